This is an optimization exercise on Yosys and OpenROAD, whose aim is small area, not a production implementation. At most, simulation tests tie the RTL to the original design; equivalence was not proved. Order is by start time. A run may have started before the one above it ended, and the first run may already hold edits. The series may have gaps, and a smaller design here may also do less where the tests do not look. No functional check of the RTL was part of run 2. Power figures rest on the tool's default switching activity, not on a simulated workload.

File: flow/run.sh
#!/bin/bash
# synth_recipe.tcl (not shown) runs the flow's synth.tcl, then flattens the netlist and writes it again
# the make line also repeats each setting of config.mk as NAME=value (left out here)
make -C /OpenROAD-flow-scripts/flow DESIGN_CONFIG=/design/flow/config.mk WORK_HOME=/design/flow/orfs CLKGATE_MAP_FILE= SYNTH_SCRIPT=/design/flow/synth_recipe.tcl finish
File: flow/config.mk
export PLATFORM = sky130hd
export DESIGN_NAME = pong_lcd
export DESIGN_NICKNAME = pong_lcd
export VERILOG_FILES = /design/flow/design.v
export SDC_FILE = /design/flow/constraint.sdc
export NUM_CORES = 4
export LEC_CHECK = 0
export CAP_MARGIN = 20
export CORE_MARGIN = 2
export CORE_UTILIZATION = 40
export SLEW_MARGIN = 20
File: flow/constraint.sdc
create_clock -name core_clock -period 10.0 [get_ports {CLK}]
set_input_delay 2.0000 -clock core_clock [delete_from_list [all_inputs] [get_ports {CLK}]]
set_output_delay 2.0000 -clock core_clock [all_outputs]
set_load 0.01 [all_outputs]
File: flow/design.v
module lcdSync
#(
	parameter LCD_HEIGHT = 280,  
	parameter LCD_WIDTH = 480  
)
(
	input wire CLK,
	input wire RST_IN,
	output wire LCD_PWM,
	output wire LCD_HSYNC,
	output wire LCD_VSYNC,
	output wire LCD_DEN,
	output wire [10:0] X,
	output wire [10:0] Y
);
localparam tvf = 4;  
localparam tvp = 9;  
localparam tvb = 1;  
localparam tv = tvf+tvp+tvb+LCD_HEIGHT;  
localparam thf = 2;  
localparam thp = 40;  
localparam thb = 1;  
localparam th = thf+thp+thb+LCD_WIDTH;  
reg [10:0] counter_hs;
reg [10:0] counter_vs;
always @(posedge CLK)
begin
	if (RST_IN == 1'b0)
	begin
		counter_hs <= 0;
		counter_vs <= 0;
	end
	else
	begin
		if (counter_hs == th)
		begin
			if (counter_vs == tv)
				counter_vs <= 0;
			else
				counter_vs <= counter_vs + 1;
			counter_hs <= 0;
		end
		else
			counter_hs <= counter_hs + 1;
	end
end
assign LCD_PWM = (RST_IN == 1) ? 1'b1 : 1'b0;
assign LCD_VSYNC = (counter_vs < tvp) ? 0 : 1;
assign LCD_HSYNC = (counter_hs < thp) ? 0 : 1;
assign LCD_DEN = (thp+thb<=counter_hs && counter_hs<=th-thf && tvp+tvb<=counter_vs && counter_vs<=tv-tvf) ? 1 : 0;
assign X = LCD_DEN ? counter_hs-thp-thb : 10'b0;
assign Y = LCD_DEN ? counter_vs-tvp-tvb : 10'b0;
endmodule
module lcdPong
  #(
    parameter LCD_HEIGHT = 280,
    parameter LCD_WIDTH = 480
    )
  (
   input wire 	      CLK,
   input wire 	      RST_IN,
   output wire [4:0]  R,
   output wire [5:0]  G,
   output wire [4:0]  B,
   input wire 	      DEN,
   input wire [10:0]  X,
   input wire [10:0]  Y,
   output wire [31:0] SEG_HEX_ALL,
   input wire [7:0]   BUTTONS
   );
  localparam BALL_SLOW = 32'd2_343;  
  localparam BALL_SIZE = 5;
  localparam RACKET_SIZE = 40;
  localparam RACKET_Y_SLOW = 9;  
  reg [23:0] 	      color;
  reg [31:0] 	      cptTime;
  reg [8:0] 	      ballX;
  reg [8:0] 	      ballY;
  reg 		      ballDirX;
  reg 		      ballDirY;
  reg [8:0] 	      racket1Y;
  reg [8:0] 	      racket2Y;
  reg [RACKET_Y_SLOW:0] racket1YSlowCpt;
  reg [RACKET_Y_SLOW:0] racket2YSlowCpt;
  reg [7:0] 		score1;
  reg [7:0] 		score2;
  always@(posedge CLK)
    begin
      if (RST_IN == 0)
	begin
	  racket1Y <= 0;
	  racket1YSlowCpt <= 0;
	  racket2Y <= 0;
	  racket2YSlowCpt <= 0;
	  score1 <= 0;
	  score2 <= 0;
	  cptTime <= 0;
	  ballX <= LCD_WIDTH/2;
	  ballY <= LCD_HEIGHT/2;
	  ballDirX <= 1'b1;
	  ballDirY <= 1'b1;
	  color <= 24'h000000;
	end
      else
	begin
	  if (cptTime == BALL_SLOW)
	    begin
	      cptTime <= 0;
	      if (ballDirX)
		begin
		  if (ballX == LCD_WIDTH-1-BALL_SIZE && racket2Y <= ballY && ballY <= racket2Y+RACKET_SIZE)
		    ballDirX <= ~ballDirX;
		  else if (ballX == LCD_WIDTH-1)
		    begin
		      ballX <= BALL_SIZE+1;
		      score1 <= score1+1;
		    end
		  else
		    ballX <= ballX + 1'b1;
		end
	      else
		begin
		  if (ballX == BALL_SIZE && racket1Y <= ballY && ballY <= racket1Y+RACKET_SIZE)
		    ballDirX <= ~ballDirX;
		  else if (ballX == 0)
		    begin
		      ballX <= LCD_WIDTH-2-BALL_SIZE;
		      score2 <= score2+1;
		    end
		  else
		    ballX <= ballX - 1'b1;
		end
	      if (ballDirY)
		begin
		  if (ballY == LCD_HEIGHT-1-BALL_SIZE)
		    ballDirY <= ~ballDirY;
		  else
		    ballY <= ballY + 1'b1;
		end
	      else
		begin
		  if (ballY == BALL_SIZE)
		    ballDirY <= ~ballDirY;
		  else
		    ballY <= ballY - 1'b1;
		end
	    end
	  else
	    cptTime <= cptTime + 1'b1;
	  {racket1Y, racket1YSlowCpt} <= {racket1Y, racket1YSlowCpt} + BUTTONS[0] - BUTTONS[1];
	  if (racket1Y == 0)
	    racket1Y <= 1;
	  else if (LCD_HEIGHT-RACKET_SIZE == racket1Y)
	    racket1Y <= LCD_HEIGHT-RACKET_SIZE-1;
	  {racket2Y, racket2YSlowCpt} <= {racket2Y, racket2YSlowCpt} + BUTTONS[6] - BUTTONS[7];
	  if (racket2Y == 0)
	    racket2Y <= 1;
	  else if (LCD_HEIGHT-RACKET_SIZE == racket2Y)
	    racket2Y <= LCD_HEIGHT-RACKET_SIZE-1;
	  if (DEN)
	    begin
	      if (X==0 && racket1Y<Y && Y<racket1Y+RACKET_SIZE)
		color[23:0] <= 24'h00ff00;
	      else if (X == LCD_WIDTH-1 && racket2Y<Y && Y<racket2Y+RACKET_SIZE)
		color[23:0] <= 24'h00ff00;
	      else if (ballX-BALL_SIZE <= X && X <= ballX+BALL_SIZE && ballY-BALL_SIZE <= Y && Y <= ballY+BALL_SIZE)
		color[23:0] <= 24'hff0000;
	      else if (Y==0 || Y==LCD_HEIGHT-1)
		color[23:0] <= 24'hffffff;		
	      else
		color[23:0] <= 24'h000000;
	    end
	  else
	    color <= 24'h000000;
	end
    end
  assign R = color[23:20];  
  assign G = color[15:10];  
  assign B = color[7:4];  
  assign SEG_HEX_ALL = {8'b0, score1, 8'b0, score2};
endmodule
module pong_lcd
  (
   input wire 	      CLK,
   input wire 	      nRST,
   input wire [7:0]   BUTTONS,
   output wire [4:0]  LCD_R,
   output wire [5:0]  LCD_G,
   output wire [4:0]  LCD_B,
   output wire 	      LCD_HSYNC,
   output wire 	      LCD_VSYNC,
   output wire 	      LCD_DEN,
   output wire [31:0] SEG_HEX_ALL
   );
  parameter LCD_HEIGHT = 272;
  parameter LCD_WIDTH = 479;
  wire [10:0] 	     x;
  wire [10:0] 	     y;
  wire 		     lcdPwm;
  lcdSync
    #(
      .LCD_HEIGHT(LCD_HEIGHT),
      .LCD_WIDTH(LCD_WIDTH)
      )
  myLcdSync
    (
     .CLK(CLK),
     .RST_IN(nRST),
     .LCD_PWM(lcdPwm),
     .LCD_HSYNC(LCD_HSYNC),
     .LCD_VSYNC(LCD_VSYNC),
     .LCD_DEN(LCD_DEN),
     .X(x),
     .Y(y)
     );
  lcdPong
    #(
      .LCD_HEIGHT(LCD_HEIGHT),
      .LCD_WIDTH(LCD_WIDTH)
      )
  myLcdPong
    (
     .CLK(CLK),
     .RST_IN(nRST),
     .R(LCD_R),
     .G(LCD_G),
     .B(LCD_B),
     .DEN(LCD_DEN),
     .X(x),
     .Y(y),
     .SEG_HEX_ALL(SEG_HEX_ALL),
     .BUTTONS(BUTTONS)
     );
endmodule
==> results.json, run 1 <==
{
  "syn_area_per_cell_sq_um": 7.978,
  "dp_hpwl_microns": 22560,
  "start_util_pct": 40.89,
  "power.density_mw_per_mm2": 196.5,
  "maxCapViolations": 0,
  "crit_arrival_ns": 3.39,
  "synthCells": 1527,
  "port_buffers": 38,
  "ys_seq_elements": 131,
  "io_pins": 61,
  "rows": 63,
  "wl_per_cell_microns": 15.39,
  "grt_first_pass_wirelength_microns": 49490,
  "avgViaCountPerCell": 5.402,
  "synthDistinctLibCells": 91,
  "antenna_left": 0,
  "post-place-ws_ns": 4.556,
  "drt_iter0_markers": 645,
  "antenna_cells": 0,
  "drt-total-wl_microns": 29840,
  "remaining_drc_errors": 0,
  "fin_crit_sh_pct": 53.89,
  "gp_congestion": 0.9193,
  "cts_setup_buffers": 0,
  "synth_area_leaders": "dfxtp_1, ha_1, xnor2_1, nor2_1, xor2_1",
  "drive_gt1_share_pct": 4.648,
  "post_cts_resized": 0,
  "holdBufCountCts": 0,
  "yosysWarnings": 2,
  "path_clk_slew_ns": 0.06,
  "ir_drop_mv": 0.1221,
  "fp.dieArea_sq_mm": 0.03187,
  "required_ns": 8.00,
  "async_reset_ff_share_pct": 0,
  "grt_setup_unrepaired": "false",
  "rrSetupSlack_ns": 4.63,
  "num-fill-cells": 3000,
  "syn_to_final_growth_pct": 9.068,
  "period_needed_ns": 5.389,
  "slew_violations": 0,
  "via_count": 10480,
  "setup_slack_ns": 4.611,
  "cp-end-kind": "primary output",
  "h-tree-depth": 4,
  "worstMarginPinSlew_ns": 0.8996,
  "synth_top_area_share_pct": 21.53,
  "syn_area_sq_mm": 0.01218,
  "fp.dieW_microns": 178.5,
  "synth_top_area_cell": "dfxtp_1",
  "status": "finished clean",
  "synth_edf_count": 0,
  "grtUsageTotal_pct": 19.36,
  "max_freq_ghz": 0.1856,
  "setup-tns-final_ns": 0,
  "die_height_microns": 178.5,
  "total_leakage_power_uw": 0.005652,
  "core_sq_mm": 0.02980,
  "start_kind": "register",
  "antenna_found_initial": 0,
  "finalSetupViolations": 0,
  "cts-root-buf": "clkbuf_16",
  "critPathMaxFanout": 19,
  "hold_viol_final": 0,
  "cts_buffer_depth": 2,
  "clock-sinks": 131,
  "cts_buffers": 17,
  "synth_common_cells": "ha_1, nor2_1, dfxtp_1",
  "tritoncts": "done",
  "drt_pass1_iterations": 6,
  "yosys_most_used_dff": "dfxtp_1",
  "clock_latency_ns": 0.44,
  "overflow": 0,
  "hold_class": "reg2reg",
  "grt_max_degree": 44,
  "yosysMostFrequentCell": "ha_1",
  "fin_worst_skew_ns": 0.01530,
  "grt_pass1_vias": 9889,
  "relSlewSlack_pct": 38.48,
  "critPathKind": "reg2out",
  "num-nets-final": 1743,
  "ys_seq_area_share_pct": 21.53
}
==> sequential cells by signal, indices dropped and copies added, names as in the netlist, 8 cells and up <==
name,cells
myLcdPong.racket1YSlowCpt,10
myLcdPong.score1,8
myLcdPong.cptTime,32
myLcdPong.racket2Y,9
myLcdPong.racket2YSlowCpt,10
myLcdPong.ballY,9
myLcdPong.racket1Y,9
myLcdPong.ballX,9
myLcdPong.score2,8
myLcdSync.counter_hs,11
myLcdSync.counter_vs,11
==> where the power goes <==
part           switching (uW)  leakage [uW]  internal (uW)  total (uW)
sequential               87.3       0.00107            594         681
clock                     272      0.000260            333         605
combinational             730       0.00432            594        1320
==> routing by layer <==
metal	share of wire [%]	global-route usage, %	wire (microns)	vias to the layer above
met2	45	31.90	13550	190
met3	3.6	3.303	1070	45
met4	2.3	7.012	679	0
met1	49	25.34	14540	4863
met5	0	0	0	-
li1	-	-	-	5377
==> area by class of cell <==
cell class	count	area [sq um]	share of cell area, %
Timing Repair Buffer	44	420.4	3.164
Inverter	114	427.9	3.220
Multi-Input combinational cell	1228	8773	66.03
Clock buffer	19	452.9	3.409
Tap cell	390	488.0	3.672
Clock inverter	13	102.6	0.7721
Sequential cell	131	2623	19.74
==> critical path: stages, from the launching register on <==
cell and delay, ns:
dfxtp_1 0.52, inv_1 0.12, ha_1 0.30, nor2b_1 0.44, a221oi_1 0.15, or3_4 0.51
inv_2 0.31, clkdlybuf4s50_1 0.60
==> stage by stage <==
| stage | instances | hold WS, ns | total power, uW | area [sq um] | util, % |
|---|---|---|---|---|---|
| floorplan | 1545 | 0.4297 | 1735 | 12250 | - |
| global placement | 1907 | 0.4423 | 1986 | 12720 | 42.71 |
| detailed placement | 1907 | 0.4511 | 2006 | 12730 | 42.71 |
| CTS | 1939 | 0.4664 | 2624 | 13280 | 44.58 |
| global route | 1939 | 0.4924 | 2844 | 13290 | 44.60 |
| finish | 1939 | 0.4587 | 2611 | 13290 | 44.60 |
==> placed cells by master (no fill, tap or decap), types with 14 or more instances in the layout <==
cell type,netlist,layout
a21o_1,24,24
a21oi_1,92,92
clkbuf_16,0,17
clkdlybuf4s50_1,0,37
conb_1,2,20
dfxtp_1,131,131
ha_1,194,194
inv_1,111,111
nand2_1,108,108
nand2b_1,30,29
nand3_1,51,51
nand4_1,50,50
nor2_1,159,159
nor2b_1,30,30
nor3_1,31,31
nor4_1,14,14
o21a_1,14,14
o21ai_0,57,57
or3_1,16,16
xnor2_1,78,78
xor2_1,58,58
==> cell families (layout without fill, tap and decap cells) <==
| kind of cell | Yosys count | after routing | share of synthesized area (%) |
|---|---|---|---|
| AOI/OAI and AO/OA | 295 | 295 | 16.00 |
| DFF | 131 | 131 | 21.53 |
| xor gates and xnor gates | 136 | 136 | 9.777 |
| other | 2 | 20 | 0.06164 |
| buffers and inverters | 186 | 190 | 7.076 |
| and+or+nand+nor | 566 | 566 | 23.97 |
| adders and majority gates | 197 | 197 | 20.42 |
| muxes | 14 | 14 | 1.171 |
==> final timing paths <==
kind | from | endpoint | depth (start not counted)
min | myLcdPong.cptTime[0] | myLcdPong.cptTime[0] | 1
min reg2reg | myLcdPong.cptTime[0] | myLcdPong.cptTime[0] | 1
max | myLcdSync.counter_vs[1] | LCD_DEN | 7
max reg2reg | myLcdSync.counter_vs[1] | myLcdPong.color[14] | 16
==> inputs of run 2 (changes only) <==
==> flow/design.v (replaced) <==
module lcdSync
(
	input wire CLK,
	input wire RST_IN,
	output wire LCD_HSYNC,
	output wire LCD_VSYNC,
	output wire LCD_DEN,
	output wire [9:0] X,
	output wire [8:0] Y
);
reg [9:0] x;
reg [8:0] y;
wire hend = ~x[9] & x[8] & x[7] & x[6] & x[5] & x[0];    
wire vend = y[8] & ~y[7] & y[4] & y[2];                   
always @(posedge CLK)
begin
	if (RST_IN == 1'b0)
	begin
		x <= 10'd983;
		y <= 9'd502;
	end
	else if (hend)
	begin
		x <= 10'd983;
		y <= vend ? 9'd502 : y + 9'd1;
	end
	else
		x <= x + 10'd1;
end
assign LCD_HSYNC = ~x[9] | (&x[8:0]);                     
assign LCD_VSYNC = ~(y[8] & y[7]) | (&y[6:0]);            
assign LCD_DEN = ~x[9] & ~(x[8] & x[7] & x[6] & x[5]) &   
                 (~y[8] | (~y[7] & ~(y[4] & (|y[3:0]))));  
assign X = x;
assign Y = y;
endmodule
module lcdPong
  (
   input wire 	      CLK,
   input wire 	      RST_IN,
   output wire [4:0]  R,
   output wire [5:0]  G,
   output wire [4:0]  B,
   input wire 	      DEN,
   input wire [9:0]   X,    
   input wire [8:0]   Y,    
   output wire [31:0] SEG_HEX_ALL,
   input wire [7:0]   BUTTONS
   );
  function automatic le10(input [9:0] a, input [9:0] b);
    integer i;
    reg c;
    begin
      c = 1'b1;
      for (i = 0; i < 10; i = i + 1)
        c = (~a[i] & b[i]) | ((~a[i] | b[i]) & c);
      le10 = c;
    end
  endfunction
  reg [11:0] cpt;
  reg [8:0]  bx;        
  reg [8:0]  by;        
  reg        ballDirX, ballDirY;
  reg [7:0]  r1, r2;    
  reg [9:0]  s1, s2;    
  reg [7:0]  score1, score2;
  reg        cr, cg, cb;
  wire tick = (cpt == 12'd1198);
  wire [7:0] rh = bx[8] ? r2 : r1;
  wire [8:0] byp = by + 9'd5;
  wire [8:0] rh40 = rh + 9'd40;
  wire inr = le10(rh, byp) & le10(byp, rh40);
  wire hit = inr & (ballDirX ? (bx == 9'd468) : (bx == 9'd0));
  wire up1 = BUTTONS[0] & ~BUTTONS[1];
  wire dn1 = BUTTONS[1] & ~BUTTONS[0];
  wire up2 = BUTTONS[6] & ~BUTTONS[7];
  wire dn2 = BUTTONS[7] & ~BUTTONS[6];
  wire c1u = up1 & (&s1);
  wire c1d = dn1 & ~(|s1);
  wire c2u = up2 & (&s2);
  wire c2d = dn2 & ~(|s2);
  wire [7:0] rd_ = X[8] ? r2 : r1;
  wire [8:0] rd39 = rd_ + 9'd39;
  wire [9:0] bx10 = bx + 10'd10;
  wire [8:0] by10 = by + 9'd10;
  wire gg = ((X == 10'd0) | (X == 10'd478)) & ~le10(Y, rd_) & le10(Y, rd39);
  wire rd = le10(bx, X[8:0]) & le10(X[8:0], bx10) & le10(by, Y) & le10(Y, by10);
  wire wh = (Y == 9'd0) | (Y == 9'd271);
  always @(posedge CLK)
    begin
      if (RST_IN == 0)
	begin
	  r1 <= 0; s1 <= 0; r2 <= 0; s2 <= 0;
	  score1 <= 0; score2 <= 0;
	  cpt <= 0;
	  bx <= 9'd234; by <= 9'd131;
	  ballDirX <= 1'b1; ballDirY <= 1'b1;
	  cr <= 0; cg <= 0; cb <= 0;
	end
      else
	begin
	  if (tick)
	    begin
	      cpt <= 0;
	      if (hit) ballDirX <= ~ballDirX;
	      else if (ballDirX)
		begin
		  if (bx == 9'd473) begin bx <= 9'd1; score1 <= score1 + 8'd1; end
		  else bx <= bx + 9'd1;
		end
	      else
		begin
		  if (bx == 9'd507) begin bx <= 9'd467; score2 <= score2 + 8'd1; end
		  else bx <= bx - 9'd1;
		end
	      if (ballDirY)
		begin
		  if (by == 9'd261) ballDirY <= 1'b0;
		  else by <= by + 9'd1;
		end
	      else
		begin
		  if (by == 9'd0) ballDirY <= 1'b1;
		  else by <= by - 9'd1;
		end
	    end
	  else
	    cpt <= {cpt[10:0], ~(cpt[11] ^ cpt[10] ^ cpt[9] ^ cpt[3])};
	  s1 <= s1 + {{9{dn1}}, up1 | dn1};
	  if (r1 == 0) r1 <= 1;
	  else if (r1 == 232) r1 <= 231;
	  else if (c1u) r1 <= r1 + 8'd1;
	  else if (c1d) r1 <= r1 - 8'd1;
	  s2 <= s2 + {{9{dn2}}, up2 | dn2};
	  if (r2 == 0) r2 <= 1;
	  else if (r2 == 232) r2 <= 231;
	  else if (c2u) r2 <= r2 + 8'd1;
	  else if (c2d) r2 <= r2 - 8'd1;
	  cr <= DEN & ~gg & (rd | wh);
	  cg <= DEN & (gg | (~rd & wh));
	  cb <= DEN & ~gg & ~rd & wh;
	end
    end
  assign R = {1'b0, {4{cr}}};
  assign G = {6{cg}};
  assign B = {1'b0, {4{cb}}};
  assign SEG_HEX_ALL = {8'b0, score1, 8'b0, score2};
endmodule
module pong_lcd
  (
   input wire 	      CLK,
   input wire 	      nRST,
   input wire [7:0]   BUTTONS,
   output wire [4:0]  LCD_R,
   output wire [5:0]  LCD_G,
   output wire [4:0]  LCD_B,
   output wire 	      LCD_HSYNC,
   output wire 	      LCD_VSYNC,
   output wire 	      LCD_DEN,
   output wire [31:0] SEG_HEX_ALL
   );
  wire [9:0] x;
  wire [8:0] y;
  lcdSync myLcdSync
    (
     .CLK(CLK),
     .RST_IN(nRST),
     .LCD_HSYNC(LCD_HSYNC),
     .LCD_VSYNC(LCD_VSYNC),
     .LCD_DEN(LCD_DEN),
     .X(x),
     .Y(y)
     );
  lcdPong myLcdPong
    (
     .CLK(CLK),
     .RST_IN(nRST),
     .R(LCD_R),
     .G(LCD_G),
     .B(LCD_B),
     .DEN(LCD_DEN),
     .X(x),
     .Y(y),
     .SEG_HEX_ALL(SEG_HEX_ALL),
     .BUTTONS(BUTTONS)
     );
endmodule
==> run 2 against run 1 <==
Compared with the run above: still clean on timing, DRC and antenna; register-to-register slack gained 2.0 ns; wire length shrank 39%; total power shrank 61%; first-iteration DRC count shrank 42%; clock skew shrank 0.0045 ns; largest cell class unchanged; highest routed layer unchanged; sequential power shrank about 30%; via count shrank 34%; largest power group is now sequential cells; hold slack lost 0.0036 ns; critical path depth grew 8; die area shrank 31%; design area shrank 33%.
==> results.json, run 2 <==
{
  "status": "finished clean",
  "grtUsageTotal_pct": 17.23,
  "drt_pass1_iterations": 4,
  "yosysWarnings": 2,
  "num-nets-final": 1086,
  "fin_crit_sh_pct": 50.55,
  "critPathKind": "in2reg",
  "drive_gt1_share_pct": 5.731,
  "grt_pass1_vias": 6616,
  "antenna_left": 0,
  "final_cell_mix": "dfxtp_1, nor2_1, nand2_1, ha_1, inv_1",
  "seq_area_sq_mm": 0.002122,
  "gp_congestion": 0.8025,
  "overflow": 0,
  "syn_area_per_cell_sq_um": 8.170,
  "grt_first_pass_wirelength_microns": 31630,
  "final_common_cell": "dfxtp_1",
  "hold_class": "reg2reg",
  "fin_worst_skew_ns": 0.01084,
  "syn_area_sq_mm": 0.008317,
  "synth_top_area_share_pct": 25.52,
  "tritoncts": "done",
  "fp.dieW_microns": 148.2,
  "rows": 52,
  "holdBufCountCts": 0,
  "path_cells": "clkdlybuf4s50_1 > inv_1 > ha_1 > nand4_1 > nor2_1 > nand4_1 > ha_1 > a21o_1 > a21oi_1 > o21bai_1 > a2111oi_0 > nor3_1 > xor2_1 > and4_1 > nor3_1",
  "synth_edf_count": 0,
  "grtUsageMet2_pct": 27.55,
  "gr-usage-met1_pct": 24.06,
  "ys_seq_area_share_pct": 25.52,
  "multi_input_area_sq_mm": 0.005565,
  "ir_drop_mv": 0.08417,
  "cp-end-kind": "register",
  "ys_seq_elements": 106,
  "cts-root-buf": "clkbuf_16",
  "slew_violations": 0,
  "maxCapViolations": 0,
  "top_register": "myLcdPong.cpt",
  "critPathMaxFanout": 9,
  "core_sq_mm": 0.02030,
  "via_count": 6935,
  "drt-total-wl_microns": 18110,
  "num-fill-cells": 2092,
  "drt_iter0_markers": 377,
  "relSlewSlack_pct": 40.94,
  "fp.dieArea_sq_mm": 0.02196,
  "port_buffers": 38,
  "io_pins": 61,
  "h-tree-depth": 3,
  "power_uw": 1018,
  "max_freq_ghz": 0.1978,
  "grt_setup_unrepaired": "false",
  "total_leakage_power_uw": 0.003617,
  "period_needed_ns": 5.055,
  "yosysMostFrequentCell": "dfxtp_1",
  "synthDistinctLibCells": 97,
  "synth_common_cells": "dfxtp_1, nor2_1, nand2_1",
  "slowest_stage": "ha_1",
  "path_clk_slew_ns": 0.08,
  "grt_max_degree": 36,
  "dp_hpwl_microns": 13280,
  "required_ns": 10.21,
  "cts_setup_buffers": 0,
  "worstMarginPinSlew_ns": 0.8832,
  "start_util_pct": 40.97,
  "hold_viol_final": 0,
  "post_cts_resized": 0,
  "antenna_found_initial": 0,
  "cts_buffers": 9,
  "finalSetupViolations": 0,
  "async_reset_ff_share_pct": 0,
  "clock-sinks": 106,
  "wl_per_cell_microns": 14.13,
  "syn_to_final_growth_pct": 7.718,
  "yosys_most_used_dff": "dfxtp_1",
  "use_met3_pct": 3.067,
  "synth_area_leaders": "dfxtp_1, ha_1, xnor2_1, xor2_1, nor2_1",
  "avgViaCountPerCell": 5.410,
  "busiest_layer": "met2",
  "crit_arrival_ns": 5.27,
  "setup-tns-final_ns": 0,
  "synth_top_area_cell": "dfxtp_1",
  "clock_latency_ns": 0.36,
  "cts_buffer_depth": 2,
  "power.density_mw_per_mm2": 113.6,
  "synthCells": 1018,
  "start_kind": "input port",
  "largest_reg_flops": 12,
  "die_height_microns": 148.2,
  "antenna_cells": 0,
  "critPathMaxStageDelay_ns": 0.46,
  "remaining_drc_errors": 0
}
[run 2: critical path, delay by kind of cell]
family | cells | cell delay [ns]
compound gates | 4 | 0.92
xor+xnor | 1 | 0.18
fa+ha+maj | 2 | 0.60
buf+inv | 2 | 0.51
simple gates | 6 | 1.04
[run 2: path summary, 6_finish.rpt]
check	from	end	slack, ns	cells after the start
max	BUTTONS[7]	myLcdPong.r2[7]	4.95	15
min	myLcdPong.cpt[6]	myLcdPong.cpt[7]	0.46	1
min reg2reg	myLcdPong.cpt[6]	myLcdPong.cpt[7]	0.46	1
max reg2reg	myLcdPong.by[2]	myLcdPong.bx[6]	6.63	10
[run 2: cell families (layout without fill, tap and decap cells)]
family / count (synthesis) / count (layout) / share of synthesized area (%)
multiplexers: 32 / 32 / 4.032
AO/OA/AOI/OAI: 225 / 225 / 19.57
adder cells (fa/ha/maj): 80 / 80 / 12.22
AND/OR/NAND/NOR: 340 / 340 / 20.52
flip-flops: 106 / 106 / 25.52
other: 1 / 18 / 0.04509
buffers and inverters: 143 / 120 / 8.425
XOR/XNOR: 91 / 91 / 9.674
[run 2: per-stage QoR]
stage,hold slack (ns),instance area [sq um],std cells,util (%),worst slack [ns]
2_1_floorplan,0.4194,8381,1035,-,5.453
3_3_place_gp,0.4385,8672,1266,42.72,4.573
3_5_place_dp,0.4350,8672,1266,42.72,4.578
4_1_cts,0.4614,8959,1282,44.13,4.944
5_1_grt,0.4813,8959,1282,44.13,4.622
6_report,0.4550,8959,1282,44.13,4.945
[run 2: report_power, final]
| group | internal (uW) | switching (uW) |
|---|---|---|
| registers | 445 | 31.6 |
| clock network | 175 | 179 |
| logic | 89.4 | 98.3 |
| total | 709 | 309 |
[run 2: cell type report]
class | count | share of cell area [%]
clock buffers | 10 | 2.556
clock inverters | 6 | 0.6425
inverters | 61 | 2.556
multi-input cells | 786 | 62.12
flip-flops and latches | 106 | 23.69
well taps | 270 | 3.771
repair buffers | 43 | 4.665
[run 2: layer usage]
| layer | vias to the layer above | part of all wire, % | wire [microns] |
|---|---|---|---|
| met4 | 0 | 1.1 | 199 |
| li1 | 3560 | - | - |
| met3 | 12 | 4.1 | 740 |
| met2 | 117 | 43 | 7846 |
| met5 | - | 0 | 0 |
| met1 | 3246 | 51 | 9325 |
==> inputs of run 3 (changes only) <==
==> flow/design.v (replaced) <==
module lcdSync
(
	input wire CLK,
	input wire RST_IN,
	output wire LCD_HSYNC,
	output wire LCD_VSYNC,
	output wire LCD_DEN,
	output wire [9:0] X,
	output wire [8:0] Y
);
reg [9:0] x;
reg [8:0] y;
wire hend = ~x[9] & x[8] & x[7] & x[6] & x[5] & x[0];    
wire vend = y[8] & ~y[7] & y[4] & y[2];                   
always @(posedge CLK)
begin
	if (RST_IN == 1'b0)
	begin
		x <= 10'd983;
		y <= 9'd502;
	end
	else if (hend)
	begin
		x <= 10'd983;
		y <= vend ? 9'd502 : y + 9'd1;
	end
	else
		x <= x + 10'd1;
end
assign LCD_HSYNC = ~x[9] | (&x[8:0]);                     
assign LCD_VSYNC = ~(y[8] & y[7]) | (&y[6:0]);            
assign LCD_DEN = ~x[9] & ~(x[8] & x[7] & x[6] & x[5]) &   
                 (~y[8] | (~y[7] & ~(y[4] & (|y[3:0]))));  
assign X = x;
assign Y = y;
endmodule
module lcdPong
  (
   input wire 	      CLK,
   input wire 	      RST_IN,
   output wire [4:0]  R,
   output wire [5:0]  G,
   output wire [4:0]  B,
   input wire 	      DEN,
   input wire [9:0]   X,    
   input wire [8:0]   Y,    
   output wire [31:0] SEG_HEX_ALL,
   input wire [7:0]   BUTTONS
   );
  wire tick, inc1, inc2;
  wire [7:0] r1, r2, score1, score2;
  wire [8:0] bx, by;
  pongTimer tmr (.CLK(CLK), .RST_IN(RST_IN), .tick(tick));
  pongRacket rk1 (.CLK(CLK), .RST_IN(RST_IN), .up(BUTTONS[0]), .dn(BUTTONS[1]), .r(r1));
  pongRacket rk2 (.CLK(CLK), .RST_IN(RST_IN), .up(BUTTONS[6]), .dn(BUTTONS[7]), .r(r2));
  pongBall ball (.CLK(CLK), .RST_IN(RST_IN), .tick(tick), .r1(r1), .r2(r2),
                 .bx(bx), .by(by), .inc1(inc1), .inc2(inc2));
  pongScore sc1 (.CLK(CLK), .RST_IN(RST_IN), .inc(inc1), .score(score1));
  pongScore sc2 (.CLK(CLK), .RST_IN(RST_IN), .inc(inc2), .score(score2));
  pongPixel pix (.CLK(CLK), .RST_IN(RST_IN), .DEN(DEN), .X(X), .Y(Y),
                 .r1(r1), .r2(r2), .bx(bx), .by(by), .R(R), .G(G), .B(B));
  assign SEG_HEX_ALL = {8'b0, score1, 8'b0, score2};
endmodule
module pongTimer (input wire CLK, input wire RST_IN, output wire tick);
  reg [11:0] cpt;
  assign tick = (cpt == 12'd1198);
  always @(posedge CLK)
    if (RST_IN == 0 || tick) cpt <= 0;
    else cpt <= {cpt[10:0], ~(cpt[11] ^ cpt[10] ^ cpt[9] ^ cpt[3])};
endmodule
module pongScore (input wire CLK, input wire RST_IN, input wire inc, output reg [7:0] score);
  always @(posedge CLK)
    if (RST_IN == 0) score <= 0;
    else if (inc) score <= score + 8'd1;
endmodule
module pongRacket (input wire CLK, input wire RST_IN, input wire up, input wire dn, output reg [7:0] r);
  reg [9:0] s;
  wire u = up & ~dn, d = dn & ~up;
  reg [10:0] cu, cd;
  reg [9:0] sn;
  reg [8:0] ru, rdd;
  reg [7:0] rn;
  integer i;
  always @* begin
    cu[0] = u; cd[0] = d;
    for (i = 0; i < 10; i = i + 1) begin
      cu[i+1] = cu[i] & s[i];
      cd[i+1] = cd[i] & ~s[i];
      sn[i] = s[i] ^ (cu[i] | cd[i]);
    end
    ru[0] = cu[10]; rdd[0] = cd[10];
    for (i = 0; i < 8; i = i + 1) begin
      ru[i+1] = ru[i] & r[i];
      rdd[i+1] = rdd[i] & ~r[i];
      rn[i] = r[i] ^ (ru[i] | rdd[i]);
    end
  end
  always @(posedge CLK)
    if (RST_IN == 0) begin r <= 0; s <= 0; end
    else begin
      s <= sn;
      if (r == 0) r <= 1;
      else if (r == 232) r <= 231;
      else r <= rn;
    end
endmodule
module pongBall (input wire CLK, input wire RST_IN, input wire tick, input wire [7:0] r1, input wire [7:0] r2,
                 output reg [8:0] bx, output reg [8:0] by, output wire inc1, output wire inc2);
  reg dirX, dirY;
  wire [7:0] rh = bx[8] ? r2 : r1;
  wire [8:0] byp = by + 9'd5;
  wire [8:0] rh40 = rh + 9'd40;
  wire inr = le10(rh, byp) & le10(byp, rh40);
  wire hit = inr & (dirX ? (bx == 9'd468) : (bx == 9'd0));
  assign inc1 = tick & ~hit & dirX & (bx == 9'd473);
  assign inc2 = tick & ~hit & ~dirX & (bx == 9'd507);
  always @(posedge CLK)
    if (RST_IN == 0) begin
      bx <= 9'd234; by <= 9'd131; dirX <= 1'b1; dirY <= 1'b1;
    end else if (tick) begin
      if (hit) dirX <= ~dirX;
      else if (dirX) bx <= (bx == 9'd473) ? 9'd1 : bx + 9'd1;
      else bx <= (bx == 9'd507) ? 9'd467 : bx - 9'd1;
      if (dirY) begin
        if (by == 9'd261) dirY <= 1'b0;
        else by <= by + 9'd1;
      end else begin
        if (by == 9'd0) dirY <= 1'b1;
        else by <= by - 9'd1;
      end
    end
  function automatic le10(input [9:0] a, input [9:0] b);
    integer i;
    reg c;
    begin
      c = 1'b1;
      for (i = 0; i < 10; i = i + 1)
        c = (~a[i] & b[i]) | ((~a[i] | b[i]) & c);
      le10 = c;
    end
  endfunction
endmodule
module pongPixel (input wire CLK, input wire RST_IN, input wire DEN, input wire [9:0] X, input wire [8:0] Y,
                  input wire [7:0] r1, input wire [7:0] r2, input wire [8:0] bx, input wire [8:0] by,
                  output wire [4:0] R, output wire [5:0] G, output wire [4:0] B);
  reg cr, cg, cb;
  wire [7:0] rd_ = X[8] ? r2 : r1;
  wire [8:0] rd39 = rd_ + 9'd39;
  wire [9:0] bx10 = bx + 10'd10;
  wire [8:0] by10 = by + 9'd10;
  wire gg = ((X == 10'd0) | (X == 10'd478)) & ~le10(Y, rd_) & le10(Y, rd39);
  wire rd = le10(bx, X[8:0]) & le10(X[8:0], bx10) & le10(by, Y) & le10(Y, by10);
  wire wh = (Y == 9'd0) | (Y == 9'd271);
  always @(posedge CLK)
    if (RST_IN == 0) begin cr <= 0; cg <= 0; cb <= 0; end
    else begin
      cr <= DEN & ~gg & (rd | wh);
      cg <= DEN & (gg | (~rd & wh));
      cb <= DEN & ~gg & ~rd & wh;
    end
  assign R = {1'b0, {4{cr}}};
  assign G = {6{cg}};
  assign B = {1'b0, {4{cb}}};
  function automatic le10(input [9:0] a, input [9:0] b);
    integer i;
    reg c;
    begin
      c = 1'b1;
      for (i = 0; i < 10; i = i + 1)
        c = (~a[i] & b[i]) | ((~a[i] | b[i]) & c);
      le10 = c;
    end
  endfunction
endmodule
module pong_lcd
  (
   input wire 	      CLK,
   input wire 	      nRST,
   input wire [7:0]   BUTTONS,
   output wire [4:0]  LCD_R,
   output wire [5:0]  LCD_G,
   output wire [4:0]  LCD_B,
   output wire 	      LCD_HSYNC,
   output wire 	      LCD_VSYNC,
   output wire 	      LCD_DEN,
   output wire [31:0] SEG_HEX_ALL
   );
  wire [9:0] x;
  wire [8:0] y;
  lcdSync myLcdSync
    (
     .CLK(CLK),
     .RST_IN(nRST),
     .LCD_HSYNC(LCD_HSYNC),
     .LCD_VSYNC(LCD_VSYNC),
     .LCD_DEN(LCD_DEN),
     .X(x),
     .Y(y)
     );
  lcdPong myLcdPong
    (
     .CLK(CLK),
     .RST_IN(nRST),
     .R(LCD_R),
     .G(LCD_G),
     .B(LCD_B),
     .DEN(LCD_DEN),
     .X(x),
     .Y(y),
     .SEG_HEX_ALL(SEG_HEX_ALL),
     .BUTTONS(BUTTONS)
     );
endmodule
==> flow/flow/run.sh (new file) <==
#!/bin/bash
# Own flow: the standard synthesis, then the combinational logic between the
# standard synthesis's registers is mapped again by ABC for area (the
# registers, their cells and names are kept as they are), then the standard
# layout from floorplan to finish.
set -euo pipefail
HERE=$(pwd)
R=$HERE/orfs/results/$FLOW_PLATFORM/pong_lcd/base
YOSYS=$(command -v yosys || echo "$FLOW_HOME/../tools/install/yosys/bin/yosys")
LIB=$FLOW_HOME/platforms/$FLOW_PLATFORM/lib/sky130_fd_sc_hd__tt_025C_1v80.lib

bash standard.sh synth > synth.log 2>&1
cp "$R/1_2_yosys.v" "$HERE/std_synth.v"

sed -e "s|@LIB@|$LIB|g" -e "s|@IN@|$HERE/std_synth.v|g" -e "s|@OUT@|$HERE/resyn.v|g" \
    -e "s|@ABC@|$HERE/flow/area.abc|g" flow/resyn.ys > resyn_run.ys
"$YOSYS" -l resyn.log -q resyn_run.ys > resyn.out 2>&1

cp resyn.v "$R/1_2_yosys.v"
rm -f "$R/1_synth.odb" "$R/1_synth.sdc"
bash standard.sh \
  "BUFFER_PORTS_ARGS=-buffer_cell sky130_fd_sc_hd__buf_1" \
  finish > finish.log 2>&1
==> flow/flow/area.abc (new file) <==
strash; &get -n; &deepsyn -T 120; &put; &get -n; &dch -f; &nf -R 1000; &put; topo; dnsize
==> flow/flow/resyn.ys (new file) <==
# combinational cells as logic, sequential cells kept as they are
read_liberty -ignore_miss_func @LIB@
blackbox sky130_fd_sc_hd__dfxtp_* sky130_fd_sc_hd__dfrtp_* sky130_fd_sc_hd__dfstp_* sky130_fd_sc_hd__edfxtp_* sky130_fd_sc_hd__dfrbp_* sky130_fd_sc_hd__dfsbp_* sky130_fd_sc_hd__dfbbp_* sky130_fd_sc_hd__dfxbp_*
read_verilog @IN@
hierarchy -top pong_lcd
flatten
delete t:$scopeinfo
opt_clean
abc -script @ABC@ -liberty @LIB@ -dont_use sky130_fd_sc_hd__lpflow_* -dont_use sky130_fd_sc_hd__probe*
opt_clean
setundef -zero
splitnets
opt_clean -purge
hilomap -singleton -hicell sky130_fd_sc_hd__conb_1 HI -locell sky130_fd_sc_hd__conb_1 LO
insbuf -buf sky130_fd_sc_hd__buf_1 A X
opt_clean -purge
delete sky130_fd_sc_hd__*
read_liberty -lib -ignore_miss_func @LIB@
stat -liberty @LIB@
write_verilog -noattr -nohex -nodec @OUT@
==> flow/standard.sh (new file) <==
#!/bin/bash
# synth_recipe.tcl (not shown) runs the flow's synth.tcl, then flattens the netlist and writes it again
# the make line also repeats each setting of config.mk as NAME=value (left out here)
make -C /OpenROAD-flow-scripts/flow DESIGN_CONFIG=/design/flow/config.mk WORK_HOME=/design/flow/orfs CLKGATE_MAP_FILE= SYNTH_SCRIPT=/design/flow/synth_recipe.tcl "${@:-finish}"
removed: flow/run.sh
==> run 3 against run 2 <==
Compared with the run above: global-route usage shrank 1.2 points; setup slack gained 0.37 ns; clock skew shrank 0.0042 ns; sequential share of layout area grew 9.3 points; sequential power shrank 2%; hold slack lost 0.0027 ns; flip-flop and latch count is the same; wire length shrank 31%; area after synthesis shrank 30%; largest cell class unchanged; still clean.
==> results.json, run 3 <==
{
  "fin_worst_skew_ns": 0.006644,
  "ir_drop_mv": 0.1003,
  "cts_buffers": 9,
  "core_sq_mm": 0.01442,
  "fin_cells": 989,
  "fin_area_sq_mm": 0.006429,
  "hold_viol_final": 0,
  "crit_arrival_ns": 4.99,
  "avgViaCountPerCell": 5.202,
  "cts_setup_buffers": 0,
  "antenna_cells": 0,
  "largest_reg_flops": 12,
  "via_count": 5145,
  "holdWs_ns": 0.4523,
  "fin_crit_sh_pct": 46.87,
  "synthCells": 781,
  "path_cells": "buf_1 > xor2_1 > a31o_1 > o211ai_1 > nor2_1 > nand2_1 > or3_1 > or3_1 > nor3_1 > nand2_1 > nor2_1 > nor2_1 > a21oi_1 > nand3_1 > xnor2_1 > o311a_1",
  "gp_congestion": 0.8598,
  "die_height_microns": 125.0,
  "power.density_mw_per_mm2": 146.8,
  "overflow": 0,
  "remaining_drc_errors": 0,
  "setup-tns-final_ns": 0,
  "critPathMaxFanout": 4,
  "required_ns": 10.30,
  "final_common_cell": "dfxtp_1",
  "io_pins": 61,
  "grt_first_pass_wirelength_microns": 21170,
  "start_kind": "input port",
  "path_clk_slew_ns": 0.07,
  "top_register": "myLcdPong.tmr.cpt",
  "power_uw": 943.7,
  "placed_cell_area_sq_mm": 0.006118,
  "tritoncts": "done",
  "post_cts_resized": 0,
  "status": "finished clean",
  "fp.dieArea_sq_mm": 0.01562,
  "grt_max_degree": 81,
  "p_comb_share_pct": 11.5,
  "clock_latency_ns": 0.36,
  "grt_setup_unrepaired": "false",
  "dp_hpwl_microns": 8619,
  "maxCapViolations": 0,
  "syn_to_final_growth_pct": 9.833,
  "drt_pass1_iterations": 5,
  "grtUsageTotal_pct": 16.06,
  "wl_per_cell_microns": 12.65,
  "yosysWarnings": 6,
  "hold_class": "reg2reg",
  "h-tree-depth": 3,
  "pwr-share-seq_pct": 49.3,
  "drt_iter0_markers": 292,
  "drive_gt1_share_pct": 2.236,
  "finalSetupViolations": 0,
  "path_common_cell": "nor2_1",
  "cts_buffer_depth": 2,
  "final_cell_mix": "dfxtp_1, nand2_1, nor2_1, o21ai_0, a21oi_1",
  "slew_violations": 0,
  "slowest_stage": "or3_1",
  "clock-sinks": 106,
  "total_leakage_power_uw": 0.002391,
  "drt-total-wl_microns": 12510,
  "holdBufCountCts": 0,
  "antenna_left": 0,
  "rows": 44,
  "dp.cells": 973,
  "cts-root-buf": "clkbuf_16",
  "p_sw_uw": 260.1,
  "relSlewSlack_pct": 36.07,
  "critPathKind": "in2reg",
  "antenna_found_initial": 0,
  "grt_pass1_vias": 4591,
  "worstMarginPinSlew_ns": 0.9348,
  "max_freq_ghz": 0.2134,
  "p_int_uw": 683.6,
  "port_buffers": 38,
  "pwr-share-clk_pct": 39.2,
  "cp-end-kind": "register",
  "syn_area_per_cell_sq_um": 7.494,
  "critPathMaxStageDelay_ns": 0.36,
  "syn_area_sq_mm": 0.005853,
  "swShare_pct": 27.56,
  "fp.dieW_microns": 125.0,
  "num-nets-final": 810,
  "period_needed_ns": 4.687,
  "start_util_pct": 40.58
}
run 3: worst paths after layout:
path	from	to	slack, ns	cells past startpoint
worst max-delay path	BUTTONS[1]	myLcdPong.rk1.r[7]	5.31	16
worst min-delay path	myLcdPong.sc1.score[7]	myLcdPong.sc1.score[7]	0.45	1
worst max register to register	myLcdPong.ball.bx[8]	myLcdPong.ball.bx[6]	6.63	13
worst min register to register	myLcdPong.sc1.score[7]	myLcdPong.sc1.score[7]	0.45	1
run 3: stage by stage:
stage	setup WS [ns]	util, %
after global placement	5.018	42.42
after floorplan	5.486	-
final	5.313	44.57
after detailed placement	4.939	42.42
after global routing	4.862	44.57
after CTS	5.301	44.57
run 3: final cells by class:
| type | instances | area, sq um |
|---|---|---|
| fillers | 1482 | 7995 |
| multi-input cells | 618 | 3517 |
| flip-flops and latches | 106 | 2122 |
| well taps | 184 | 230.2 |
| clock buffers | 9 | 225.2 |
| repair buffers | 39 | 151.4 |
| inverters | 26 | 97.59 |
| clock inverters | 7 | 85.08 |
run 3: per-layer routing:
layer | routed length (microns) | GRT usage (%) | share of wire (%)
met3 | 369 | 3.680 | 2.9
met2 | 5623 | 25.80 | 45
met5 | 0 | 0 | 0
met1 | 6323 | 21.27 | 51
met4 | 193 | 5.686 | 1.5
run 3: power by group through the flow:
stage               Sequential, uW  Combinational (uW)  Clock (uW)
floorplan                      468                90.0           0
global placement               475                 108           0
detailed placement             475                 108           0
CTS                            465                 109         387
global route                   469                 127         400
finish                         465                 108         370
run 3: critical path: cells and delay by family:
kind,cells,cell delay [ns]
AND/OR/NAND/NOR,9,1.63
AO/OA/AOI/OAI,4,0.81
XOR/XNOR,2,0.42
buffers and inverters,1,0.15
==> inputs of run 4 (changes only) <==
--- a/flow/design.v
+++ b/flow/design.v
@@ -27,8 +27,8 @@
 	else
 		x <= x + 10'd1;
 end
-assign LCD_HSYNC = ~x[9] | (&x[8:0]);                     
-assign LCD_VSYNC = ~(y[8] & y[7]) | (&y[6:0]);            
+assign LCD_HSYNC = ~x[9] | (&x[5:0]);                     
+assign LCD_VSYNC = ~(y[8] & y[7]) | (&y[3:0]);            
 assign LCD_DEN = ~x[9] & ~(x[8] & x[7] & x[6] & x[5]) &   
                  (~y[8] | (~y[7] & ~(y[4] & (|y[3:0]))));  
 assign X = x;
@@ -100,7 +100,7 @@
     else begin
       s <= sn;
       if (r == 0) r <= 1;
-      else if (r == 232) r <= 231;
+      else if (r[7] & r[6] & r[5] & r[3]) r <= 231;    
       else r <= rn;
     end
 endmodule
@@ -111,23 +111,36 @@
   wire [8:0] byp = by + 9'd5;
   wire [8:0] rh40 = rh + 9'd40;
   wire inr = le10(rh, byp) & le10(byp, rh40);
-  wire hit = inr & (dirX ? (bx == 9'd468) : (bx == 9'd0));
-  assign inc1 = tick & ~hit & dirX & (bx == 9'd473);
-  assign inc2 = tick & ~hit & ~dirX & (bx == 9'd507);
+  wire bx468 = bx[8] & bx[7] & bx[6] & bx[4] & bx[2] & ~bx[1] & ~bx[0];
+  wire bx473 = bx[8] & bx[7] & bx[6] & bx[4] & bx[3] & bx[0];
+  wire bx507 = bx[8] & bx[7] & bx[6] & bx[5] & ~bx[2];
+  wire bx0 = ~(|bx);
+  wire hit = inr & (dirX ? bx468 : bx0);
+  assign inc1 = tick & ~hit & dirX & bx473;
+  assign inc2 = tick & ~hit & ~dirX & bx507;
+  wire bounceY = dirY ? (by[8] & by[2] & by[0]) : ~(|by);
+  reg [9:0] cx, cy;
+  reg [8:0] bxn, byn;
+  integer i;
+  always @* begin
+    cx[0] = 1'b1; cy[0] = 1'b1;
+    for (i = 0; i < 9; i = i + 1) begin
+      cx[i+1] = cx[i] & ~(bx[i] ^ dirX);
+      cy[i+1] = cy[i] & ~(by[i] ^ dirY);
+      bxn[i] = bx[i] ^ cx[i];
+      byn[i] = by[i] ^ cy[i];
+    end
+  end
   always @(posedge CLK)
     if (RST_IN == 0) begin
       bx <= 9'd234; by <= 9'd131; dirX <= 1'b1; dirY <= 1'b1;
     end else if (tick) begin
       if (hit) dirX <= ~dirX;
-      else if (dirX) bx <= (bx == 9'd473) ? 9'd1 : bx + 9'd1;
-      else bx <= (bx == 9'd507) ? 9'd467 : bx - 9'd1;
-      if (dirY) begin
-        if (by == 9'd261) dirY <= 1'b0;
-        else by <= by + 9'd1;
-      end else begin
-        if (by == 9'd0) dirY <= 1'b1;
-        else by <= by - 9'd1;
-      end
+      else if (inc1) bx <= 9'd1;
+      else if (inc2) bx <= 9'd467;
+      else bx <= bxn;
+      if (bounceY) dirY <= ~dirY;
+      else by <= byn;
     end
   function automatic le10(input [9:0] a, input [9:0] b);
     integer i;
@@ -148,9 +161,10 @@
   wire [8:0] rd39 = rd_ + 9'd39;
   wire [9:0] bx10 = bx + 10'd10;
   wire [8:0] by10 = by + 9'd10;
-  wire gg = ((X == 10'd0) | (X == 10'd478)) & ~le10(Y, rd_) & le10(Y, rd39);
+  wire x478 = X[8] & X[7] & X[6] & X[4] & X[3] & X[2] & X[1] & ~X[0];
+  wire gg = (~(|X[8:0]) | x478) & ~le10(Y, rd_) & le10(Y, rd39);
   wire rd = le10(bx, X[8:0]) & le10(X[8:0], bx10) & le10(by, Y) & le10(Y, by10);
-  wire wh = (Y == 9'd0) | (Y == 9'd271);
+  wire wh = ~(|Y) | (Y[8] & (&Y[3:0]));
   always @(posedge CLK)
     if (RST_IN == 0) begin cr <= 0; cg <= 0; cb <= 0; end
     else begin
==> flow/flow/area.abc (replaced) <==
strash; &get -n; &deepsyn -T 300; &put; &get -n; &dch -f; &nf -R 1000; &put; topo; dnsize
--- a/flow/config.mk
+++ b/flow/config.mk
@@ -7,5 +7,6 @@
 export LEC_CHECK = 0
 export CAP_MARGIN = 20
 export CORE_MARGIN = 2
-export CORE_UTILIZATION = 40
+export CORE_UTILIZATION = 70
+export CTS_BUF_LIST = sky130_fd_sc_hd__clkbuf_8
 export SLEW_MARGIN = 20
==> run 4 against run 3 <==
Compared with the run above: still clean on timing, DRC and antenna; via count increased by 4.6%; sequential power shrank 2%; sequential share of layout area is 1.5 points higher; total power fell by 15%; design area is 4.4% lower; global-route usage rose by 12 points; critical endpoint is now myLcdPong.rk2.r[6]; largest cell class unchanged.
==> results.json, run 4 <==
{
  "hold_viol_final": 0,
  "finish.utilization_pct": 75.96,
  "holdBufCountCts": 0,
  "path_clk_slew_ns": 0.10,
  "grt_setup_unrepaired": "false",
  "fin_area_sq_mm": 0.006147,
  "via_count": 5383,
  "r2r-start": "myLcdPong.rk1.s[0]",
  "finalSetupViolations": 0,
  "setup-tns-final_ns": 0,
  "num-nets-final": 802,
  "core_sq_mm": 0.008093,
  "wl_per_cell_microns": 13.59,
  "post_cts_resized": 0,
  "period_needed_ns": 4.993,
  "ir_drop_mv": 0.1218,
  "drt_pass1_iterations": 5,
  "required_ns": 10.30,
  "cp_top_family": "compound AO/OA/AOI/OAI gates",
  "p_int_uw": 586.1,
  "grt_first_pass_wirelength_microns": 20590,
  "cts_buffers": 9,
  "remaining_drc_errors": 0,
  "antenna_left": 0,
  "port_buffers": 38,
  "p_sw_uw": 216.0,
  "start_util_pct": 71.32,
  "maxCapViolations": 0,
  "cp-end-kind": "register",
  "largest_reg_flops": 12,
  "placed_cell_area_sq_mm": 0.005946,
  "drive_gt1_share_pct": 2.384,
  "syn_area_sq_mm": 0.005772,
  "relSlewSlack_pct": 52.58,
  "critPathMaxStageDelay_ns": 0.45,
  "gp_congestion": 0.8676,
  "rows": 33,
  "drt_iter0_markers": 306,
  "setup.worst_path.start": "BUTTONS[7]",
  "status": "finished clean",
  "path_cells": "buf_1 > or3b_1 > or3_1 > o21ai_0 > and2_0 > and3_1 > nand4_1 > a21oi_1 > o21ai_0 > a211oi_1 > xnor2_1 > a21oi_1 > nor2_1 > a31oi_1",
  "die_height_microns": 94.81,
  "grtUsageTotal_pct": 27.86,
  "slew_violations": 0,
  "h-tree-depth": 3,
  "top_register": "myLcdPong.tmr.cpt",
  "antenna_found_initial": 0,
  "io_pins": 61,
  "final_cell_mix": "dfxtp_1, nor2_1, a21oi_1, o21ai_0, nand2_1",
  "worstHoldStart": "myLcdPong.sc1.score[7]",
  "grt_pass1_vias": 4697,
  "pwr-share-seq_pct": 57.0,
  "clock-sinks": 106,
  "critPathKind": "in2reg",
  "pwr-share-clk_pct": 33.7,
  "fin_crit_sh_pct": 49.93,
  "start_kind": "input port",
  "max_freq_ghz": 0.2003,
  "cts-root-buf": "clkbuf_8",
  "syn_area_per_cell_sq_um": 7.476,
  "hold_class": "reg2reg",
  "p_comb_share_pct": 9.2,
  "antenna_cells": 0,
  "power.density_mw_per_mm2": 130.5,
  "fp.dieArea_sq_mm": 0.008988,
  "fp.dieW_microns": 94.81,
  "fin_worst_skew_ns": 0.01078,
  "total_leakage_power_uw": 0.002359,
  "overflow": 0,
  "cts_buffer_depth": 2,
  "critPathMaxFanout": 6,
  "clock_latency_ns": 0.37,
  "worstMarginPinSlew_ns": 0.7103,
  "final_common_cell": "dfxtp_1",
  "cp_num_buf_inv": 1,
  "dp_hpwl_microns": 9048,
  "cts_setup_buffers": 0,
  "syn_to_final_growth_pct": 6.503,
  "num-fill-cells": 660,
  "yosysWarnings": 6,
  "crit_arrival_ns": 5.30,
  "drt-total-wl_microns": 12260,
  "avgViaCountPerCell": 5.968,
  "swShare_pct": 26.93,
  "grt_max_degree": 53,
  "tritoncts": "done",
  "slowest_stage": "a211oi_1",
  "synthCells": 772
}
## run 4: worst paths after layout
path / end / slack (ns) / cells after the start
worst max-delay path: myLcdPong.rk2.r[6] / 5.01 / 14
worst min-delay path: myLcdPong.sc1.score[7] / 0.46 / 2
worst max register to register: myLcdPong.rk1.r[6] / 6.47 / 16
worst min register to register: myLcdPong.sc1.score[7] / 0.46 / 2
## run 4: final cells by class
class / instances / area [sq um] / share of cell area (%)
well taps: 105 / 131.4 / 2.137
clock inverters: 7 / 77.57 / 1.262
inverters: 27 / 101.3 / 1.649
multi-input cells: 608 / 3432 / 55.83
clock buffers: 9 / 123.9 / 2.015
repair buffers: 40 / 158.9 / 2.585
flip-flops and latches: 106 / 2122 / 34.52
## run 4: worst reg2reg max path, cell delays in order, from the launching register on
cell and delay [ns]:
dfxtp_1 0.45, nand2_1 0.09, nor2_1 0.18, nand3_1 0.11
nand2_1 0.07, o21ai_0 0.20, nand2b_1 0.29, a211oi_1 0.41
nor3b_1 0.49, nand3_1 0.19, nand2_1 0.13, xnor2_1 0.07
a21oi_1 0.26, nand3_1 0.13, o21ai_0 0.14, o21ai_0 0.10
a21oi_1 0.13
## run 4: through the flow
stage                     std cells  hold WS, ns  total power (uW)  setup slack, ns
final                           902       0.4642             802.1            5.007
after global routing            902       0.4739             834.6            4.659
after CTS                       902       0.4651             803.5            5.005
after detailed placement        886       0.4514             540.2            4.650
after global placement          886       0.4357             534.9            4.830
after floorplan                 789       0.4272             521.5            5.302
## run 4: power groups by stage
| stage | Combinational, uW | Sequential, uW | Clock [uW] |
|---|---|---|---|
| finish | 74.0 | 457 | 271 |
| global route | 85.3 | 461 | 289 |
| CTS | 73.8 | 457 | 273 |
| detailed placement | 73.4 | 467 | 0 |
| global placement | 69.6 | 465 | 0 |
| floorplan | 60.5 | 461 | 0 |
## run 4: metal layers
metal  vias to the layer above  wire [microns]  GRT usage, %
met5                         -               0             0
li1                       2724               -             -
met4                         0             147         9.300
met1                      2529            5503         34.43
met3                        17             464         4.549
met2                       113            6143         49.17
==> inputs of run 5 (changes only) <==
==> flow/flow/run.sh (replaced) <==
#!/bin/bash
# Own flow: the standard synthesis, then the combinational logic between the
# standard synthesis's registers is mapped again by ABC for area (the
# registers, their cells and names are kept as they are; four ABC runs with
# different seeds, the smallest netlist is kept), then the standard layout from
# floorplan to finish, with 1x port buffers and a clock tree of clkbuf_8
# without dummy loads.
set -euo pipefail
HERE=$(pwd)
R=$HERE/orfs/results/$FLOW_PLATFORM/pong_lcd/base
YOSYS=$(command -v yosys || echo "$FLOW_HOME/../tools/install/yosys/bin/yosys")
LIB=$FLOW_HOME/platforms/$FLOW_PLATFORM/lib/sky130_fd_sc_hd__tt_025C_1v80.lib
T=${RESYN_SECONDS:-300}

bash standard.sh synth > synth.log 2>&1
cp "$R/1_2_yosys.v" "$HERE/std_synth.v"

for s in 0 1 2 3; do
  echo "strash; &get -n; &deepsyn -T $T -S $s; &put; &get -n; &dch -f; &nf -R 1000; &put; topo; dnsize" > area_$s.abc
  sed -e "s|@LIB@|$LIB|g" -e "s|@IN@|$HERE/std_synth.v|g" -e "s|@OUT@|$HERE/resyn_$s.v|g" \
      -e "s|@ABC@|$HERE/area_$s.abc|g" flow/resyn.ys > resyn_$s.ys
  "$YOSYS" -l resyn_$s.log -q resyn_$s.ys > resyn_$s.out 2>&1 &
done
wait
best=""; barea=""
for s in 0 1 2 3; do
  a=$(grep "Chip area for module" resyn_$s.log | tail -1 | awk '{print $NF}')
  echo "seed $s: $a" >> resyn_choice.log
  if [[ -n "$a" && -s resyn_$s.v ]] && { [[ -z "$barea" ]] || awk -v a="$a" -v b="$barea" 'BEGIN{exit !(a<b)}'; }; then
    best=$s; barea=$a
  fi
done
echo "kept seed $best ($barea)" >> resyn_choice.log
cp resyn_$best.v "$R/1_2_yosys.v"
rm -f "$R/1_synth.odb" "$R/1_synth.sdc"
bash standard.sh \
  "BUFFER_PORTS_ARGS=-buffer_cell sky130_fd_sc_hd__buf_1" \
  "CTS_ARGS=-sink_clustering_enable -repair_clock_nets -buf_list sky130_fd_sc_hd__clkbuf_8 -dont_use_dummy_load" \
  finish > finish.log 2>&1
--- a/flow/config.mk
+++ b/flow/config.mk
@@ -8,5 +8,4 @@
 export CAP_MARGIN = 20
 export CORE_MARGIN = 2
 export CORE_UTILIZATION = 70
-export CTS_BUF_LIST = sky130_fd_sc_hd__clkbuf_8
 export SLEW_MARGIN = 20
removed: flow/flow/area.abc
==> run 5 against run 4 <==
Compared with the run above: still clean on timing, DRC and antenna; wire length is 0.29% lower; design area is 2.0% lower; clock-buffer cell count stayed put; fmax is 1.2% lower; critical path type unchanged; largest power group unchanged.
==> results.json, run 5 <==
{
  "slew_violations": 0,
  "hold_viol_final": 0,
  "tritoncts": "done",
  "finish.utilization_pct": 74.41,
  "clock-sinks": 106,
  "cts_buffer_depth": 2,
  "maxCapViolations": 0,
  "drt_pass1_iterations": 6,
  "cp-end-kind": "register",
  "largest_reg_flops": 12,
  "r2r-start": "myLcdPong.rk1.s[3]",
  "top_register": "myLcdPong.tmr.cpt",
  "ir_drop_mv": 0.1027,
  "synthCells": 754,
  "drt_iter0_markers": 302,
  "antenna_left": 0,
  "fin_crit_sh_pct": 50.55,
  "setup-tns-final_ns": 0,
  "avgViaCountPerCell": 6.005,
  "critPathMaxFanout": 7,
  "max_freq_ghz": 0.1978,
  "remaining_drc_errors": 0,
  "io_pins": 61,
  "setup.worst_path.start": "BUTTONS[7]",
  "via_count": 5260,
  "period_needed_ns": 5.055,
  "die_height_microns": 94.49,
  "grt_first_pass_wirelength_microns": 20050,
  "slowest_stage": "a211oi_1",
  "power_uw": 726.4,
  "total_leakage_power_uw": 0.002324,
  "post_cts_resized": 0,
  "crit_arrival_ns": 5.35,
  "cts-root-buf": "clkbuf_8",
  "critPathKind": "in2reg",
  "grt_setup_unrepaired": "false",
  "port_buffers": 38,
  "antenna_cells": 0,
  "syn_area_sq_mm": 0.005732,
  "p_sw_uw": 182.1,
  "syn_to_final_growth_pct": 5.064,
  "final_common_cell": "dfxtp_1",
  "drive_gt1_share_pct": 1.427,
  "yosysWarnings": 6,
  "power.density_mw_per_mm2": 120.6,
  "swShare_pct": 25.07,
  "status": "finished clean",
  "pwr-share-seq_pct": 62.4,
  "pwr-share-clk_pct": 28.5,
  "p_comb_share_pct": 9.1,
  "cts_buffers": 9,
  "wl_met1_microns": 5477,
  "hold_class": "reg2reg",
  "fp.dieArea_sq_mm": 0.008928,
  "rows": 33,
  "grt_max_degree": 73,
  "gp_congestion": 0.8665,
  "path_cells": "buf_1 > xor2_1 > nand3_1 > a21oi_1 > a31oi_1 > nor2_1 > nand2_1 > nor4_1 > mux2_1 > o211ai_1 > a211oi_1 > xnor2_1 > a21oi_1 > nor2_1 > a31oi_1",
  "worstMarginPinSlew_ns": 0.9866,
  "top_layer": "met4",
  "holdBufCountCts": 0,
  "core_sq_mm": 0.008093,
  "cts_setup_buffers": 0,
  "dp_hpwl_microns": 8835,
  "final_cell_mix": "dfxtp_1, nand2_1, nor2_1, a21oi_1, o21ai_0",
  "overflow": 0,
  "wl_met3_microns": 561,
  "start_util_pct": 70.83,
  "critPathMaxStageDelay_ns": 0.45,
  "required_ns": 10.30,
  "wl_per_cell_microns": 13.95,
  "grtUsageTotal_pct": 27.46,
  "path_clk_slew_ns": 0.09,
  "start_kind": "input port",
  "h-tree-depth": 3,
  "p_int_uw": 544.3,
  "antenna_found_initial": 0,
  "num-nets-final": 783,
  "grt_pass1_vias": 4563,
  "drt-total-wl_microns": 12220,
  "fin_worst_skew_ns": 0.03079,
  "worstHoldStart": "myLcdSync.x[0]",
  "rrSetupSlack_ns": 6.17,
  "routed-wl-met2_microns": 5924,
  "finalSetupViolations": 0,
  "clock_latency_ns": 0.37,
  "syn_area_per_cell_sq_um": 7.602,
  "num-fill-cells": 668,
  "fp.dieW_microns": 94.49,
  "relSlewSlack_pct": 32.52
}
[run 5: area by class of cell]
| cell class | instances | area (sq um) | share of cell area (%) |
|---|---|---|---|
| clock buffer | 9 | 123.9 | 2.057 |
| timing repair buffer | 39 | 151.4 | 2.514 |
| tap | 105 | 131.4 | 2.182 |
| inverter | 23 | 86.33 | 1.434 |
| sequential | 106 | 2122 | 35.24 |
| multi-input combinational | 594 | 3407 | 56.58 |
[run 5: power groups by stage]
stage	Combinational, uW	Clock (uW)	Sequential, uW
finish	66.2	207	453
CTS	66.2	212	453
global route	75.6	226	456
detailed placement	65.4	0	463
floorplan	53.7	0	458
global placement	62.0	0	462
[run 5: path summary, 6_finish.rpt]
check | to | depth (start not counted)
min | myLcdSync.x[0] | 1
max | myLcdPong.rk2.r[6] | 15
max reg2reg | myLcdPong.rk1.r[6] | 17
min reg2reg | myLcdSync.x[0] | 1
[run 5: metal layers]
metal / vias to the layer above / GRT usage, %
met5: - / 0
met4: 0 / 10.39
met3: 32 / 5.587
met2: 148 / 45.95
met1: 2434 / 35.00
li1: 2646 / -
[run 5: critical path, delay by kind of cell]
family / cells / cell delay, ns
compound gates: 6 / 1.55
simple gates: 5 / 0.84
xor+xnor: 2 / 0.41
mux: 1 / 0.28
buf+inv: 1 / 0.27
[run 5: metrics by stage]
| step | setup slack [ns] | area (sq um) | std cells | hold slack [ns] |
|---|---|---|---|---|
| finish | 4.945 | 6022 | 876 | 0.4650 |
| global route | 4.513 | 6022 | 876 | 0.4847 |
| CTS | 4.960 | 6022 | 876 | 0.4589 |
| detailed placement | 4.570 | 5898 | 867 | 0.4408 |
| global placement | 4.784 | 5898 | 867 | 0.4334 |
| floorplan | 5.350 | 5796 | 771 | 0.4121 |
==> inputs of run 6 (changes only) <==
--- a/flow/design.v
+++ b/flow/design.v
@@ -55,8 +55,7 @@
   pongRacket rk2 (.CLK(CLK), .RST_IN(RST_IN), .up(BUTTONS[6]), .dn(BUTTONS[7]), .r(r2));
   pongBall ball (.CLK(CLK), .RST_IN(RST_IN), .tick(tick), .r1(r1), .r2(r2),
                  .bx(bx), .by(by), .inc1(inc1), .inc2(inc2));
-  pongScore sc1 (.CLK(CLK), .RST_IN(RST_IN), .inc(inc1), .score(score1));
-  pongScore sc2 (.CLK(CLK), .RST_IN(RST_IN), .inc(inc2), .score(score2));
+  pongScores sc (.CLK(CLK), .RST_IN(RST_IN), .inc1(inc1), .inc2(inc2), .score1(score1), .score2(score2));
   pongPixel pix (.CLK(CLK), .RST_IN(RST_IN), .DEN(DEN), .X(X), .Y(Y),
                  .r1(r1), .r2(r2), .bx(bx), .by(by), .R(R), .G(G), .B(B));
   assign SEG_HEX_ALL = {8'b0, score1, 8'b0, score2};
@@ -67,6 +66,16 @@
   always @(posedge CLK)
     if (RST_IN == 0 || tick) cpt <= 0;
     else cpt <= {cpt[10:0], ~(cpt[11] ^ cpt[10] ^ cpt[9] ^ cpt[3])};
+endmodule
+module pongScores (input wire CLK, input wire RST_IN, input wire inc1, input wire inc2,
+                   output reg [7:0] score1, output reg [7:0] score2);
+  wire [7:0] nx = (inc1 ? score1 : score2) + 8'd1;
+  always @(posedge CLK)
+    if (RST_IN == 0) begin score1 <= 0; score2 <= 0; end
+    else begin
+      if (inc1) score1 <= nx;
+      if (inc2) score2 <= nx;
+    end
 endmodule
 module pongScore (input wire CLK, input wire RST_IN, input wire inc, output reg [7:0] score);
   always @(posedge CLK)
@@ -108,9 +117,8 @@
                  output reg [8:0] bx, output reg [8:0] by, output wire inc1, output wire inc2);
   reg dirX, dirY;
   wire [7:0] rh = bx[8] ? r2 : r1;
-  wire [8:0] byp = by + 9'd5;
-  wire [8:0] rh40 = rh + 9'd40;
-  wire inr = le10(rh, byp) & le10(byp, rh40);
+  wire [9:0] dh = {1'b0, by} + 10'd5 - {2'b0, rh};
+  wire inr = ~dh[9] & (dh[8:0] <= 9'd40);
   wire bx468 = bx[8] & bx[7] & bx[6] & bx[4] & bx[2] & ~bx[1] & ~bx[0];
   wire bx473 = bx[8] & bx[7] & bx[6] & bx[4] & bx[3] & bx[0];
   wire bx507 = bx[8] & bx[7] & bx[6] & bx[5] & ~bx[2];
@@ -156,22 +164,23 @@
 module pongPixel (input wire CLK, input wire RST_IN, input wire DEN, input wire [9:0] X, input wire [8:0] Y,
                   input wire [7:0] r1, input wire [7:0] r2, input wire [8:0] bx, input wire [8:0] by,
                   output wire [4:0] R, output wire [5:0] G, output wire [4:0] B);
-  reg cr, cg, cb;
+  reg cr, cg;    
   wire [7:0] rd_ = X[8] ? r2 : r1;
   wire [8:0] rd39 = rd_ + 9'd39;
   wire [9:0] bx10 = bx + 10'd10;
   wire [8:0] by10 = by + 9'd10;
   wire x478 = X[8] & X[7] & X[6] & X[4] & X[3] & X[2] & X[1] & ~X[0];
-  wire gg = (~(|X[8:0]) | x478) & ~le10(Y, rd_) & le10(Y, rd39);
+  wire [9:0] dr = {1'b0, Y} - {2'b0, rd_};
+  wire gg = (~(|X[8:0]) | x478) & ~dr[9] & (dr[8:0] >= 9'd1) & (dr[8:0] <= 9'd39);
   wire rd = le10(bx, X[8:0]) & le10(X[8:0], bx10) & le10(by, Y) & le10(Y, by10);
   wire wh = ~(|Y) | (Y[8] & (&Y[3:0]));
   always @(posedge CLK)
-    if (RST_IN == 0) begin cr <= 0; cg <= 0; cb <= 0; end
+    if (RST_IN == 0) begin cr <= 0; cg <= 0; end
     else begin
       cr <= DEN & ~gg & (rd | wh);
       cg <= DEN & (gg | (~rd & wh));
-      cb <= DEN & ~gg & ~rd & wh;
-    end
+    end
+  wire cb = cr & cg;
   assign R = {1'b0, {4{cr}}};
   assign G = {6{cg}};
   assign B = {1'b0, {4{cb}}};
==> run 6 against run 5 <==
Compared with the run above: core utilization grew 2.3 points; die area shrank 1.0%; clock power is essentially flat; sequential power shrank 1%; non-clock buffer count is the same; first-iteration DRC count shrank 6.0%; largest cell class unchanged; combinational power shrank 6.6%; still clean.
==> results.json, run 6 <==
{
  "status": "finished clean",
  "grt_setup_unrepaired": "false",
  "finalSetupViolations": 0,
  "critPathKind": "in2reg",
  "power.density_mw_per_mm2": 120.8,
  "remaining_drc_errors": 0,
  "syn_to_final_growth_pct": 5.120,
  "slowest_stage": "or3_1",
  "start_kind": "input port",
  "finish.utilization_pct": 76.72,
  "cp_top_family": "simple AND/OR/NAND/NOR gates",
  "syn_area_sq_mm": 0.005669,
  "total_leakage_power_uw": 0.002253,
  "min_to": "myLcdPong.sc.score2[7]",
  "worstMarginPinSlew_ns": 0.6604,
  "fin_worst_skew_ns": 0.03936,
  "critPathMaxFanout": 4,
  "crit_arrival_ns": 4.99,
  "tritoncts": "done",
  "die_height_microns": 94.00,
  "holdBufCountCts": 0,
  "fin_cells": 882,
  "antenna_found_initial": 0,
  "cts_buffer_depth": 2,
  "gp_congestion": 0.8322,
  "r2r-start": "myLcdPong.rk1.s[0]",
  "cp-end-kind": "register",
  "grtUsageTotal_pct": 27.68,
  "top_register": "myLcdPong.tmr.cpt",
  "path_clk_slew_ns": 0.12,
  "path_depth": 14,
  "worstHoldStart": "myLcdPong.sc.score2[7]",
  "start_util_pct": 72.99,
  "drt-total-wl_microns": 12180,
  "port_buffers": 38,
  "antenna_cells": 0,
  "dp.cells": 873,
  "clock_latency_ns": 0.39,
  "relSlewSlack_pct": 55.91,
  "fp.dieArea_sq_mm": 0.008835,
  "cts_buffers": 9,
  "grt_pass1_vias": 4746,
  "rrSetupSlack_ns": 6.71,
  "maxCapViolations": 0,
  "antenna_left": 0,
  "holdWs_ns": 0.4629,
  "drt_iter0_markers": 284,
  "setup_slack_ns": 5.301,
  "required_ns": 10.29,
  "drt_pass1_iterations": 5,
  "post-place-ws_ns": 4.934,
  "grt_max_degree": 70,
  "final_cell_mix": "dfxtp_1, nor2_1, nand2_1, o21ai_0, a21oi_1",
  "grt_first_pass_wirelength_microns": 19900,
  "h-tree-depth": 3,
  "synthCells": 762,
  "fin_crit_sh_pct": 46.99,
  "cts-root-buf": "clkbuf_8",
  "io_pins": 61,
  "rows": 32,
  "hold_viol_final": 0,
  "final_common_cell": "dfxtp_1",
  "overflow": 0,
  "path_cells": "buf_1 > nor3b_1 > nand2b_1 > or3_1 > or3_1 > nor4_1 > nor2b_1 > nor2b_1 > nand2b_1 > nor3_1 > nand2_1 > o21ai_0 > a21oi_1 > nor3_1",
  "cts_setup_buffers": 0,
  "rr_worst_depth": 13,
  "fp.dieW_microns": 94.00,
  "yosysWarnings": 6,
  "critPathMaxStageDelay_ns": 0.38,
  "hold_depth": 1,
  "cp_num_buf_inv": 1,
  "period_needed_ns": 4.699,
  "num-nets-final": 792,
  "clock-sinks": 105,
  "drive_gt1_share_pct": 1.410,
  "max_freq_ghz": 0.2128,
  "hold_class": "reg2reg",
  "setup-tns-final_ns": 0,
  "via_count": 5338,
  "post_cts_resized": 0,
  "largest_reg_flops": 12,
  "syn_area_per_cell_sq_um": 7.440,
  "avgViaCountPerCell": 6.052,
  "core_sq_mm": 0.007767,
  "slew_violations": 0,
  "wl_per_cell_microns": 13.80,
  "dp_hpwl_microns": 8697,
  "reg2reg_to": "myLcdPong.rk1.r[6]",
  "ir_drop_mv": 0.09743
}
run 6: per-layer routing:
metal / wire, microns / global-route usage (%)
met1: 5361 / 33.55
met2: 5845 / 48.33
met3: 685 / 4.735
met4: 283 / 11.59
met5: 0 / 0
run 6: worst max-delay path by stage:
stage / from / endpoint / slack [ns]
final: BUTTONS[1] / myLcdPong.rk1.r[6] / 5.30
after global routing: BUTTONS[1] / myLcdPong.rk1.r[6] / 4.89
after global placement: BUTTONS[1] / myLcdPong.rk1.r[6] / 5.07
after floorplan: BUTTONS[0] / myLcdPong.rk1.r[6] / 5.48
after detailed placement: BUTTONS[1] / myLcdPong.rk1.r[6] / 4.93
after CTS: BUTTONS[1] / myLcdPong.rk1.r[6] / 5.32
run 6: final cells by class:
| class | count | area [sq um] |
|---|---|---|
| Fill cell | 605 | 1808 |
| Timing Repair Buffer | 39 | 151.4 |
| Sequential cell | 105 | 2102 |
| Clock buffer | 9 | 123.9 |
| Inverter | 23 | 86.33 |
| Tap cell | 102 | 127.6 |
| Multi-Input combinational cell | 604 | 3368 |
run 6: where the power goes:
group | switching (uW) | total, uW | internal (uW)
combinational | 37.5 | 61.8 | 24.3
clock | 129 | 210 | 81.2
sequential | 16.8 | 448 | 431
total | 183 | 720 | 536
run 6: through the flow:
| step | instance area [sq um] | total power (uW) |
|---|---|---|
| after floorplan | 5733 | 502.7 |
| after global placement | 5836 | 514.5 |
| after detailed placement | 5836 | 518.3 |
| after CTS | 5959 | 723.0 |
| after global routing | 5959 | 749.9 |
| final | 5959 | 719.6 |
run 6: worst register-to-register path, cell delays in order, from the launching register on:
cell	delay [ns]
dfxtp_1	0.34
nor3b_1	0.26
nand2b_1	0.12
or3_1	0.35
or3_1	0.38
nor4_1	0.33
nor2b_1	0.21
nor2b_1	0.28
nand2b_1	0.14
nor3_1	0.29
nand2_1	0.14
o21ai_0	0.17
a21oi_1	0.05
nor3_1	0.15
==> inputs of run 7 (changes only) <==
--- a/flow/flow/run.sh
+++ b/flow/flow/run.sh
@@ -10,7 +10,7 @@
 R=$HERE/orfs/results/$FLOW_PLATFORM/pong_lcd/base
 YOSYS=$(command -v yosys || echo "$FLOW_HOME/../tools/install/yosys/bin/yosys")
 LIB=$FLOW_HOME/platforms/$FLOW_PLATFORM/lib/sky130_fd_sc_hd__tt_025C_1v80.lib
-T=${RESYN_SECONDS:-300}
+T=${RESYN_SECONDS:-600}
 
 bash standard.sh synth > synth.log 2>&1
 cp "$R/1_2_yosys.v" "$HERE/std_synth.v"
==> run 7 against run 6 <==
Compared with the run above: setup slack stayed put; global-route usage stayed put; sequential share of layout area stayed put; design area stayed put; clock skew stayed put; critical path type unchanged.
==> results.json, run 7 <==
{
  "status": "finished clean",
  "critPathMaxStageDelay_ns": 0.38,
  "clock_latency_ns": 0.39,
  "grtUsageTotal_pct": 27.68,
  "post_cts_resized": 0,
  "maxCapViolations": 0,
  "port_buffers": 38,
  "start_kind": "input port",
  "cts_buffers": 9,
  "cp_num_buf_inv": 1,
  "worstMarginPinSlew_ns": 0.6604,
  "core_sq_mm": 0.007767,
  "fin_crit_sh_pct": 46.99,
  "max_freq_ghz": 0.2128,
  "syn_to_final_growth_pct": 5.120,
  "dp_hpwl_microns": 8697,
  "power.density_mw_per_mm2": 120.8,
  "ir_drop_mv": 0.09743,
  "grt_first_pass_wirelength_microns": 19900,
  "largest_reg_flops": 12,
  "wl_per_cell_microns": 13.80,
  "die_height_microns": 94.00,
  "slew_violations": 0,
  "io_pins": 61,
  "crit_arrival_ns": 4.99,
  "start_util_pct": 72.99,
  "period_needed_ns": 4.699,
  "drive_gt1_share_pct": 1.410,
  "drt-total-wl_microns": 12180,
  "fp.dieArea_sq_mm": 0.008835,
  "setup-tns-final_ns": 0,
  "power_uw": 719.6,
  "antenna_left": 0,
  "clock-sinks": 105,
  "remaining_drc_errors": 0,
  "via_count": 5338,
  "overflow": 0,
  "syn_area_sq_mm": 0.005669,
  "grt_pass1_vias": 4746,
  "path_cells": "buf_1 > nor3b_1 > nand2b_1 > or3_1 > or3_1 > nor4_1 > nor2b_1 > nor2b_1 > nand2b_1 > nor3_1 > nand2_1 > o21ai_0 > a21oi_1 > nor3_1",
  "drt_iter0_markers": 284,
  "num-fill-cells": 605,
  "fp.dieW_microns": 94.00,
  "total_leakage_power_uw": 0.002253,
  "finalSetupViolations": 0,
  "top_register": "myLcdPong.tmr.cpt",
  "h-tree-depth": 3,
  "final_common_cell": "dfxtp_1",
  "gp_congestion": 0.8322,
  "critPathKind": "in2reg",
  "grt_setup_unrepaired": "false",
  "final_cell_mix": "dfxtp_1, nor2_1, nand2_1, o21ai_0, a21oi_1",
  "tritoncts": "done",
  "antenna_cells": 0,
  "setup_slack_ns": 5.301,
  "path_clk_slew_ns": 0.12,
  "synthCells": 762,
  "hold_class": "reg2reg",
  "cp-end-kind": "register",
  "required_ns": 10.29,
  "relSlewSlack_pct": 55.91,
  "drt_pass1_iterations": 5,
  "cp_top_family": "simple AND/OR/NAND/NOR gates",
  "num-nets-final": 792,
  "slowest_stage": "or3_1",
  "post-place-ws_ns": 4.934,
  "syn_area_per_cell_sq_um": 7.440,
  "holdBufCountCts": 0,
  "cts_setup_buffers": 0,
  "fin_worst_skew_ns": 0.03936,
  "avgViaCountPerCell": 6.052,
  "critPathMaxFanout": 4,
  "cts-root-buf": "clkbuf_8",
  "yosysWarnings": 6,
  "antenna_found_initial": 0,
  "hold_viol_final": 0,
  "cts_buffer_depth": 2,
  "grt_max_degree": 70,
  "rows": 32
}
==> run 7: power by group <==
part	internal (uW)	switching, uW
clock network	81.2	129
logic	24.3	37.5
registers	431	16.8
total	536	183
==> run 7: layout make-up <==
type	instances	area (sq um)	area share (%)
Multi-Input combinational cell	604	3368	56.52
Sequential cell	105	2102	35.27
Timing Repair Buffer	39	151.4	2.540
Tap cell	102	127.6	2.141
Clock buffer	9	123.9	2.079
Inverter	23	86.33	1.449
==> run 7: worst paths after layout <==
| path | from | endpoint | slack (ns) | cells past startpoint |
|---|---|---|---|---|
| worst min-delay path | myLcdPong.sc.score2[7] | myLcdPong.sc.score2[7] | 0.46 | 1 |
| worst min register to register | myLcdPong.sc.score2[7] | myLcdPong.sc.score2[7] | 0.46 | 1 |
| worst max-delay path | BUTTONS[1] | myLcdPong.rk1.r[6] | 5.30 | 14 |
| worst max register to register | myLcdPong.rk1.s[0] | myLcdPong.rk1.r[6] | 6.71 | 13 |
==> run 7: stage by stage <==
step | util, % | hold slack (ns) | cell area (sq um) | std cells
3_3_place_gp | 75.13 | 0.4337 | 5836 | 873
5_1_grt | 76.72 | 0.5042 | 5959 | 882
4_1_cts | 76.72 | 0.4602 | 5959 | 882
6_report | 76.72 | 0.4629 | 5959 | 882
2_1_floorplan | - | 0.4199 | 5733 | 779
3_5_place_dp | 75.13 | 0.4410 | 5836 | 873
==> run 7: layer usage <==
metal,track usage [%],routed length [microns],vias up
li1,-,-,2704
met1,33.55,5361,2445
met2,48.33,5845,160
met3,4.735,685,29
met4,11.59,283,0
met5,0,0,-
==> run 7: worst register-to-register path, cell delays in order, from the launching register on <==
cell and delay [ns]:
dfxtp_1 0.34, nor3b_1 0.26, nand2b_1 0.12, or3_1 0.35
or3_1 0.38, nor4_1 0.33, nor2b_1 0.21, nor2b_1 0.28
nand2b_1 0.14, nor3_1 0.29, nand2_1 0.14, o21ai_0 0.17
a21oi_1 0.05, nor3_1 0.15
==> inputs of run 8 (changes only) <==
--- a/flow/config.mk
+++ b/flow/config.mk
@@ -7,5 +7,5 @@
 export LEC_CHECK = 0
 export CAP_MARGIN = 20
 export CORE_MARGIN = 2
-export CORE_UTILIZATION = 70
+export CORE_UTILIZATION = 80
 export SLEW_MARGIN = 20
==> run 8 against run 7 <==
Compared with the run above: synthesized cell count stayed put; still clean on timing, DRC and antenna; total power hardly changed; largest cell class unchanged; fmax shrank 4.6%.
==> results.json, run 8 <==
{
  "start_util_pct": 82.99,
  "post_cts_resized": 0,
  "max_freq_ghz": 0.2030,
  "port_buffers": 38,
  "worstMarginPinSlew_ns": 0.6809,
  "antenna_found_initial": 0,
  "required_ns": 10.30,
  "top_register": "myLcdPong.tmr.cpt",
  "drt_pass1_iterations": 6,
  "hold_viol_final": 0,
  "cts_buffer_depth": 2,
  "period_needed_ns": 4.925,
  "critPathMaxFanout": 4,
  "post-place-ws_ns": 4.728,
  "syn_area_per_cell_sq_um": 7.440,
  "syn_area_sq_mm": 0.005669,
  "antenna_left": 0,
  "wl_per_cell_microns": 15.14,
  "cts_buffers": 9,
  "grt_setup_unrepaired": "false",
  "power.density_mw_per_mm2": 121.0,
  "largest_reg_flops": 12,
  "crit_arrival_ns": 5.22,
  "slew_violations": 0,
  "critPathKind": "in2reg",
  "power_uw": 720.0,
  "clock_latency_ns": 0.40,
  "synthCells": 762,
  "holdWs_ns": 0.4701,
  "clock-sinks": 105,
  "setup_slack_ns": 5.075,
  "final_cell_mix": "dfxtp_1, nor2_1, nand2_1, o21ai_0, a21oi_1",
  "holdBufCountCts": 0,
  "cp-end-kind": "register",
  "cts-root-buf": "clkbuf_8",
  "drt_iter0_markers": 663,
  "ir_drop_mv": 0.1143,
  "core_sq_mm": 0.006832,
  "die_height_microns": 88.18,
  "slowest_stage": "nor4_1",
  "fin_worst_skew_ns": 0.04333,
  "fp.dieW_microns": 88.18,
  "rows": 30,
  "path_clk_slew_ns": 0.12,
  "total_leakage_power_uw": 0.002253,
  "maxCapViolations": 0,
  "path_cells": "buf_1 > nor3b_1 > nand2b_1 > or3_1 > or3_1 > nor4_1 > nor2b_1 > nor2b_1 > nand2b_1 > nor3_1 > nand2_1 > o21ai_0 > a21oi_1 > nor3_1",
  "syn_to_final_growth_pct": 4.988,
  "drive_gt1_share_pct": 1.410,
  "io_pins": 61,
  "tritoncts": "done",
  "grtUsageTotal_pct": 34.59,
  "drt-total-wl_microns": 13260,
  "avgViaCountPerCell": 6.390,
  "routed-wl-met2_microns": 6536,
  "wl_met1_microns": 5229,
  "relSlewSlack_pct": 54.54,
  "dp_hpwl_microns": 9358,
  "cts_setup_buffers": 0,
  "top_layer": "met4",
  "grt_pass1_vias": 5074,
  "wl_met3_microns": 1103,
  "yosysWarnings": 6,
  "grt_max_degree": 70,
  "cp_num_buf_inv": 1,
  "antenna_cells": 0,
  "final_common_cell": "dfxtp_1",
  "fp.dieArea_sq_mm": 0.007776,
  "finalSetupViolations": 0,
  "num-nets-final": 792,
  "fin_crit_sh_pct": 49.25,
  "hold_class": "reg2reg",
  "start_kind": "input port",
  "cp_top_family": "simple AND/OR/NAND/NOR gates",
  "gp_congestion": 0.8957,
  "overflow": 0,
  "grt_first_pass_wirelength_microns": 21750,
  "status": "finished clean",
  "setup-tns-final_ns": 0,
  "via_count": 5598,
  "critPathMaxStageDelay_ns": 0.41,
  "remaining_drc_errors": 0,
  "h-tree-depth": 3
}
## run 8: routing by layer
metal | GRT usage [%] | vias up
met3 | 7.729 | 59
met5 | 0 | -
met2 | 60.56 | 317
met1 | 40.68 | 2521
li1 | - | 2701
met4 | 14.60 | 0
## run 8: stage by stage
| step | instance area, sq um | std cells | utilization, % |
|---|---|---|---|
| final | 5952 | 876 | 87.12 |
| after global routing | 5952 | 876 | 87.12 |
| after CTS | 5952 | 876 | 87.12 |
| after detailed placement | 5828 | 867 | 85.31 |
| after global placement | 5828 | 867 | 85.31 |
| after floorplan | 5733 | 779 | - |
## run 8: cell type report
cell class	instances	area, sq um
Multi-Input combinational cell	604	3368
Sequential cell	105	2102
Fill cell	399	879.6
Timing Repair Buffer	39	151.4
Clock buffer	9	123.9
Tap cell	96	120.1
Inverter	23	86.33
## run 8: report_power, final
part	total (uW)	internal (uW)	switching (uW)	leakage, uW
registers	449	431	17.8	0.000853
logic	62.7	24.3	38.3	0.00134
clock network	209	81.0	128	0.0000647
total	720	536	184	0.00225
## run 8: worst reg2reg max path, delay by kind of cell (launching register included)
kind,cells,cell delay (ns)
and+or+nand+nor,11,2.84
AOI/OAI and AO/OA,2,0.23
DFF,1,0.34
## run 8: final timing paths
path                   startpoint              endpoint  cells past startpoint  slack, ns
max                    BUTTONS[1]    myLcdPong.rk1.r[6]                     14       5.07
min          myLcdPong.tmr.cpt[6]  myLcdPong.tmr.cpt[7]                      1       0.47
max reg2reg    myLcdPong.rk1.s[0]    myLcdPong.rk1.r[6]                     13       6.50
min reg2reg  myLcdPong.tmr.cpt[6]  myLcdPong.tmr.cpt[7]                      1       0.47
==> inputs of run 9 (changes only) <==
--- a/flow/flow/run.sh
+++ b/flow/flow/run.sh
@@ -4,13 +4,13 @@
 # registers, their cells and names are kept as they are; four ABC runs with
 # different seeds, the smallest netlist is kept), then the standard layout from
 # floorplan to finish, with 1x port buffers and a clock tree of clkbuf_8
-# without dummy loads.
+# without dummy loads, and one tie cell for all constant outputs.
 set -euo pipefail
 HERE=$(pwd)
 R=$HERE/orfs/results/$FLOW_PLATFORM/pong_lcd/base
 YOSYS=$(command -v yosys || echo "$FLOW_HOME/../tools/install/yosys/bin/yosys")
 LIB=$FLOW_HOME/platforms/$FLOW_PLATFORM/lib/sky130_fd_sc_hd__tt_025C_1v80.lib
-T=${RESYN_SECONDS:-600}
+T=${RESYN_SECONDS:-300}
 
 bash standard.sh synth > synth.log 2>&1
 cp "$R/1_2_yosys.v" "$HERE/std_synth.v"
@@ -35,5 +35,6 @@
 rm -f "$R/1_synth.odb" "$R/1_synth.sdc"
 bash standard.sh \
   "BUFFER_PORTS_ARGS=-buffer_cell sky130_fd_sc_hd__buf_1" \
+  SKIP_REPAIR_TIE_FANOUT=1 \
   "CTS_ARGS=-sink_clustering_enable -repair_clock_nets -buf_list sky130_fd_sc_hd__clkbuf_8 -dont_use_dummy_load" \
   finish > finish.log 2>&1
--- a/flow/config.mk
+++ b/flow/config.mk
@@ -7,5 +7,5 @@
 export LEC_CHECK = 0
 export CAP_MARGIN = 20
 export CORE_MARGIN = 2
-export CORE_UTILIZATION = 80
+export CORE_UTILIZATION = 70
 export SLEW_MARGIN = 20
==> run 9 against run 8 <==
Compared with the run above: total power down 0.42%; critical endpoint unchanged; wire length down 8.3%; still clean on timing, DRC and antenna; clock skew down 0.0042 ns; largest power group unchanged; global-route usage down 5.8 points.
==> results.json, run 9 <==
{
  "via_count": 5365,
  "clock_latency_ns": 0.38,
  "cp_num_buf_inv": 1,
  "die_height_microns": 94.00,
  "power.density_mw_per_mm2": 121.6,
  "io_pins": 61,
  "syn_area_sq_mm": 0.005669,
  "largest_reg_flops": 12,
  "hold_class": "reg2reg",
  "seq_area_sq_mm": 0.002102,
  "start_kind": "input port",
  "slew_violations": 0,
  "r2r-start": "myLcdPong.ball.bx[8]",
  "post_cts_resized": 0,
  "syn_area_per_cell_sq_um": 7.440,
  "cp_top_family": "simple AND/OR/NAND/NOR gates",
  "fin_worst_skew_ns": 0.03913,
  "yosysWarnings": 6,
  "drt-total-wl_microns": 12160,
  "status": "finished clean",
  "rr_worst_depth": 15,
  "grt_first_pass_wirelength_microns": 20920,
  "holdBufCountCts": 0,
  "worstHoldStart": "myLcdPong.sc.score2[7]",
  "num-nets-final": 775,
  "fin_cells": 865,
  "grt_pass1_vias": 4923,
  "path_cells": "buf_1 > nor3b_1 > nand2b_1 > or3_1 > or3_1 > nor4_1 > nor2b_1 > nor2b_1 > nand2b_1 > nor3_1 > nand2_1 > o21ai_0 > a21oi_1 > nor3_1",
  "antenna_cells": 0,
  "maxCapViolations": 0,
  "min_to": "myLcdPong.sc.score2[7]",
  "cts_buffers": 9,
  "rows": 32,
  "cts_setup_buffers": 0,
  "antenna_found_initial": 0,
  "core_sq_mm": 0.007767,
  "period_needed_ns": 4.725,
  "fin_crit_sh_pct": 47.25,
  "antenna_left": 0,
  "overflow": 0,
  "syn_to_final_growth_pct": 3.995,
  "ir_drop_mv": 0.09387,
  "wl_per_cell_microns": 14.06,
  "slowest_stage": "or3_1",
  "finalSetupViolations": 0,
  "multi_input_area_sq_mm": 0.003304,
  "top_register": "myLcdPong.tmr.cpt",
  "grt_setup_unrepaired": "false",
  "reg2reg_to": "myLcdPong.ball.bx[2]",
  "drt_pass1_iterations": 7,
  "drt_iter0_markers": 427,
  "max_freq_ghz": 0.2116,
  "path_depth": 14,
  "required_ns": 10.28,
  "crit_arrival_ns": 5.00,
  "relSlewSlack_pct": 55.92,
  "dp_hpwl_microns": 8838,
  "num-fill-cells": 604,
  "grtUsageTotal_pct": 28.79,
  "drive_gt1_share_pct": 1.442,
  "cp-end-kind": "register",
  "tritoncts": "done",
  "critPathMaxFanout": 4,
  "total_leakage_power_uw": 0.002198,
  "final_cell_mix": "dfxtp_1, nor2_1, nand2_1, o21ai_0, a21oi_1",
  "hold_viol_final": 0,
  "cts_buffer_depth": 2,
  "fp.dieArea_sq_mm": 0.008835,
  "critPathMaxStageDelay_ns": 0.38,
  "critPathKind": "in2reg",
  "h-tree-depth": 3,
  "cts-root-buf": "clkbuf_8",
  "gp_congestion": 0.8253,
  "clock-sinks": 105,
  "port_buffers": 38,
  "hold_depth": 1,
  "fp.dieW_microns": 94.00,
  "synthCells": 762,
  "avgViaCountPerCell": 6.202,
  "path_clk_slew_ns": 0.12,
  "final_common_cell": "dfxtp_1",
  "grt_max_degree": 70,
  "rrSetupSlack_ns": 6.66,
  "dp.cells": 856,
  "worstMarginPinSlew_ns": 0.6603,
  "remaining_drc_errors": 0,
  "start_util_pct": 72.99,
  "setup-tns-final_ns": 0
}
[run 9: power by group]
part / total, uW / leakage, uW / switching (uW) / internal [uW]
Combinational: 61.5 / 0.00128 / 37.2 / 24.4
Clock: 208 / 0.0000647 / 126 / 81.1
Sequential: 448 / 0.000853 / 16.9 / 431
Total: 717 / 0.00220 / 181 / 536
[run 9: how the worst max path moves through the flow]
stage                     startpoint                  to  slack, ns
after floorplan           BUTTONS[0]  myLcdPong.rk1.r[6]       5.48
after global placement    BUTTONS[1]  myLcdPong.rk1.r[6]       5.06
after detailed placement  BUTTONS[1]  myLcdPong.rk1.r[6]       4.95
after CTS                 BUTTONS[1]  myLcdPong.rk1.r[6]       5.31
after global routing      BUTTONS[1]  myLcdPong.rk1.r[6]       4.78
final                     BUTTONS[1]  myLcdPong.rk1.r[6]       5.27
[run 9: final cells by class]
type / count / share of cell area (%)
clock buffer: 9 / 2.101
tap: 102 / 2.165
inverter: 23 / 1.464
sequential: 105 / 35.65
timing repair buffer: 39 / 2.568
multi-input combinational: 587 / 56.05
[run 9: per-stage QoR]
stage	worst slack [ns]	hold WS, ns	cell area [sq um]	utilization, %	power (uW)
final	5.275	0.4679	5896	75.90	717.0
after global routing	4.783	0.4884	5896	75.90	748.8
after CTS	5.307	0.4689	5896	75.90	721.5
after detailed placement	4.952	0.4460	5772	74.31	518.1
after global placement	5.057	0.4338	5772	74.31	514.3
after floorplan	5.480	0.4199	5669	-	502.7
[run 9: per-layer routing]
metal / GRT usage (%) / vias up / wire length (microns)
met4: 9.420 / 0 / 225
met3: 5.538 / 28 / 687
met2: 50.36 / 189 / 5965
met1: 35.51 / 2456 / 5286
li1: - / 2692 / -
met5: 0 / - / 0
==> inputs of run 10 (changes only) <==
--- a/flow/config.mk
+++ b/flow/config.mk
@@ -5,7 +5,7 @@
 export SDC_FILE = /design/flow/constraint.sdc
 export NUM_CORES = 4
 export LEC_CHECK = 0
-export CAP_MARGIN = 20
+export CAP_MARGIN = 0
 export CORE_MARGIN = 2
 export CORE_UTILIZATION = 70
-export SLEW_MARGIN = 20
+export SLEW_MARGIN = 0
==> run 10 against run 9 <==
Compared with the run above: total power unchanged; non-clock buffer count unchanged; critical path type unchanged; largest power group unchanged; die area did not move; clock-buffer cell count is the same; fmax unchanged; sequential share of layout area unchanged; wire length unchanged; synthesized cell count unchanged; still clean on timing, DRC and antenna; critical path depth is the same.
==> results.json, run 10 <==
{
  "overflow": 0,
  "port_buffers": 38,
  "p_comb_share_pct": 8.6,
  "cts_buffers": 9,
  "slew_violations": 0,
  "post-place-ws_ns": 4.952,
  "cts_setup_buffers": 0,
  "fin_cells": 865,
  "synthCells": 762,
  "path_depth": 14,
  "hold_class": "reg2reg",
  "gr-usage-met1_pct": 35.51,
  "worstMarginPinSlew_ns": 0.6603,
  "path_cells": "buf_1 > nor3b_1 > nand2b_1 > or3_1 > or3_1 > nor4_1 > nor2b_1 > nor2b_1 > nand2b_1 > nor3_1 > nand2_1 > o21ai_0 > a21oi_1 > nor3_1",
  "largest_reg_flops": 12,
  "cts_buffer_depth": 2,
  "ir_drop_mv": 0.09387,
  "total_leakage_power_uw": 0.002198,
  "drive_gt1_share_pct": 1.442,
  "power.density_mw_per_mm2": 121.6,
  "hold_viol_final": 0,
  "drt_pass1_iterations": 7,
  "die_height_microns": 94.00,
  "antenna_left": 0,
  "critPathKind": "in2reg",
  "syn_area_per_cell_sq_um": 7.440,
  "gp_congestion": 0.8253,
  "fin_area_sq_mm": 0.005896,
  "maxCapViolations": 0,
  "p_sw_uw": 180.5,
  "cp_top_family": "simple AND/OR/NAND/NOR gates",
  "yosysWarnings": 6,
  "drt-total-wl_microns": 12160,
  "pwr-share-clk_pct": 29.0,
  "pwr-share-seq_pct": 62.5,
  "setup-tns-final_ns": 0,
  "setup_slack_ns": 5.275,
  "grt_max_degree": 70,
  "fp.dieW_microns": 94.00,
  "syn_to_final_growth_pct": 3.995,
  "antenna_cells": 0,
  "wl_per_cell_microns": 14.06,
  "start_kind": "input port",
  "rr_worst_depth": 15,
  "required_ns": 10.28,
  "dp.cells": 856,
  "top_register": "myLcdPong.tmr.cpt",
  "finalSetupViolations": 0,
  "p_int_uw": 536.5,
  "fp.dieArea_sq_mm": 0.008835,
  "relSlewSlack_pct": 55.92,
  "critPathMaxFanout": 4,
  "max_freq_ghz": 0.2116,
  "slowest_stage": "or3_1",
  "clock-sinks": 105,
  "post_cts_resized": 0,
  "syn_area_sq_mm": 0.005669,
  "path_clk_slew_ns": 0.12,
  "period_needed_ns": 4.725,
  "status": "finished clean",
  "tritoncts": "done",
  "cp_num_buf_inv": 1,
  "grt_setup_unrepaired": "false",
  "drt_iter0_markers": 427,
  "critPathMaxStageDelay_ns": 0.38,
  "grt_first_pass_wirelength_microns": 20920,
  "clock_latency_ns": 0.38,
  "cts-root-buf": "clkbuf_8",
  "final_common_cell": "dfxtp_1",
  "hold_depth": 1,
  "grtUsageMet2_pct": 50.36,
  "crit_arrival_ns": 5.00,
  "grtUsageTotal_pct": 28.79,
  "remaining_drc_errors": 0,
  "h-tree-depth": 3,
  "placed_cell_area_sq_mm": 0.005772,
  "final_cell_mix": "dfxtp_1, nor2_1, nand2_1, o21ai_0, a21oi_1",
  "fin_crit_sh_pct": 47.25,
  "io_pins": 61,
  "num-nets-final": 775,
  "rows": 32,
  "fin_worst_skew_ns": 0.03913,
  "busiest_layer": "met2",
  "cp-end-kind": "register",
  "holdBufCountCts": 0,
  "core_sq_mm": 0.007767,
  "grt_pass1_vias": 4923,
  "antenna_found_initial": 0,
  "use_met3_pct": 5.538,
  "via_count": 5365,
  "swShare_pct": 25.18,
  "dp_hpwl_microns": 8838,
  "start_util_pct": 72.99,
  "avgViaCountPerCell": 6.202
}
-- run 10: final timing paths --
path	start	end	slack (ns)
setup / recovery	BUTTONS[1]	myLcdPong.rk1.r[6]	5.27
setup reg to reg	myLcdPong.ball.bx[8]	myLcdPong.ball.bx[2]	6.66
hold reg to reg	myLcdPong.sc.score2[7]	myLcdPong.sc.score2[7]	0.47
hold / removal	myLcdPong.sc.score2[7]	myLcdPong.sc.score2[7]	0.47
-- run 10: final cells by class --
type | instances | area [sq um]
Timing Repair Buffer | 39 | 151.4
Fill cell | 604 | 1872
Multi-Input combinational cell | 587 | 3304
Tap cell | 102 | 127.6
Clock buffer | 9 | 123.9
Sequential cell | 105 | 2102
Inverter | 23 | 86.33
-- run 10: power by group through the flow --
stage | clock network [uW] | logic, uW | registers [uW]
after global placement | 0 | 57.9 | 456
after global routing | 228 | 70.6 | 451
final | 208 | 61.5 | 448
after detailed placement | 0 | 61.0 | 457
after floorplan | 0 | 49.9 | 453
after CTS | 213 | 61.3 | 448
-- run 10: per-stage QoR --
| stage | power [uW] | utilization (%) | hold WS (ns) |
|---|---|---|---|
| 2_1_floorplan | 502.7 | - | 0.4199 |
| 3_3_place_gp | 514.3 | 74.31 | 0.4338 |
| 3_5_place_dp | 518.1 | 74.31 | 0.4460 |
| 4_1_cts | 721.5 | 75.90 | 0.4689 |
| 5_1_grt | 748.8 | 75.90 | 0.4884 |
| 6_report | 717.0 | 75.90 | 0.4679 |
-- run 10: worst reg2reg max path: stages, from the launching register on --
cell      delay [ns]
dfxtp_1         0.76
mux2i_1         0.49
xnor2_1         0.20
a21o_1          0.21
nand2_1         0.07
nand2_1         0.07
xnor2_1         0.16
nor4_1          0.06
nand3_1         0.13
nand2_1         0.17
clkinv_1        0.12
o21ai_0         0.16
a21oi_1         0.21
nor2_1          0.07
or3_1           0.32
a21oi_1         0.11
-- run 10: metal layers --
layer | share of wire (%) | vias to the layer above
li1 | - | 2692
met1 | 43 | 2456
met2 | 49 | 189
met3 | 5.6 | 28
met4 | 1.8 | 0
met5 | 0 | -

-- static timing again, ports no longer ideal --
The results above use ideal ports. As a check the final layouts listed here were re-extracted and re-timed, cells and wires unchanged.
Step 1 (the two cells are an assumption about what drives the block):
set clk [get_ports {CLK}]
set_driving_cell -lib_cell sky130_fd_sc_hd__clkbuf_16 $clk
set_driving_cell -lib_cell sky130_fd_sc_hd__buf_2 [delete_from_list [all_inputs] $clk]
Step 2, shift: input delay + t, output delay - t, t = (earliest + latest rising clock arrival at the registers) / 2. This alone moves slack from input paths to output paths.
a / b / c = ideal / step 1 / step 2; a / b = the first two.
run | shift t [ns] | slack for setup (ns) | worst hold slack (ns)
run 1 | 0.485 | 4.611 / 4.561 / 4.538 | 0.459 / 0.459 / 0.459
run 2 | 0.402 | 4.945 / 4.966 / 4.564 | 0.455 / 0.455 / 0.455
run 3 | 0.397 | 5.313 / 5.334 / 4.937 | 0.452 / 0.452 / 0.452
run 4 | 0.401 | 5.007 / 5.020 / 4.620 | 0.464 / 0.464 / 0.464
run 5 | 0.391 | 4.945 / 4.958 / 4.567 | 0.465 / 0.465 / 0.465
run 6 | 0.399 | 5.301 / 5.311 / 4.911 | 0.463 / 0.463 / 0.463
run 7 | 0.399 | 5.301 / 5.311 / 4.911 | 0.463 / 0.463 / 0.463
run 8 | 0.405 | 5.075 / 5.086 / 4.680 | 0.470 / 0.470 / 0.470
run 9 | 0.394 | 5.275 / 5.284 / 4.890 | 0.468 / 0.468 / 0.468
run 10 | 0.394 | 5.275 / 5.284 / 4.890 | 0.468 / 0.468 / 0.468
After both steps setup and hold are still met in every run listed. For run 8, which loses most, drivers alone change the setup slack by +0.011 ns; drivers and shift together by -0.395 ns.
